This design comes from an exercise in tuning for small area and a short achievable clock period on the open sky130 flow, not from production work.
Only simulation tests tie the RTL to the original design; equivalence was not proved.
Order is by start time. A run may have started before the one above it ended, and the first run may already hold edits.
The series may have gaps, and a smaller design here may also do less where the tests do not look.
Power figures rest on the tool's default switching activity, not on a simulated workload.

==> flow/run.sh <==
#!/bin/bash
# synth_recipe.tcl (not shown) runs the flow's synth.tcl, then flattens the netlist and writes it again
# the make line also repeats each setting of config.mk as NAME=value (left out here)
make -C /OpenROAD-flow-scripts/flow DESIGN_CONFIG=/design/flow/config.mk WORK_HOME=/design/flow/orfs CLKGATE_MAP_FILE= SYNTH_SCRIPT=/design/flow/synth_recipe.tcl finish
==> flow/constraint.sdc <==
create_clock -name core_clock -period 6.0 [get_ports {clk}]
set_input_delay 1.2000 -clock core_clock [delete_from_list [all_inputs] [get_ports {clk}]]
set_output_delay 1.2000 -clock core_clock [all_outputs]
set_load 0.01 [all_outputs]
==> flow/config.mk <==
export PLATFORM = sky130hd
export DESIGN_NAME = fifo
export DESIGN_NICKNAME = fifo
export VERILOG_FILES = /design/flow/design.v
export SDC_FILE = /design/flow/constraint.sdc
export NUM_CORES = 4
export LEC_CHECK = 0
export CAP_MARGIN = 20
export CORE_MARGIN = 2
export CORE_UTILIZATION = 35
export SETUP_SLACK_MARGIN = 0.3
export SLEW_MARGIN = 20
==> flow/design.v <==
module fifo(clk,res,wr_en,rd_en,wdata,rdata,empty,full,overflow,underflow);
	parameter WIDTH=32;
	parameter FIFO_SIZE=32;
	parameter PTR_WIDTH=$clog2(FIFO_SIZE);
	input clk,res,wr_en,rd_en;
	input [WIDTH-1:0]wdata;
	output reg empty,full,overflow,underflow;
	output reg[WIDTH-1:0]rdata;
	integer i;
	reg[WIDTH-1:0]mem[FIFO_SIZE-1:0];
	reg[PTR_WIDTH-1:0]wr_ptr,rd_ptr;
	reg wr_tg_f,rd_tg_f;
	always@(posedge clk) begin
		if(res==1) begin
			overflow=0;
			underflow=0;
			rdata=0;
			wr_ptr=0;
			rd_ptr=0;
			wr_tg_f=0;
			rd_tg_f=0;
			for(i=0;i<FIFO_SIZE;i=i+1) mem[i]=0;
		end
		else begin
			if(wr_en==1) begin
				if(full==1) overflow=1;
				else begin
					mem[wr_ptr]=wdata;
					if(wr_ptr==FIFO_SIZE-1) begin
						wr_ptr=0;
						wr_tg_f=~wr_tg_f;
					end
					else wr_ptr=wr_ptr+1;
				end
			end
			if(rd_en==1) begin
				if(empty==1) underflow=1;
				else begin
					rdata=mem[rd_ptr];
					if(rd_ptr==FIFO_SIZE-1) begin
						rd_ptr=0;
						rd_tg_f=~rd_tg_f;
					end
					else rd_ptr=rd_ptr+1;
				end
			end
		end
	end
	always@(*) begin
		if(wr_ptr==rd_ptr && wr_tg_f!=rd_tg_f)full=1;
		else full=0;
		if(wr_ptr==rd_ptr && wr_tg_f==rd_tg_f) empty=1;
		else empty=0;
	end
endmodule
==> results_dict.tcl, run 1 <==
set metrics [dict create \
    status "timing/DRC/antenna clean" \
    initial_core_util_pct 35.3 \
    num_vias 46800 \
    met1_length_um 99200 \
    hpwl_um 169000 \
    fin_util_pct 41.0 \
    drive_gt1_share_pct 11.9 \
    required_ns 6.63 \
    async_flop_share_pct 0 \
    route.met3.wl_um 32200 \
    cts.sinks 1070 \
    rows 134 \
    wire_per_inst_um 34.7 \
    place_area_um2 50900 \
    drt_wl_total_um 256000 \
    synth_compound_area_share_pct 16.1 \
    syn_inst 5548 \
    nets 5563 \
    drv_slew 0 \
    die_area_um2 138000 \
    clockBufferDepth 3 \
    min_period_over_period_pct 92.9 \
    p_per_area_nw_per_um2 336 \
    drt_iter0_markers 7096 \
    drc_errors 0 \
    synth_xor_xnor_area_share_pct 0.167 \
    fmax_mhz 179 \
    grt_pass1_wl_um 347000 \
    rsz0062_at_grt "false" \
    ys_types 90 \
    p_int_mw 12.7 \
    cts_tree "built" \
    syn_area_per_cell_um2 8.51 \
    tightestPinTransition_ns 1.31 \
    total_power_mw 18.4 \
    r2r_cells 14 \
    antenna_left 0 \
    fillers 13400 \
    syn-num-nets 5597 \
    viasPerCell 6.33 \
    coreArea_um2 134000 \
    timing.critical_path.from "wr_ptr[0]$_SDFFE_PP0P_" \
    tns_ns 0 \
    skew_ns 0.0853 \
    grt_antenna_before_repair 15 \
    synth_flop_cell "dfxtp_1" \
    ios 72 \
    ctsHoldBuffers 0 \
    routabilityCongestion 1.07 \
    combPwrFrac_pct 17.8 \
    vdd_ir_drop_max_v 0.000275 \
    die_w_um 371 \
    clock_power_share_pct 40.2 \
    drv_cap 0 \
    r2r_setup_slack_ns 0.43 \
    io_buffers 71 \
    synth-edff-count 0 \
    path_max_fanout 18 \
    multi_input_area_um2 24100 \
    synthAdderAreaFrac_pct 0.345 \
    worstSetupEndpoint "rdata[18]$_SDFFE_PP0P_" \
    ys_ff_latch 1070 \
    syn_area_um2 47200 \
    cts-root-buf "clkbuf_16" \
    die_h_um 371 \
    seq_area_um2 21400 \
    grt.overflow.total 0 \
    r2r_end "rdata[18]$_SDFFE_PP0P_" \
    seq_area_frac_synth_pct 45.4 \
    fin_area_um2 54800 \
    synth.area.mux_share_pct 14.7 \
    grt_max_degree 222 \
    p_leak_nw 23.0 \
    yosys.area_share.simple_pct 18.7 \
    dr.pass1.iters 8 \
    slew-limit-headroom_pct 12.4 \
    switchingPower_mw 5.71 \
    startpoint_type "flop" \
    reg2reg_from "wr_ptr[0]$_SDFFE_PP0P_" \
    routed-wl-met2_um 104000 \
    setup_viol 0 \
    numCtsBuffers 114 \
    synth_warnings 2 \
    grt_use_total_pct 36.1 \
    grt_pass1_vias 42400 \
    cts_setup_buffers 0 \
    syn2layout_area_growth_pct 16.2 \
    synth_top_family_by_area "simple AND/OR/NAND/NOR gates" \
    cts.reportedPaths.clkPinSlew_ns 0.06 \
    period_minus_slack_ns 5.57 \
    finalHoldViolations 0 \
    hold_path.class "reg -> reg" \
    clk_latency_ns 0.80 \
    switching_share_pct 31.0 \
    routed.top_layer "met5" \
    worstSetupPathType "reg -> reg" \
    cp-end-kind "flop" \
    htree_num_levels 3 \
    cp_data_arrival_time_ns 6.20 \
    seqPwrFrac_pct 42.0 \
]
## cells by family after synthesis
family,after synthesis
AO/OA/AOI/OAI,1183
XOR/XNOR,9
adder cells (fa/ha/maj),13
buffers and inverters,547
flip-flops,1070
multiplexers,688
AND/OR/NAND/NOR,2038
## state kept, by name (all words and copies together), names as in the netlist
signal / cells
mem: 1024
wr_tg_f: 1
overflow: 1
rd_ptr: 5
rdata: 32
wr_ptr: 5
underflow: 1
rd_tg_f: 1
## cell type report
| cell class | instances | share of cell area, % |
|---|---|---|
| multi-input combinational | 3931 | 43.9 |
| antenna | 12 | 0.0548 |
| tap | 1768 | 4.03 |
| clock inverter | 30 | 0.744 |
| timing repair buffer | 374 | 5.70 |
| clock buffer | 179 | 6.36 |
| inverter | 23 | 0.157 |
| sequential | 1070 | 39.1 |
## stage by stage
step           setup slack (ns)  hold WS, ns  std cells
2_1_floorplan              2.10        0.427       5548
5_1_grt                   0.431        0.469       7375
3_3_place_gp              0.358        0.439       7162
6_report                  0.425        0.454       7387
3_5_place_dp              0.476        0.447       7166
4_1_cts                   0.521        0.455       7375
## metal layers
metal  GRT usage [%]  vias up
met5               0        -
met4            25.5       12
met3            10.0      875
met2            51.2     3490
met1            46.9    22900
li1                -    19500
## power by group through the flow
stage | Sequential [mW] | Combinational (mW) | Clock (mW)
3_5_place_dp | 7.87 | 3.13 | 0
6_report | 7.74 | 3.28 | 7.42
2_1_floorplan | 7.77 | 1.73 | 0
3_3_place_gp | 7.87 | 3.11 | 0
4_1_cts | 7.72 | 3.14 | 7.43
5_1_grt | 7.76 | 3.35 | 7.72
## cells in the final DEF, fill, tap and decap left out, types with 24 or more instances in the layout
cell type,synthesis,routed
o2111ai_1,25,25
buf_4,9,288
o221ai_1,35,34
mux2_2,37,37
o22ai_1,224,224
nor3_1,145,134
clkdlybuf4s50_1,0,62
nand2_1,556,538
or4_1,26,26
o21ai_0,105,105
nor2b_1,44,44
mux2i_1,651,651
nor2_1,962,946
a22oi_1,24,24
nand4_1,42,42
a21oi_1,434,429
dfxtp_1,1070,1070
clkbuf_16,0,115
clkbuf_8,0,37
nor4_1,84,79
a31oi_1,63,57
nand3_1,80,62
clkbuf_1,391,27
## critical path: stages, from the launching register on
cell	delay, ns
dfxtp_1	0.38
ha_1	0.25
inv_1	0.18
nor2_1	0.12
ha_1	0.41
nor2_1	0.68
nand2_1	0.23
a21oi_4	0.73
nand2_2	0.66
buf_4	0.43
mux2i_1	0.23
o22ai_1	0.09
or4_1	0.57
nor3_1	0.38
a31oi_1	0.14
## worst min-delay path by stage
| stage | start | end | slack [ns] | depth (start not counted) |
|---|---|---|---|---|
| 6_report | mem[7][24]$_SDFF_PP0_ | mem[7][24]$_SDFF_PP0_ | 0.45 | 2 |
| 5_1_grt | mem[31][17]$_SDFF_PP0_ | mem[31][17]$_SDFF_PP0_ | 0.47 | 2 |
| 4_1_cts | mem[9][25]$_SDFF_PP0_ | mem[9][25]$_SDFF_PP0_ | 0.45 | 2 |
| 3_5_place_dp | mem[9][17]$_SDFF_PP0_ | mem[9][17]$_SDFF_PP0_ | 0.45 | 2 |
| 3_3_place_gp | mem[23][13]$_SDFF_PP0_ | mem[23][13]$_SDFF_PP0_ | 0.44 | 2 |
| 2_1_floorplan | mem[30][14]$_SDFF_PP0_ | mem[30][14]$_SDFF_PP0_ | 0.43 | 2 |
## synthesized netlist by cell type (all sizes together), types with 14 or more instances
master | n | share of area [%]
buf | 132 | 1.4
or3 | 18 | 0.24
o22ai | 224 | 3.0
a221oi | 22 | 0.42
o22a | 15 | 0.28
nor2 | 962 | 7.7
o221ai | 35 | 0.65
nor3 | 149 | 1.6
nor2b | 44 | 0.58
and3 | 14 | 0.19
nand2 | 559 | 4.5
nand4 | 42 | 0.56
nand3 | 80 | 0.85
or4 | 27 | 0.44
nand2b | 15 | 0.20
a21oi | 435 | 4.6
a211oi | 16 | 0.28
clkbuf | 392 | 3.1
dfxtp | 1070 | 45
o211ai | 25 | 0.44
a31oi | 64 | 0.86
a22oi | 24 | 0.38
o21ai | 112 | 1.2
o2111ai | 25 | 0.46
nor4 | 87 | 1.2
inv | 23 | 0.18
o2bb2ai | 14 | 0.26
mux2i | 651 | 14
mux2 | 37 | 0.88
a22o | 18 | 0.33
## repair_timing
item / 4_1_cts / 5_1_grt
endpoints found under the hold margin: 0 / 0
resized for setup: 0 / 1
endpoints found under the setup margin: 0 / 1
==> inputs of run 2 (changes only) <==
==> flow/design.v (replaced) <==
module fifo(clk,res,wr_en,rd_en,wdata,rdata,empty,full,overflow,underflow);
	parameter WIDTH=32;
	parameter FIFO_SIZE=32;
	parameter PTR_WIDTH=$clog2(FIFO_SIZE);
	input clk,res,wr_en,rd_en;
	input [WIDTH-1:0]wdata;
	output reg empty,full,overflow,underflow;
	output reg[WIDTH-1:0]rdata;
	reg[WIDTH-1:0]mem[FIFO_SIZE-1:0];
	reg[PTR_WIDTH-1:0]wr_ptr,rd_ptr;
	wire do_w = wr_en & ~full;
	wire do_r = rd_en & ~empty;
	wire [PTR_WIDTH-1:0] wr_inc = wr_ptr + 1'b1;
	wire [PTR_WIDTH-1:0] rd_inc = rd_ptr + 1'b1;
	always @(posedge clk)
		if (do_w) mem[wr_ptr] <= wdata;
	always @(posedge clk) begin
		if (res) begin
			wr_ptr <= 0;
			rd_ptr <= 0;
			empty <= 1'b1;
			full <= 1'b0;
			overflow <= 1'b0;
			underflow <= 1'b0;
			rdata <= 0;
		end else begin
			if (do_w) wr_ptr <= wr_inc;
			if (do_r) begin
				rd_ptr <= rd_inc;
				rdata <= mem[rd_ptr];
			end
			if (wr_en & full) overflow <= 1'b1;
			if (rd_en & empty) underflow <= 1'b1;
			if (do_w) empty <= 1'b0;
			else if (do_r) empty <= (rd_inc == wr_ptr);
			if (do_r) full <= 1'b0;
			else if (do_w) full <= (wr_inc == rd_ptr);
		end
	end
endmodule
==> results_dict.tcl, run 2 <==
set metrics [dict create \
    finalHoldViolations 0 \
    dr.pass1.iters 7 \
    cp_data_arrival_time_ns 4.19 \
    reg2reg_from "rd_ptr[0]$_SDFFE_PP0P_" \
    yosysTopAreaCellShare_pct 74.1 \
    status "timing/DRC/antenna clean" \
    slew-limit-headroom_pct 26.0 \
    ctsHoldBuffers 0 \
    drt_wl_total_um 105000 \
    coreArea_um2 118000 \
    tns_ns 0 \
    holdPathStages 2 \
    worstHoldEndpoint "rdata[7]$_SDFFE_PP0P_" \
    cp-end-kind "flop" \
    grt_pass1_wl_um 149000 \
    period_minus_slack_ns 3.89 \
    hpwl_um 64900 \
    antenna_left 0 \
    htree_num_levels 3 \
    synth_warnings 1 \
    seq_area_um2 31700 \
    min_period_over_period_pct 64.9 \
    drt_iter0_markers 2229 \
    grt_max_degree 82 \
    final_common_cell "edfxtp_1" \
    synth_flop_cell "edfxtp_1" \
    ios 72 \
    tightestPinTransition_ns 1.11 \
    syn_area_um2 41500 \
    required_ns 6.30 \
    grt_pass1_vias 20700 \
    rsz0062_at_grt "false" \
    yosysTopAreaCell "edfxtp_1" \
    fmax_mhz 257 \
    seq_area_frac_synth_pct 76.3 \
    total_power_mw 15.8 \
    cts.reportedPaths.clkPinSlew_ns 0.06 \
    cts.sinks 1070 \
    syn-num-nets 2228 \
    layout_common_cells "edfxtp_1, mux2i_1, clkbuf_16" \
    initial_core_util_pct 35.2 \
    slowest_delay_ns 1.07 \
    cts-root-buf "clkbuf_16" \
    path_cells "clkdlybuf4s50_1 > nor2b_1 > nand2_1 > nor2_4" \
    die_h_um 348 \
    largest_register_ffs 1024 \
    ys_top_cells_by_count "edfxtp_1, mux2i_1, a22o_1" \
    rows 126 \
    async_flop_share_pct 0 \
    grt_use_total_pct 17.0 \
    cts_tree "built" \
    syn_area_per_cell_um2 19.0 \
    grt.overflow.total 0 \
    cp_slowest_cell "nor2_4" \
    r2r_end "rdata[3]$_SDFFE_PP0P_" \
    numCtsBuffers 105 \
    p_leak_nw 14.4 \
    fillers 10300 \
    syn2layout_area_growth_pct 14.8 \
    clockBufferDepth 3 \
    io_buffers 71 \
    r2r_setup_slack_ns 2.69 \
    nets 2322 \
    setup_viol 0 \
    viasPerCell 5.37 \
    min_from "rdata[7]$_SDFFE_PP0P_" \
    die_area_um2 121000 \
    synth.most_common_cell "edfxtp_1" \
    skew_ns 0.0409 \
    grt_antenna_before_repair 5 \
    ys_ff_latch 1070 \
    path_max_fanout 32 \
    die_w_um 348 \
    multi_input_area_um2 9240 \
    p_per_area_nw_per_um2 331 \
    drv_cap 0 \
    worstSetupPathType "in -> reg" \
    cts_setup_buffers 0 \
    clk_latency_ns 0.70 \
    drv_slew 0 \
    synth-edff-count 1024 \
    num_vias 21000 \
    synth_area_leaders "edfxtp_1, mux2i_1, dfxtp_1" \
    hold_path.class "reg -> reg" \
    drc_errors 0 \
    cts_resized 0 \
    drive_gt1_share_pct 14.4 \
    vdd_ir_drop_max_v 0.000230 \
    syn_inst 2187 \
    startpoint_type "primary input" \
    wire_per_inst_um 27.0 \
    r2r_cells 6 \
    routabilityCongestion 0.804 \
    ys_types 40 \
]
-- run 2: changes by cell type after synthesis, moves of 329 or more --
cell	change
clkbuf_1	-329
nand2_1	-514
nor2_1	-910
a21oi_1	-410
dfxtp_1	-1024
edfxtp_1	+1024
-- run 2: cell families (layout without fill, tap and decap cells) --
logic type | Yosys count | count (layout) | share of synthesized area [%]
other | 0 | 1 | 0
and+or+nand+nor | 139 | 139 | 1.52
AOI/OAI and AO/OA | 342 | 342 | 6.97
adders and majority gates | 5 | 5 | 0.151
muxes | 475 | 475 | 12.6
buffers and inverters | 139 | 323 | 2.08
xor gates and xnor gates | 17 | 17 | 0.359
DFF | 1070 | 1070 | 76.3
-- run 2: routing by layer --
layer	global-route usage, %	vias to the layer above	share of wire, %
met5	0	-	0.026
met4	4.59	4	2.3
met3	3.66	140	7.8
met2	27.0	761	47
met1	23.7	10900	43
li1	-	9149	-
-- run 2: layout make-up --
class | instances | area share [%]
Antenna cell | 1 | 0.00526
Sequential cell | 1070 | 66.5
Clock buffer | 139 | 5.98
Multi-Input combinational cell | 978 | 19.4
Clock inverter | 58 | 1.28
Tap cell | 1536 | 4.04
Inverter | 3 | 0.0236
Timing Repair Buffer | 123 | 2.75
-- run 2: stage by stage --
step	cells	hold slack (ns)	utilization (%)	cell area (um^2)	worst slack, ns
finish	3908	0.471	40.4	47600	2.11
global placement	3694	0.471	37.2	43800	1.41
floorplan	2187	0.479	-	41500	2.32
CTS	3895	0.478	40.2	47300	2.08
detailed placement	3698	0.456	37.3	43900	1.34
global route	3907	0.491	40.4	47600	1.96
-- run 2: power breakdown --
group / internal (mW) / switching, mW / total, mW
clock network: 3.78 / 2.75 / 6.52
registers: 8.26 / 0.0518 / 8.31
logic: 0.338 / 0.597 / 0.935
total: 12.4 / 3.40 / 15.8
-- run 2: how the worst max path moves through the flow --
stage | cells past startpoint | slack (ns) | end | start
2_1_floorplan | 4 | 2.32 | mem[15][0]$_DFFE_PP_ | wr_en
3_3_place_gp | 4 | 1.41 | mem[26][31]$_DFFE_PP_ | wr_en
3_5_place_dp | 4 | 1.34 | mem[29][0]$_DFFE_PP_ | wr_en
4_1_cts | 4 | 2.08 | mem[10][13]$_DFFE_PP_ | wr_en
5_1_grt | 4 | 1.96 | mem[4][23]$_DFFE_PP_ | wr_en
6_report | 4 | 2.11 | mem[17][26]$_DFFE_PP_ | wr_en
-- run 2: critical path, delay by kind of cell --
| kind | cells | cell delay [ns] |
|---|---|---|
| AND/OR/NAND/NOR | 3 | 2.41 |
| buffers and inverters | 1 | 0.53 |
==> inputs of run 3 (changes only) <==
--- a/flow/design.v
+++ b/flow/design.v
@@ -12,6 +12,26 @@
 	wire do_r = rd_en & ~empty;
 	wire [PTR_WIDTH-1:0] wr_inc = wr_ptr + 1'b1;
 	wire [PTR_WIDTH-1:0] rd_inc = rd_ptr + 1'b1;
+	wire [31:0] rd_sel = 32'd1 << rd_ptr;
+	wire [WIDTH-1:0] rd_word;
+	genvar b, g;
+	generate
+		for (b = 0; b < WIDTH; b = b + 1) begin : rbit
+			wire [10:0] n;
+			for (g = 0; g < 10; g = g + 1) begin : grp
+				fifo_aoi222 u (.a1(rd_sel[3*g]), .a2(mem[3*g][b]),
+				               .b1(rd_sel[3*g+1]), .b2(mem[3*g+1][b]),
+				               .c1(rd_sel[3*g+2]), .c2(mem[3*g+2][b]), .y(n[g]));
+			end
+			fifo_aoi22 u10 (.a1(rd_sel[30]), .a2(mem[30][b]),
+			                .b1(rd_sel[31]), .b2(mem[31][b]), .y(n[10]));
+			wire o0, o1, o2;
+			fifo_nand4 u11 (.a(n[0]), .b(n[1]), .c(n[2]), .d(n[3]), .y(o0));
+			fifo_nand4 u12 (.a(n[4]), .b(n[5]), .c(n[6]), .d(n[7]), .y(o1));
+			fifo_nand3 u13 (.a(n[8]), .b(n[9]), .c(n[10]), .y(o2));
+			assign rd_word[b] = o0 | o1 | o2;
+		end
+	endgenerate
 	always @(posedge clk)
 		if (do_w) mem[wr_ptr] <= wdata;
 	always @(posedge clk) begin
@@ -27,7 +47,7 @@
 			if (do_w) wr_ptr <= wr_inc;
 			if (do_r) begin
 				rd_ptr <= rd_inc;
-				rdata <= mem[rd_ptr];
+				rdata <= rd_word;
 			end
 			if (wr_en & full) overflow <= 1'b1;
 			if (rd_en & empty) underflow <= 1'b1;
@@ -38,3 +58,23 @@
 		end
 	end
 endmodule
+module fifo_aoi222(a1,a2,b1,b2,c1,c2,y);
+	input a1,a2,b1,b2,c1,c2;
+	output y;
+	assign y = ~((a1 & a2) | (b1 & b2) | (c1 & c2));
+endmodule
+module fifo_aoi22(a1,a2,b1,b2,y);
+	input a1,a2,b1,b2;
+	output y;
+	assign y = ~((a1 & a2) | (b1 & b2));
+endmodule
+module fifo_nand4(a,b,c,d,y);
+	input a,b,c,d;
+	output y;
+	assign y = ~(a & b & c & d);
+endmodule
+module fifo_nand3(a,b,c,y);
+	input a,b,c;
+	output y;
+	assign y = ~(a & b & c);
+endmodule
--- a/flow/config.mk
+++ b/flow/config.mk
@@ -7,6 +7,9 @@
 export LEC_CHECK = 0
 export CAP_MARGIN = 20
 export CORE_MARGIN = 2
-export CORE_UTILIZATION = 35
-export SETUP_SLACK_MARGIN = 0.3
+export CORE_UTILIZATION = 50
+export PLACE_DENSITY = 0.65
+export SETUP_SLACK_MARGIN = 3.3
 export SLEW_MARGIN = 20
+export SYNTH_HIERARCHICAL = 1
+export SYNTH_MINIMUM_KEEP_SIZE = 0
==> results_dict.tcl, run 3 <==
set metrics [dict create \
    status "timing/DRC/antenna clean" \
    ios 72 \
    syn-num-nets 1842 \
    rows 100 \
    p_leak_nw 14.2 \
    viasPerCell 6.93 \
    min_period_over_period_pct 47.2 \
    skew_ns 0.0387 \
    p_per_area_nw_per_um2 340 \
    cts.sinks 1070 \
    grt_antenna_before_repair 3 \
    yosysTopAreaCellShare_pct 82.5 \
    layout_common_cells "edfxtp_1, a222oi_1, clkbuf_16" \
    startpoint_type "flop" \
    antenna_left 0 \
    drv_cap 0 \
    ys_top_cells_by_count "edfxtp_1, a222oi_1, nor2_1" \
    yosysTopAreaCell "edfxtp_1" \
    fillers 5079 \
    drc_errors 0 \
    vdd_ir_drop_max_v 0.000222 \
    hpwl_um 61900 \
    synth-edff-count 1024 \
    syn_inst 1796 \
    path_max_fanout 8 \
    total_power_mw 15.4 \
    cts_tree "built" \
    io_buffers 71 \
    rsz0062_at_grt "true" \
    async_flop_share_pct 0 \
    slew-limit-headroom_pct 27.7 \
    worstSetupPathType "reg -> reg" \
    numCtsBuffers 103 \
    grt_use_total_pct 29.1 \
    syn2layout_area_growth_pct 21.2 \
    grt.overflow.total 0 \
    place_area_um2 39500 \
    die_h_um 277 \
    cp-end-kind "flop" \
    drt_wl_total_um 114000 \
    setup_slack_ns 3.17 \
    synth_flop_cell "edfxtp_1" \
    die_area_um2 76800 \
    clockBufferDepth 3 \
    num_vias 22100 \
    period_minus_slack_ns 2.83 \
    grt_pass1_wl_um 156000 \
    nets 2179 \
    setup_viol 0 \
    tns_ns 0 \
    drt_iter0_markers 4346 \
    ctsHoldBuffers 0 \
    grt_max_degree 34 \
    drv_slew 0 \
    die_w_um 277 \
    tightestPinTransition_ns 1.08 \
    cts.reportedPaths.clkPinSlew_ns 0.06 \
    synth.most_common_cell "edfxtp_1" \
    drive_gt1_share_pct 24.0 \
    synth_warnings 7 \
    hold_path.class "reg -> reg" \
    finalHoldViolations 0 \
    fin_area_um2 45200 \
    routabilityCongestion 0.934 \
    wire_per_inst_um 35.8 \
    coreArea_um2 74100 \
    largest_register_ffs 1024 \
    dr.pass1.iters 9 \
    syn_area_um2 37300 \
    seq_area_frac_synth_pct 84.9 \
    fmax_mhz 353 \
    ys_ff_latch 1070 \
    ys_types 37 \
    cp_data_arrival_time_ns 3.36 \
    final_common_cell "edfxtp_1" \
    htree_num_levels 3 \
    clk_latency_ns 0.68 \
    cts-root-buf "clkbuf_16" \
    initial_core_util_pct 50.3 \
    syn_area_per_cell_um2 20.8 \
    dpl_worst_slack_ns 1.44 \
    grt_pass1_vias 21100 \
    synth_area_leaders "edfxtp_1, a222oi_1, dfxtp_1" \
    required_ns 6.53 \
]
## run 3: cell count changes in the layout (fill, tap and decap cells not counted), moves of 36 or more
cell,delta
a22oi_1,-38
nor2_4,+49
o22ai_1,-45
clkdlybuf4s50_1,-41
a222oi_1,+320
buf_4,+53
nand4_1,+64
a22o_1,-90
dlygate4sd2_1,+36
mux2i_1,-437
mux4_2,-38
a221oi_1,-79
## run 3: cell type report
class | instances | area [um^2] | share of cell area [%]
Antenna cell | 2 | 5.00 | 0.0111
Tap cell | 969 | 1210 | 2.68
Multi-Input combinational cell | 744 | 6690 | 14.8
Timing Repair Buffer | 207 | 2150 | 4.75
Sequential cell | 1070 | 31700 | 70.2
Timing Repair inverter | 1 | 7.51 | 0.0166
Clock buffer | 119 | 2640 | 5.84
Inverter | 6 | 26.3 | 0.0582
Clock inverter | 69 | 733 | 1.62
## run 3: repair_timing
action	CTS	global route
buffers inserted	110	8
cloned	38	6
gates resized for setup	169	34
pin swaps	130	72
endpoints found under the setup margin	1092	158
## run 3: power breakdown
group / internal [mW] / leakage, nW / total [mW] / switching, mW
Combinational: 0.143 / 2.91 / 0.591 / 0.449
Clock: 3.78 / 1.65 / 6.49 / 2.70
Sequential: 8.24 / 9.61 / 8.29 / 0.0411
Total: 12.2 / 14.2 / 15.4 / 3.19
## run 3: logic make-up after synthesis
kind of cell             share of synthesized area (%)
AO/OA/AOI/OAI                                     10.3
XOR/XNOR                                         0.352
adder cells (fa/ha/maj)                          0.336
buffers and inverters                            0.282
flip-flops                                        84.9
AND/OR/NAND/NOR                                   3.77
## run 3: path summary, 6_finish.rpt
check                                               to  slack (ns)              startpoint  depth (start not counted)
worst max register to register  rdata[17]$_SDFFE_PP0P_        3.17  rd_ptr[0]$_SDFFE_PP0P_                          8
worst min-delay path            rdata[12]$_SDFFE_PP0P_        0.46  rdata[12]$_SDFFE_PP0P_                          2
worst min register to register  rdata[12]$_SDFFE_PP0P_        0.46  rdata[12]$_SDFFE_PP0P_                          2
worst max-delay path            rdata[17]$_SDFFE_PP0P_        3.17  rd_ptr[0]$_SDFFE_PP0P_                          8
## run 3: metal layers
| layer | track usage [%] | share of wire, % | wire length [um] | vias up |
|---|---|---|---|---|
| li1 | - | - | - | 8902 |
| met1 | 37.5 | 34 | 39200 | 11400 |
| met2 | 47.0 | 48 | 54700 | 1522 |
| met3 | 5.21 | 11 | 13000 | 275 |
| met4 | 16.5 | 6.4 | 7270 | 2 |
| met5 | 0 | 0.011 | 13 | - |
## run 3: per-module statistics from Yosys (local to each module, per instance)
module | cells inside | times used | flops+latches | cell area (um^2)
fifo | 1348 | 1 | 1070 | 33100
fifo_nand4 | 1 | 64 | 0 | 6.26
fifo_aoi22 | 1 | 32 | 0 | 12.5
fifo_nand3 | 1 | 32 | 0 | 5.00
fifo_aoi222 | 1 | 320 | 0 | 10.0
## run 3: through the flow
step	utilization, %	hold slack [ns]	cells
6_report	61.0	0.464	3187
5_1_grt	61.0	0.486	3185
4_1_cts	60.7	0.466	3171
3_5_place_dp	53.4	0.457	2835
3_3_place_gp	53.4	0.451	2835
2_1_floorplan	-	0.474	1796
## run 3: critical path, cell delays in order, from the launching register on
cell and delay, ns:
dfxtp_4 0.36, ha_4 0.18, ha_4 0.17, and3b_2 0.30, buf_12 0.18, a222oi_1 0.73, nand4_1 0.37, nor3_2 0.28
o21ai_0 0.11
==> inputs of run 4 (changes only) <==
==> flow/flow/run.sh (new file) <==
#!/bin/bash
# Standard synthesis, then the standard ORFS layout with the I/O port buffers
# made from sky130_fd_sc_hd__buf_2 instead of the tool's default pick (a delay cell).
set -euo pipefail
bash standard.sh synth > synth_make.log 2>&1
export BUFFER_PORTS_ARGS="-buffer_cell sky130_fd_sc_hd__buf_2"
bash standard.sh finish > layout_make.log 2>&1
==> flow/standard.sh (new file) <==
#!/bin/bash
# synth_recipe.tcl (not shown) runs the flow's synth.tcl, then flattens the netlist and writes it again
# the make line also repeats each setting of config.mk as NAME=value (left out here)
make -C /OpenROAD-flow-scripts/flow DESIGN_CONFIG=/design/flow/config.mk WORK_HOME=/design/flow/orfs CLKGATE_MAP_FILE= SYNTH_SCRIPT=/design/flow/synth_recipe.tcl "${@:-finish}"
removed: flow/run.sh
==> results_dict.tcl, run 4 <==
set metrics [dict create \
    synth_area_leaders "edfxtp_1, a222oi_1, dfxtp_1" \
    vdd_ir_drop_max_v 0.000268 \
    worstSetupPathType "in -> reg" \
    final_common_cell "edfxtp_1" \
    place_area_um2 39300 \
    r2r_cells 3 \
    slew-limit-headroom_pct 18.4 \
    drive_gt1_share_pct 22.4 \
    viasPerCell 7.05 \
    r2r_end "mem[10][24]$_DFFE_PP_" \
    grt_antenna_before_repair 3 \
    required_ns 6.27 \
    tns_ns 0 \
    ys_ff_latch 1070 \
    wire_per_inst_um 35.6 \
    skew_ns 0.0336 \
    grt_pass1_wl_um 148000 \
    holdPathStages 2 \
    cp_data_arrival_time_ns 3.65 \
    ios 72 \
    clockBufferDepth 3 \
    synth_warnings 7 \
    drv_cap 0 \
    largest_register_ffs 1024 \
    drt_wl_total_um 111000 \
    synth-edff-count 1024 \
    rsz0062_at_grt "true" \
    ys_top_cells_by_count "edfxtp_1, a222oi_1, nor2_1" \
    synth.most_common_cell "edfxtp_1" \
    yosysTopAreaCell "edfxtp_1" \
    cp_top_family "simple AND/OR/NAND/NOR gates" \
    yosysTopAreaCellShare_pct 82.5 \
    seq_area_frac_synth_pct 84.9 \
    period_minus_slack_ns 3.39 \
    drc_errors 0 \
    p_per_area_nw_per_um2 342 \
    fin_area_um2 44200 \
    async_flop_share_pct 0 \
    syn2layout_area_growth_pct 18.5 \
    grt.overflow.total 0 \
    initial_core_util_pct 50.3 \
    path_cells "buf_2 > nor2b_2 > nand2_1 > nor2_4" \
    drv_slew 0 \
    worstHoldEndpoint "rdata[17]$_SDFFE_PP0P_" \
    hpwl_um 61800 \
    synth_flop_cell "edfxtp_1" \
    die_h_um 277 \
    min_period_over_period_pct 56.4 \
    antenna_left 0 \
    syn_area_per_cell_um2 20.8 \
    ctsHoldBuffers 0 \
    r2r_setup_slack_ns 2.93 \
    cts-root-buf "clkbuf_16" \
    min_from "rdata[17]$_SDFFE_PP0P_" \
    die_w_um 277 \
    drt_iter0_markers 4269 \
    critPathBufInv 1 \
    finalHoldViolations 0 \
    grt_max_degree 34 \
    tightestPinTransition_ns 1.22 \
    setup_viol 0 \
    reg2reg_from "full$_SDFFE_PP0P_" \
    htree_num_levels 3 \
    numCtsBuffers 102 \
    io_buffers 71 \
    cp-end-kind "flop" \
    fmax_mhz 295 \
    rows 100 \
    syn-num-nets 1842 \
    crit_cells 4 \
    nets 2119 \
    cts.sinks 1070 \
    grt_use_total_pct 27.4 \
    cts_tree "built" \
    grt_pass1_vias 20100 \
    slowest_delay_ns 1.12 \
    num_vias 22000 \
    path_max_fanout 32 \
    syn_area_um2 37300 \
    syn_inst 1796 \
    dr.pass1.iters 7 \
    startpoint_type "primary input" \
    clk_latency_ns 0.68 \
    status "timing/DRC/antenna clean" \
    cts.reportedPaths.clkPinSlew_ns 0.06 \
    p_leak_nw 13.7 \
    coreArea_um2 74100 \
    layout_common_cells "edfxtp_1, a222oi_1, clkbuf_16" \
    cp_slowest_cell "nor2_4" \
    ys_types 37 \
    hold_path.class "reg -> reg" \
    routabilityCongestion 0.949 \
    die_area_um2 76800 \
]
[run 4: cell counts after synthesis]
No cell type changed its count.
[run 4: where the power goes]
group          leakage (nW)  total, mW  switching (mW)  internal (mW)
clock                  1.59       6.26            2.68           3.58
sequential             9.60       8.28          0.0385           8.24
combinational          2.49      0.555           0.432          0.122
[run 4: what timing repair did]
item / 4_1_cts / 5_1_grt
buffers inserted: 22 / 56
pin swaps: 53 / 103
endpoints found under the setup margin: 1056 / 897
gates cloned: 12 / 19
gates resized for setup: 62 / 60
endpoints found under the hold margin: 0 / 0
[run 4: cell type report]
type	count	area (um^2)
Fill cell	5213	29900
Clock buffer	127	2710
Antenna cell	2	5.00
Timing Repair inverter	1	7.51
Multi-Input combinational cell	729	6510
Tap cell	969	1210
Sequential cell	1070	31700
Timing Repair Buffer	163	1470
Inverter	6	30.0
Clock inverter	58	529
[run 4: cells by family (layout without fill, tap and decap cells)]
kind of cell / after synthesis / after routing / synth area share [%]
AND/OR/NAND/NOR: 282 / 308 / 3.77
other: 0 / 2 / 0
XOR/XNOR: 15 / 15 / 0.352
adder cells (fa/ha/maj): 10 / 10 / 0.336
buffers and inverters: 23 / 355 / 0.282
AO/OA/AOI/OAI: 396 / 396 / 10.3
flip-flops: 1070 / 1070 / 84.9
[run 4: worst register-to-register path: stages (launching register included)]
cell and delay [ns]:
dfxtp_1 0.35, nor2b_2 0.37, nand2_1 0.80, nor2_4 1.13
[run 4: per-layer routing]
metal  track usage [%]  up-vias  share of wire (%)
li1                  -     8761                  -
met1              35.7    11400                 35
met2              45.7     1634                 49
met3              4.77      226                 12
met4              11.9        0                5.0
met5                 0        -                  0
[run 4: worst max path at each step]
stage,slack (ns),start,end
2_1_floorplan,2.99,wr_en,mem[10][0]$_DFFE_PP_
3_3_place_gp,1.91,wr_en,mem[10][18]$_DFFE_PP_
3_5_place_dp,1.87,wr_en,mem[9][12]$_DFFE_PP_
4_1_cts,2.74,wr_en,mem[9][10]$_DFFE_PP_
5_1_grt,2.63,wr_en,mem[10][24]$_DFFE_PP_
6_report,2.61,wr_en,mem[10][24]$_DFFE_PP_
[run 4: per-stage QoR]
step                instances  power (mW)  utilization [%]  hold slack [ns]  worst slack (ns)
floorplan                1796        8.59                -            0.474              2.99
global placement         2829        8.91             53.0            0.446              1.91
detailed placement       2829        8.93             53.0            0.457              1.87
CTS                      3048        15.1             58.2            0.472              2.74
global route             3123        15.5             59.6            0.494              2.63
finish                   3125        15.1             59.6            0.463              2.61
[run 4: modules after synthesis (local to each module, per instance)]
module	cells inside	times used
fifo_aoi22	1	32
fifo_nand4	1	64
fifo_aoi222	1	320
fifo	1348	1
fifo_nand3	1	32
==> inputs of run 5 (changes only) <==
--- a/flow/design.v
+++ b/flow/design.v
@@ -12,7 +12,7 @@
 	wire do_r = rd_en & ~empty;
 	wire [PTR_WIDTH-1:0] wr_inc = wr_ptr + 1'b1;
 	wire [PTR_WIDTH-1:0] rd_inc = rd_ptr + 1'b1;
-	wire [31:0] rd_sel = 32'd1 << rd_ptr;
+	reg [FIFO_SIZE-1:0] rd_sel;    
 	wire [WIDTH-1:0] rd_word;
 	genvar b, g;
 	generate
@@ -38,6 +38,7 @@
 		if (res) begin
 			wr_ptr <= 0;
 			rd_ptr <= 0;
+			rd_sel <= 1;
 			empty <= 1'b1;
 			full <= 1'b0;
 			overflow <= 1'b0;
@@ -47,6 +48,7 @@
 			if (do_w) wr_ptr <= wr_inc;
 			if (do_r) begin
 				rd_ptr <= rd_inc;
+				rd_sel <= {rd_sel[FIFO_SIZE-2:0], rd_sel[FIFO_SIZE-1]};
 				rdata <= rd_word;
 			end
 			if (wr_en & full) overflow <= 1'b1;
==> results_dict.tcl, run 5 <==
set metrics [dict create \
    cts-root-buf "clkbuf_16" \
    reg2reg_from "wr_ptr[3]$_SDFFE_PP0P_" \
    setup_viol 0 \
    syn2layout_area_growth_pct 14.0 \
    r2r_setup_slack_ns 3.12 \
    tns_ns 0 \
    layout_common_cells "edfxtp_1, a222oi_1, clkbuf_16" \
    largest_register_ffs 1024 \
    ctsHoldBuffers 0 \
    grt_use_total_pct 27.6 \
    r2r_end "mem[25][27]$_DFFE_PP_" \
    htree_num_levels 3 \
    cp-end-kind "flop" \
    r2r_cells 2 \
    worstHoldEndpoint "overflow$_SDFFE_PP0P_" \
    cts_setup_buffers 0 \
    drc_errors 0 \
    yosysTopAreaCell "edfxtp_1" \
    synth.most_common_cell "edfxtp_1" \
    syn_area_per_cell_um2 20.2 \
    holdPathStages 2 \
    cp_data_arrival_time_ns 3.21 \
    numCtsBuffers 106 \
    die_w_um 280 \
    ys_top_cells_by_count "edfxtp_1, a222oi_1, dfxtp_1" \
    routabilityCongestion 0.907 \
    fmax_mhz 343 \
    yosysTopAreaCellShare_pct 80.5 \
    wire_per_inst_um 35.1 \
    grt_max_degree 79 \
    clockBufferDepth 3 \
    io_buffers 71 \
    async_flop_share_pct 0 \
    dpl.cell_count 2922 \
    drt_wl_total_um 110000 \
    rows 101 \
    antennaDiodeCount 0 \
    startpoint_type "primary input" \
    slew-limit-headroom_pct 19.5 \
    fin_util_pct 57.4 \
    syn_inst 1896 \
    hpwl_um 64000 \
    initial_core_util_pct 50.4 \
    seq_area_um2 32400 \
    nets 2099 \
    syn-num-nets 1937 \
    stdcell_count 3130 \
    period_minus_slack_ns 2.92 \
    hold_path.class "reg -> reg" \
    cp_slowest_cell "nor2_4" \
    synth-edff-count 1024 \
    dr.pass1.iters 8 \
    drive_gt1_share_pct 16.0 \
    ys_types 31 \
    status "timing/DRC/antenna clean" \
    timing.critical_path.from "wr_en" \
    vdd_ir_drop_max_v 0.000239 \
    path_max_fanout 32 \
    synth_area_leaders "edfxtp_1, a222oi_1, dfxtp_1" \
    clk_latency_ns 0.69 \
    tightestPinTransition_ns 1.21 \
    p_leak_nw 13.3 \
    num_vias 21900 \
    drv_cap 0 \
    drv_slew 0 \
    cts.sinks 1102 \
    seq_area_frac_synth_pct 84.6 \
    die_area_um2 78600 \
    ys_ff_latch 1102 \
    required_ns 6.29 \
    grt_pass1_vias 20000 \
    worstSetupPathType "in -> reg" \
    multi_input_area_um2 6070 \
    grt.overflow.total 0 \
    p_per_area_nw_per_um2 358 \
    antenna_left 0 \
    slowest_delay_ns 1.00 \
    skew_ns 0.0425 \
    rsz0062_at_grt "true" \
    min_period_over_period_pct 48.6 \
    fillers 5574 \
    synth_warnings 7 \
    path_cells "buf_2 > nor2b_1 > buf_4 > nand2_2 > nor2_4" \
    grt_antenna_before_repair 3 \
    coreArea_um2 75800 \
    synth_flop_cell "edfxtp_1" \
    min_from "overflow$_SDFFE_PP0P_" \
    syn_area_um2 38200 \
    cts_tree "built" \
    ios 72 \
    final_common_cell "edfxtp_1" \
    die_h_um 280 \
    finalHoldViolations 0 \
    grt_pass1_wl_um 151000 \
    drt_iter0_markers 4763 \
    cts.reportedPaths.clkPinSlew_ns 0.06 \
    viasPerCell 6.99 \
]
-- run 5: changes by cell type after synthesis, moves of 7 or more --
cell      change
a21oi_1      +32
clkbuf_1      +9
dfxtp_1      +32
nand2_1      +25
nor2_1        +7
nor4_1       +32
o21ai_0      -27
-- run 5: routing by layer --
layer / global-route usage (%) / vias to the layer above / share of wire (%)
met4: 11.1 / 0 / 4.1
li1: - / 8847 / -
met3: 4.65 / 181 / 13
met1: 40.5 / 11300 / 38
met2: 41.5 / 1602 / 45
met5: 0 / - / 0
-- run 5: modules after synthesis (local to each module, per instance) --
module	copies in the design	cells	flip-flops and latches
fifo	1	1448	1102
fifo_nand3	32	1	0
fifo_nand4	64	1	0
fifo_aoi222	320	1	0
fifo_aoi22	32	1	0
-- run 5: kinds of logic after synthesis --
logic type	count (synthesis)	synth area share, %
AOI/OAI and AO/OA	398	10.1
xor gates and xnor gates	13	0.347
DFF	1102	84.6
and+or+nand+nor	343	4.44
adders and majority gates	5	0.164
buffers and inverters	35	0.409
-- run 5: area by class of cell --
| cell class | instances | area share [%] |
|---|---|---|
| Clock inverter | 59 | 1.24 |
| Clock buffer | 143 | 6.66 |
| Tap cell | 978 | 2.81 |
| Inverter | 4 | 0.0431 |
| Timing Repair Buffer | 79 | 0.969 |
| Sequential cell | 1102 | 74.3 |
| Timing Repair inverter | 1 | 0.0172 |
| Multi-Input combinational cell | 764 | 13.9 |
-- run 5: worst max path at each step --
stage	to	slack, ns
finish	mem[22][14]$_DFFE_PP_	3.08
global route	mem[24][2]$_DFFE_PP_	3.04
CTS	mem[1][31]$_DFFE_PP_	3.20
detailed placement	mem[1][7]$_DFFE_PP_	2.52
global placement	mem[8][9]$_DFFE_PP_	2.56
floorplan	mem[24][0]$_DFFE_PP_	3.29
-- run 5: critical path, delay by kind of cell --
kind          cells  cell delay (ns)
buf+inv           2             0.34
simple gates      3             1.63
-- run 5: power breakdown --
group / switching [mW] / leakage [nW] / internal, mW
combinational: 0.454 / 1.75 / 0.0913
sequential: 0.0426 / 9.87 / 8.48
clock: 2.82 / 1.69 / 3.71
total: 3.32 / 13.3 / 12.3
-- run 5: per-stage QoR --
step / area (um^2) / setup WS, ns / total power, mW / hold slack (ns)
CTS: 43500 / 3.20 / 15.6 / 0.471
global route: 43500 / 3.04 / 16.0 / 0.513
detailed placement: 40000 / 2.52 / 9.21 / 0.454
finish: 43500 / 3.08 / 15.6 / 0.473
floorplan: 38500 / 3.29 / 8.84 / 0.493
global placement: 40000 / 2.56 / 9.20 / 0.446
-- run 5: repair_timing --
item	CTS	global route
gates resized for setup	4	8
setup endpoints to repair	687	738
gates cloned	4	2
pin swaps	9	15
==> inputs of run 6 (changes only) <==
--- a/flow/design.v
+++ b/flow/design.v
@@ -2,29 +2,51 @@
 	parameter WIDTH=32;
 	parameter FIFO_SIZE=32;
 	parameter PTR_WIDTH=$clog2(FIFO_SIZE);
+	localparam HALF=WIDTH/2;
+	localparam NGO=8;             
 	input clk,res,wr_en,rd_en;
 	input [WIDTH-1:0]wdata;
 	output reg empty,full,overflow,underflow;
 	output reg[WIDTH-1:0]rdata;
-	reg[WIDTH-1:0]mem[FIFO_SIZE-1:0];
 	reg[PTR_WIDTH-1:0]wr_ptr,rd_ptr;
-	wire do_w = wr_en & ~full;
+	reg[FIFO_SIZE-1:0]rd_sel;     
 	wire do_r = rd_en & ~empty;
 	wire [PTR_WIDTH-1:0] wr_inc = wr_ptr + 1'b1;
 	wire [PTR_WIDTH-1:0] rd_inc = rd_ptr + 1'b1;
-	reg [FIFO_SIZE-1:0] rd_sel;    
+	wire [FIFO_SIZE-1:0] wr_dec = {{(FIFO_SIZE-1){1'b0}},1'b1} << wr_ptr;
+	wire [NGO-1:0] go;
+	wire do_w = go[0];
+	genvar b, g, k;
+	generate
+		for (g = 0; g < NGO; g = g + 1) begin : wgo
+			fifo_andn u (.a(wr_en), .b(full), .y(go[g]));
+		end
+	endgenerate
+	wire [WIDTH-1:0] word [FIFO_SIZE-1:0];
+	generate
+		for (k = 0; k < FIFO_SIZE; k = k + 1) begin : w
+			wire we_lo, we_hi;
+			fifo_and2 ul (.a(go[(2*k)%NGO]), .b(wr_dec[k]), .y(we_lo));
+			fifo_and2 uh (.a(go[(2*k+1)%NGO]), .b(wr_dec[k]), .y(we_hi));
+			reg [WIDTH-1:0] q;
+			always @(posedge clk) begin
+				if (we_lo) q[HALF-1:0] <= wdata[HALF-1:0];
+				if (we_hi) q[WIDTH-1:HALF] <= wdata[WIDTH-1:HALF];
+			end
+			assign word[k] = q;
+		end
+	endgenerate
 	wire [WIDTH-1:0] rd_word;
-	genvar b, g;
 	generate
 		for (b = 0; b < WIDTH; b = b + 1) begin : rbit
 			wire [10:0] n;
 			for (g = 0; g < 10; g = g + 1) begin : grp
-				fifo_aoi222 u (.a1(rd_sel[3*g]), .a2(mem[3*g][b]),
-				               .b1(rd_sel[3*g+1]), .b2(mem[3*g+1][b]),
-				               .c1(rd_sel[3*g+2]), .c2(mem[3*g+2][b]), .y(n[g]));
+				fifo_aoi222 u (.a1(rd_sel[3*g]), .a2(word[3*g][b]),
+				               .b1(rd_sel[3*g+1]), .b2(word[3*g+1][b]),
+				               .c1(rd_sel[3*g+2]), .c2(word[3*g+2][b]), .y(n[g]));
 			end
-			fifo_aoi22 u10 (.a1(rd_sel[30]), .a2(mem[30][b]),
-			                .b1(rd_sel[31]), .b2(mem[31][b]), .y(n[10]));
+			fifo_aoi22 u10 (.a1(rd_sel[30]), .a2(word[30][b]),
+			                .b1(rd_sel[31]), .b2(word[31][b]), .y(n[10]));
 			wire o0, o1, o2;
 			fifo_nand4 u11 (.a(n[0]), .b(n[1]), .c(n[2]), .d(n[3]), .y(o0));
 			fifo_nand4 u12 (.a(n[4]), .b(n[5]), .c(n[6]), .d(n[7]), .y(o1));
@@ -32,8 +54,6 @@
 			assign rd_word[b] = o0 | o1 | o2;
 		end
 	endgenerate
-	always @(posedge clk)
-		if (do_w) mem[wr_ptr] <= wdata;
 	always @(posedge clk) begin
 		if (res) begin
 			wr_ptr <= 0;
@@ -60,6 +80,16 @@
 		end
 	end
 endmodule
+module fifo_andn(a,b,y);
+	input a,b;
+	output y;
+	assign y = a & ~b;
+endmodule
+module fifo_and2(a,b,y);
+	input a,b;
+	output y;
+	assign y = a & b;
+endmodule
 module fifo_aoi222(a1,a2,b1,b2,c1,c2,y);
 	input a1,a2,b1,b2,c1,c2;
 	output y;
--- a/flow/config.mk
+++ b/flow/config.mk
@@ -8,6 +8,8 @@
 export CAP_MARGIN = 20
 export CORE_MARGIN = 2
 export CORE_UTILIZATION = 50
+export CTS_CLUSTER_DIAMETER = 100
+export CTS_CLUSTER_SIZE = 30
 export PLACE_DENSITY = 0.65
 export SETUP_SLACK_MARGIN = 3.3
 export SLEW_MARGIN = 20
==> results_dict.tcl, run 6 <==
set metrics [dict create \
    worstSetupPathType "reg -> reg" \
    grt_max_degree 79 \
    min_from "underflow$_SDFFE_PP0P_" \
    num_vias 21200 \
    worstHoldEndpoint "underflow$_SDFFE_PP0P_" \
    drv_slew 0 \
    p_leak_nw 12.6 \
    cp_data_arrival_time_ns 3.23 \
    cts.reportedPaths.clkPinSlew_ns 0.11 \
    io_buffers 71 \
    die_w_um 282 \
    syn_area_per_cell_um2 19.8 \
    numCtsBuffers 42 \
    cp_slowest_cell "a222oi_1" \
    drv_cap 0 \
    routabilityCongestion 0.881 \
    ios 72 \
    seq_area_frac_synth_pct 83.4 \
    fmax_mhz 363 \
    final_common_cell "edfxtp_1" \
    fillers 5955 \
    p_per_area_nw_per_um2 300 \
    cts_tree "built" \
    skew_ns 0.0256 \
    synth_warnings 7 \
    grt_pass1_vias 19800 \
    finalHoldViolations 0 \
    ys_top_cells_by_count "edfxtp_1, a222oi_1, dfxtp_1" \
    dr.pass1.iters 10 \
    cts.sinks 1102 \
    viasPerCell 6.74 \
    antenna_left 0 \
    hold_path.class "reg -> reg" \
    r2r_setup_slack_ns 3.24 \
    largest_register_ffs 1024 \
    timing.critical_path.from "rd_sel[14]$_SDFFE_PP0P_" \
    coreArea_um2 77100 \
    grt_pass1_wl_um 140000 \
    multi_input_area_um2 6260 \
    layout_common_cells "edfxtp_1, a222oi_1, nand2_1" \
    setup_slack_ns 3.24 \
    syn-num-nets 2000 \
    clockBufferDepth 3 \
    ys_types 38 \
    cts-root-buf "clkbuf_16" \
    synth.most_common_cell "edfxtp_1" \
    wire_per_inst_um 31.3 \
    synth-edff-count 1024 \
    nets 2115 \
    required_ns 6.47 \
    tightestPinTransition_ns 1.13 \
    r2r_cells 5 \
    rsz0062_at_grt "true" \
    startpoint_type "flop" \
    period_minus_slack_ns 2.76 \
    syn_inst 1957 \
    synth_flop_cell "edfxtp_1" \
    ctsHoldBuffers 0 \
    ys_ff_latch 1102 \
    dpl_worst_slack_ns 2.93 \
    rows 102 \
    holdPathStages 2 \
    grt.overflow.total 0 \
    async_flop_share_pct 0 \
    seq_area_um2 32300 \
    r2r_end "rdata[7]$_SDFFE_PP0P_" \
    vdd_ir_drop_max_v 0.000207 \
    reg2reg_from "rd_sel[14]$_SDFFE_PP0P_" \
    syn_area_um2 38700 \
    die_area_um2 79700 \
    hpwl_um 62000 \
    syn2layout_area_growth_pct 7.79 \
    slew-limit-headroom_pct 25.0 \
    clk_latency_ns 0.61 \
    htree_num_levels 2 \
    setup_viol 0 \
    die_h_um 282 \
    yosysTopAreaCell "edfxtp_1" \
    drive_gt1_share_pct 9.79 \
    drc_errors 0 \
    yosysTopAreaCellShare_pct 79.4 \
    grt_antenna_before_repair 4 \
    cp-end-kind "flop" \
    initial_core_util_pct 50.2 \
    synth_area_leaders "edfxtp_1, a222oi_1, dfxtp_1" \
    drt_wl_total_um 98500 \
    status "timing/DRC/antenna clean" \
    cts_setup_buffers 0 \
    min_period_over_period_pct 46.0 \
    path_max_fanout 18 \
    grt_use_total_pct 24.5 \
    tns_ns 0 \
    slowest_delay_ns 0.71 \
    drt_iter0_markers 4349 \
    path_cells "buf_4 > a222oi_1 > nand4_1 > nor4_1 > nor3_1" \
]
run 6: critical path, delay by kind of cell, from the launching register on:
family                 cells  cell delay [ns]
and+or+nand+nor            3             0.98
AOI/OAI and AO/OA          1             0.71
DFF                        1             0.59
buffers and inverters      1             0.35
run 6: metrics by stage:
step	hold slack, ns	total power, mW	instance area (um^2)	util [%]	instances
after floorplan	0.478	8.85	38700	-	1957
after global placement	0.461	9.12	40500	52.5	3068
after detailed placement	0.474	9.14	40500	52.5	3068
after CTS	0.497	12.6	41700	54.1	3145
after global routing	0.515	12.9	41700	54.1	3145
final	0.489	12.5	41700	54.2	3147
run 6: logic make-up after synthesis:
group | synth area share (%)
flip-flops | 83.4
adder cells (fa/ha/maj) | 0.226
AND/OR/NAND/NOR | 5.60
multiplexers | 0.0258
buffers and inverters | 0.498
AO/OA/AOI/OAI | 9.87
XOR/XNOR | 0.339
run 6: worst max-delay path by stage:
| stage | depth (start not counted) | slack [ns] | endpoint |
|---|---|---|---|
| finish | 5 | 3.24 | rdata[7]$_SDFFE_PP0P_ |
| detailed placement | 3 | 2.93 | w[28].q[13]$_DFFE_PP_ |
| global placement | 3 | 2.95 | w[20].q[10]$_DFFE_PP_ |
| floorplan | 2 | 3.78 | w[16].q[0]$_DFFE_PP_ |
| global route | 5 | 3.20 | rdata[5]$_SDFFE_PP0P_ |
| CTS | 1 | 3.27 | full |
run 6: where the power goes:
part           internal, mW  leakage, nW  switching (mW)
sequential             8.47         9.86          0.0453
clock                  1.44        0.596            2.14
combinational        0.0954         2.17           0.351
run 6: area by class of cell:
type                    count  area share [%]
diodes                      2          0.0120
clock buffers              76            2.98
clock inverters             1          0.0210
inverters                   4          0.0360
multi-input cells         820            15.0
flip-flops and latches   1102            77.4
well taps                1040            3.12
repair buffers            102            1.41
run 6: modules after synthesis (local to each module, per instance):
module	flops+latches	cells	copies in the design
fifo_nand4	0	1	64
fifo_andn	0	1	8
fifo_nand3	0	1	32
fifo_and2	0	1	64
fifo_aoi222	0	1	320
fifo_aoi22	0	1	32
fifo	1102	1437	1
run 6: what timing repair did:
action                     CTS  global route
setup endpoints to repair    3            90
resized for setup            3             9
pin swaps                    0             4
hold endpoints to repair     0             0
run 6: routing by layer:
| metal | global-route usage [%] | routed length (um) |
|---|---|---|
| met1 | 36.6 | 39700 |
| met2 | 38.9 | 47000 |
| met3 | 2.97 | 9820 |
| met4 | 5.59 | 1920 |
| met5 | 0 | 0 |
==> inputs of run 7 (changes only) <==
==> flow/design.v (replaced) <==
module fifo(clk,res,wr_en,rd_en,wdata,rdata,empty,full,overflow,underflow);
	parameter WIDTH=32;
	parameter FIFO_SIZE=32;
	parameter PTR_WIDTH=$clog2(FIFO_SIZE);
	localparam HALF=WIDTH/2;
	localparam NGO=8;             
	input clk,res,wr_en,rd_en;
	input [WIDTH-1:0]wdata;
	output reg empty,full,overflow,underflow;
	output reg[WIDTH-1:0]rdata;
	reg[PTR_WIDTH-1:0]wr_ptr,rd_ptr;
	reg[FIFO_SIZE-1:0]rd_sel;     
	reg nfull, nempty;
	wire do_r = rd_en & nempty;
	wire [PTR_WIDTH-1:0] wr_inc = wr_ptr + 1'b1;
	wire [PTR_WIDTH-1:0] rd_inc = rd_ptr + 1'b1;
	wire [NGO-1:0] go;
	wire do_w = go[0];
	genvar b, g, k;
	generate
		for (g = 0; g < NGO; g = g + 1) begin : wgo
			fifo_and2 u (.a(wr_en), .b(nfull), .y(go[g]));
		end
	endgenerate
	wire [3:0] pa;
	wire [7:0] pb;
	fifo_dec2 upa (.a(wr_ptr[1:0]), .y(pa));
	fifo_dec3 upb (.a(wr_ptr[4:2]), .y(pb));
	wire [WIDTH-1:0] word [FIFO_SIZE-1:0];
	generate
		for (k = 0; k < FIFO_SIZE; k = k + 1) begin : w
			wire we_lo, we_hi;
			fifo_and3 ul (.a(go[(2*k)%NGO]), .b(pa[k%4]), .c(pb[k/4]), .y(we_lo));
			fifo_and3 uh (.a(go[(2*k+1)%NGO]), .b(pa[k%4]), .c(pb[k/4]), .y(we_hi));
			reg [WIDTH-1:0] q;
			always @(posedge clk) begin
				if (we_lo) q[HALF-1:0] <= wdata[HALF-1:0];
				if (we_hi) q[WIDTH-1:HALF] <= wdata[WIDTH-1:HALF];
			end
			assign word[k] = q;
		end
	endgenerate
	wire [WIDTH-1:0] rd_word_n;
	generate
		for (b = 0; b < WIDTH; b = b + 1) begin : rbit
			wire [10:0] n;
			for (g = 0; g < 10; g = g + 1) begin : grp
				fifo_aoi222 u (.a1(rd_sel[3*g]), .a2(word[3*g][b]),
				               .b1(rd_sel[3*g+1]), .b2(word[3*g+1][b]),
				               .c1(rd_sel[3*g+2]), .c2(word[3*g+2][b]), .y(n[g]));
			end
			fifo_aoi22 u10 (.a1(rd_sel[30]), .a2(word[30][b]),
			                .b1(rd_sel[31]), .b2(word[31][b]), .y(n[10]));
			wire o0, o1, o2;
			fifo_nand4 u11 (.a(n[0]), .b(n[1]), .c(n[2]), .d(n[3]), .y(o0));
			fifo_nand4 u12 (.a(n[4]), .b(n[5]), .c(n[6]), .d(n[7]), .y(o1));
			fifo_nand3 u13 (.a(n[8]), .b(n[9]), .c(n[10]), .y(o2));
			fifo_nor3 u14 (.a(o0), .b(o1), .c(o2), .y(rd_word_n[b]));
		end
	endgenerate
	always @(posedge clk) begin
		if (res) begin
			wr_ptr <= 0;
			rd_ptr <= 0;
			rd_sel <= 1;
			empty <= 1'b1;
			nempty <= 1'b0;
			full <= 1'b0;
			nfull <= 1'b1;
			overflow <= 1'b0;
			underflow <= 1'b0;
			rdata <= 0;
		end else begin
			if (do_w) wr_ptr <= wr_inc;
			if (do_r) begin
				rd_ptr <= rd_inc;
				rd_sel <= {rd_sel[FIFO_SIZE-2:0], rd_sel[FIFO_SIZE-1]};
				rdata <= ~rd_word_n;
			end
			if (wr_en & ~nfull) overflow <= 1'b1;
			if (rd_en & ~nempty) underflow <= 1'b1;
			if (do_w) begin
				empty <= 1'b0;
				nempty <= 1'b1;
			end else if (do_r) begin
				empty <= (rd_inc == wr_ptr);
				nempty <= (rd_inc != wr_ptr);
			end
			if (do_r) begin
				full <= 1'b0;
				nfull <= 1'b1;
			end else if (do_w) begin
				full <= (wr_inc == rd_ptr);
				nfull <= (wr_inc != rd_ptr);
			end
		end
	end
endmodule
module fifo_and2(a,b,y);
	input a,b;
	output y;
	assign y = a & b;
endmodule
module fifo_and3(a,b,c,y);
	input a,b,c;
	output y;
	assign y = a & b & c;
endmodule
module fifo_dec2(a,y);
	input [1:0] a;
	output [3:0] y;
	assign y = 4'd1 << a;
endmodule
module fifo_dec3(a,y);
	input [2:0] a;
	output [7:0] y;
	assign y = 8'd1 << a;
endmodule
module fifo_aoi22(a1,a2,b1,b2,y);
	input a1,a2,b1,b2;
	output y;
	assign y = ~((a1 & a2) | (b1 & b2));
endmodule
module fifo_nand4(a,b,c,d,y);
	input a,b,c,d;
	output y;
	assign y = ~(a & b & c & d);
endmodule
module fifo_aoi222(a1,a2,b1,b2,c1,c2,y);
	input a1,a2,b1,b2,c1,c2;
	output y;
	assign y = ~((a1 & a2) | (b1 & b2) | (c1 & c2));
endmodule
module fifo_nand3(a,b,c,y);
	input a,b,c;
	output y;
	assign y = ~(a & b & c);
endmodule
module fifo_nor3(a,b,c,y);
	input a,b,c;
	output y;
	assign y = ~(a | b | c);
endmodule
--- a/flow/config.mk
+++ b/flow/config.mk
@@ -7,11 +7,11 @@
 export LEC_CHECK = 0
 export CAP_MARGIN = 20
 export CORE_MARGIN = 2
-export CORE_UTILIZATION = 50
+export CORE_UTILIZATION = 60
 export CTS_CLUSTER_DIAMETER = 100
 export CTS_CLUSTER_SIZE = 30
-export PLACE_DENSITY = 0.65
-export SETUP_SLACK_MARGIN = 3.3
+export PLACE_DENSITY = 0.72
+export SETUP_SLACK_MARGIN = 3.8
 export SLEW_MARGIN = 20
 export SYNTH_HIERARCHICAL = 1
 export SYNTH_MINIMUM_KEEP_SIZE = 0
==> results_dict.tcl, run 7 <==
set metrics [dict create \
    cp_slowest_cell "dfxtp_4" \
    path_max_fanout 2 \
    wire_per_inst_um 30.1 \
    place_area_um2 40400 \
    seq_area_um2 32400 \
    die_h_um 258 \
    cp_data_arrival_time_ns 1.16 \
    die_area_um2 66600 \
    setup_slack_ns 3.64 \
    grt_antenna_before_repair 3 \
    drc_errors 0 \
    ios 72 \
    min_period_over_period_pct 39.4 \
    cts.reportedPaths.clkPinSlew_ns 0.11 \
    fmax_mhz 423 \
    tightestPinTransition_ns 0.853 \
    cts_tree "built" \
    total_power_mw 12.6 \
    numCtsBuffers 42 \
    cts.sinks 1104 \
    synth.most_common_cell "edfxtp_1" \
    critPathBufInv 1 \
    grt.overflow.total 0 \
    nets 2098 \
    ctsHoldBuffers 0 \
    rsz0062_at_grt "true" \
    slew-limit-headroom_pct 43.1 \
    grt_use_total_pct 26.4 \
    fin_area_um2 42100 \
    syn2layout_area_growth_pct 8.69 \
    yosysTopAreaCell "edfxtp_1" \
    syn_area_per_cell_um2 20.1 \
    rows 93 \
    clk_latency_ns 0.63 \
    dpl_worst_slack_ns 3.09 \
    startpoint_type "flop" \
    syn_area_um2 38700 \
    p_per_area_nw_per_um2 299 \
    seq_area_frac_synth_pct 83.6 \
    setup_viol 0 \
    coreArea_um2 64100 \
    syn-num-nets 1964 \
    grt_max_degree 53 \
    antenna_left 0 \
    layout_common_cells "edfxtp_1, a222oi_1, nand2_1" \
    clockBufferDepth 3 \
    grt_pass1_vias 20100 \
    worstSetupPathType "reg -> out" \
    io_buffers 71 \
    r2r_setup_slack_ns 3.85 \
    async_flop_share_pct 0 \
    drive_gt1_share_pct 17.0 \
    syn_inst 1926 \
    grt_pass1_wl_um 130000 \
    slowest_delay_ns 0.42 \
    required_ns 4.80 \
    path_cells "buf_6" \
    synth_area_leaders "edfxtp_1, a222oi_1, dfxtp_1" \
    skew_ns 0.0201 \
    final_common_cell "edfxtp_1" \
    period_minus_slack_ns 2.36 \
    viasPerCell 7.11 \
    drv_slew 0 \
    synth_flop_cell "edfxtp_1" \
    routabilityCongestion 0.841 \
    vdd_ir_drop_max_v 0.000188 \
    ys_ff_latch 1104 \
    cp-end-kind "primary output" \
    num_vias 21000 \
    tns_ns 0 \
    htree_num_levels 2 \
    multi_input_area_um2 6390 \
    drv_cap 0 \
    drt_iter0_markers 3856 \
    initial_core_util_pct 60.4 \
    die_w_um 258 \
    cts-root-buf "clkbuf_16" \
    ys_top_cells_by_count "edfxtp_1, a222oi_1, dfxtp_1" \
    cp_top_family "flip-flops" \
    ys_types 46 \
    synth_warnings 7 \
    hold_path.class "reg -> reg" \
    hpwl_um 52400 \
    dr.pass1.iters 9 \
    finalHoldViolations 0 \
    drt_wl_total_um 88700 \
    largest_register_ffs 1024 \
    yosysTopAreaCellShare_pct 79.4 \
    synth-edff-count 1024 \
    status "timing/DRC/antenna clean" \
    fillers 4149 \
    p_leak_nw 12.8 \
]
[run 7: cell types whose count changed after synthesis, moves of 8 or more]
cell / change
nor3_2: +32
a211oi_1: +31
nor4_1: -32
nor3_1: -30
buf_2: -8
nor2_1: -23
nor2b_4: -8
and2_1: -56
and3_1: +62
[run 7: per-stage QoR]
step	util, %	instances	hold WS (ns)
6_report	65.6	2951	0.507
4_1_cts	65.5	2943	0.508
3_3_place_gp	63.0	2861	0.446
3_5_place_dp	63.0	2861	0.480
5_1_grt	65.6	2950	0.525
2_1_floorplan	-	1926	0.470
[run 7: cell families (layout without fill, tap and decap cells)]
| logic type | Yosys count | count (layout) | share of synthesized area [%] |
|---|---|---|---|
| AOI/OAI and AO/OA | 432 | 432 | 10.6 |
| xor gates and xnor gates | 14 | 14 | 0.336 |
| adders and majority gates | 2 | 2 | 0.0646 |
| buffers and inverters | 29 | 196 | 0.307 |
| DFF | 1104 | 1104 | 83.6 |
| muxes | 1 | 1 | 0.0259 |
| other | 0 | 2 | 0 |
| and+or+nand+nor | 344 | 345 | 5.08 |
[run 7: what timing repair did]
action	in CTS	in global routing
setup endpoints to repair	528	463
pin swaps	0	8
cloned	1	0
resized for setup	85	18
setup buffers	3	6
[run 7: worst paths after layout]
kind / startpoint / endpoint / depth (start not counted)
worst min register to register: rd_sel[24]$_SDFFE_PP0P_ / rd_sel[24]$_SDFFE_PP0P_ / 2
worst min-delay path: rd_sel[24]$_SDFFE_PP0P_ / rd_sel[24]$_SDFFE_PP0P_ / 2
worst max register to register: rd_sel[21]$_SDFFE_PP0P_ / rdata[31]$_SDFFE_PP0P_ / 5
worst max-delay path: empty$_SDFFE_PP1P_ / empty / 1
[run 7: routing by layer]
metal  up-vias  track usage [%]  wire [um]
li1       8873                -          -
met2      1265             41.2      41800
met3        87             4.97      10500
met4         4             5.15       1200
met5         -                0         23
met1     10800             39.8      35200
[run 7: layout make-up]
cell class / instances / area share (%)
sequential: 1104 / 77.1
inverter: 3 / 0.0268
clock inverter: 1 / 0.0208
clock buffer: 77 / 2.96
timing repair buffer: 115 / 2.18
tap: 855 / 2.54
antenna: 2 / 0.0119
multi-input combinational: 794 / 15.2
[run 7: report_power, final]
group / internal [mW] / leakage, nW / switching, mW
registers: 8.48 / 9.90 / 0.0448
logic: 0.149 / 2.33 / 0.339
clock network: 1.43 / 0.596 / 2.14
total: 10.1 / 12.8 / 2.52
[run 7: Yosys stat by module (local to each module, per instance), a selection]
module       times used  flip-flops and latches
fifo_and2             8                       0
fifo_and3            64                       0
fifo_aoi22           32                       0
fifo_aoi222         320                       0
fifo_dec2             1                       0
fifo_dec3             1                       0
fifo_nand4           64                       0
==> inputs of run 8 (changes only) <==
--- a/flow/config.mk
+++ b/flow/config.mk
@@ -11,7 +11,7 @@
 export CTS_CLUSTER_DIAMETER = 100
 export CTS_CLUSTER_SIZE = 30
 export PLACE_DENSITY = 0.72
-export SETUP_SLACK_MARGIN = 3.8
+export SETUP_SLACK_MARGIN = 3.5
 export SLEW_MARGIN = 20
 export SYNTH_HIERARCHICAL = 1
 export SYNTH_MINIMUM_KEEP_SIZE = 0
==> results_dict.tcl, run 8 <==
set metrics [dict create \
    status "timing/DRC/antenna clean" \
    layout_common_cells "edfxtp_1, a222oi_1, nand2_1, buf_2, dfxtp_1" \
    synth_compound_area_share_pct 10.6 \
    cts-root-buf "clkbuf_16" \
    syn_area_um2 38700 \
    fillers 4257 \
    whs_ns 0.468 \
    routabilityCongestion 0.881 \
    syn_area_per_cell_um2 20.1 \
    synthAdderAreaFrac_pct 0.0646 \
    yosysTopAreaCell "edfxtp_1" \
    grt_util_met1_pct 39.9 \
    worstSetupPathType "in -> reg" \
    reg2reg_from "wr_ptr[3]$_SDFFE_PP0P_" \
    slew-limit-headroom_pct 26.8 \
    clockBufferDepth 3 \
    initial_core_util_pct 60.4 \
    grt_antenna_before_repair 2 \
    tns_ns 0 \
    hpwl_um 59200 \
    wire_per_inst_um 32.9 \
    final_common_cell "edfxtp_1" \
    skew_ns 0.0167 \
    required_ns 6.26 \
    finalHoldViolations 0 \
    holdPathStages 2 \
    rows 93 \
    clk_latency_ns 0.63 \
    largest_register_ffs 1024 \
    grt_max_degree 61 \
    die_area_um2 66600 \
    yosys.area_share.simple_pct 5.08 \
    syn2layout_area_growth_pct 7.46 \
    min_from "rd_sel[24]$_SDFFE_PP0P_" \
    die_h_um 258 \
    r2r_end "w[11].q[23]$_DFFE_PP_" \
    grt.overflow.total 0 \
    die_w_um 258 \
    synth.most_common_cell "edfxtp_1" \
    htree_num_levels 2 \
    rsz0062_at_grt "false" \
    startpoint_type "primary input" \
    synth-edff-count 1024 \
    cts.reportedPaths.clkPinSlew_ns 0.11 \
    coreArea_um2 64100 \
    ys_top_cells_by_count "edfxtp_1, a222oi_1, dfxtp_1" \
    p_per_area_nw_per_um2 303 \
    ys_ff_latch 1104 \
    viasPerCell 7.22 \
    cts_tree "built" \
    drt_iter0_markers 3974 \
    synth_top_family_by_area "compound AO/OA/AOI/OAI gates" \
    drc_errors 0 \
    seq_area_frac_synth_pct 83.6 \
    top_usage_layer "met2" \
    dr.pass1.iters 8 \
    synth_flop_cell "edfxtp_1" \
    ys_types 46 \
    hold_path.class "reg -> reg" \
    cp-end-kind "flop" \
    vdd_ir_drop_max_v 0.000201 \
    drv_cap 0 \
    synth.area.mux_share_pct 0.0259 \
    grtUsageMet2_pct 46.8 \
    antenna_left 0 \
    grt_use_total_pct 28.5 \
    r2r_setup_slack_ns 3.51 \
    nets 2084 \
    min_period_over_period_pct 41.9 \
    p_leak_nw 12.7 \
    drt_wl_total_um 96600 \
    drive_gt1_share_pct 13.1 \
    ctsHoldBuffers 0 \
    gr-usage-met3_pct 5.37 \
    r2r_cells 2 \
    num_vias 21200 \
    setup_viol 0 \
    syn_inst 1926 \
    grt_pass1_wl_um 136000 \
    io_buffers 71 \
    synth_area_leaders "edfxtp_1, a222oi_1, dfxtp_1" \
    async_flop_share_pct 0 \
    syn-num-nets 1964 \
    grt_pass1_vias 19900 \
    path_max_fanout 16 \
    cp_data_arrival_time_ns 2.77 \
    synth_xor_xnor_area_share_pct 0.336 \
    cts.sinks 1104 \
    worstHoldEndpoint "rd_sel[24]$_SDFFE_PP0P_" \
    tightestPinTransition_ns 1.10 \
    numCtsBuffers 42 \
    drv_slew 0 \
    period_minus_slack_ns 2.51 \
    fmax_mhz 398 \
    ios 72 \
    synth_warnings 7 \
    yosysTopAreaCellShare_pct 79.4 \
]
-- run 8: cell types whose count changed in the layout (fill, tap and decap cells not counted), moves of 2 or more --
cell / change
and2_4: -2
nor3b_4: -2
dfxtp_4: -6
and3_2: -30
buf_6: -38
buf_4: -11
dfxtp_1: +38
and3_1: +32
dfxtp_2: -32
buf_2: +36
and3_4: -2
-- run 8: how the worst max path moves through the flow --
stage,endpoint,startpoint,cells past startpoint
CTS,w[5].q[29]$_DFFE_PP_,wr_ptr[2]$_SDFFE_PP0P_,2
finish,w[9].q[10]$_DFFE_PP_,wr_en,3
global route,w[19].q[30]$_DFFE_PP_,wr_ptr[4]$_SDFFE_PP0P_,2
global placement,w[28].q[10]$_DFFE_PP_,wr_en,3
floorplan,nempty$_SDFFE_PP0P_,wr_en,4
detailed placement,w[24].q[12]$_DFFE_PP_,wr_en,3
-- run 8: routing by layer --
metal  vias to the layer above  part of all wire, %
li1                       8839                    -
met1                     10800                   37
met2                      1374                   49
met3                       156                   11
met4                         2                  2.8
met5                         -                0.011
-- run 8: repair_timing --
action                     4_1_cts  5_1_grt
buffers inserted                 0        0
setup endpoints to repair      401      417
pin swaps                        0        7
gates resized for setup          8       33
-- run 8: power breakdown --
part / switching (mW) / internal, mW
combinational: 0.381 / 0.119
clock: 2.14 / 1.43
sequential: 0.0436 / 8.48
-- run 8: area by class of cell --
class	instances	area (um^2)	share of cell area, %
Sequential cell	1104	32400	77.8
Multi-Input combinational cell	793	6310	15.2
Clock buffer	76	1240	2.99
Tap cell	855	1070	2.57
Timing Repair Buffer	102	588	1.41
Inverter	3	11.3	0.0271
Clock inverter	1	8.76	0.0211
Antenna cell	1	2.50	0.00602
-- run 8: kinds of logic (layout without fill, tap and decap cells) --
logic type | Yosys count | count (layout)
DFF | 1104 | 1104
AOI/OAI and AO/OA | 432 | 432
and+or+nand+nor | 344 | 344
buffers and inverters | 29 | 182
xor gates and xnor gates | 14 | 14
adders and majority gates | 2 | 2
muxes | 1 | 1
other | 0 | 1
-- run 8: modules after synthesis (local to each module, per instance), a selection --
module	cells inside	copies in the design
fifo_nor3	1	32
fifo_dec3	8	1
fifo_nand4	1	64
fifo_dec2	4	1
fifo_and3	1	64
fifo_and2	1	8
fifo	1362	1
-- run 8: through the flow --
step | total power [mW] | utilization (%) | instance area [um^2] | std cells | worst slack [ns]
after floorplan | 8.89 | - | 38700 | 1926 | 3.54
after global placement | 9.17 | 62.8 | 40300 | 2857 | 2.73
after detailed placement | 9.19 | 62.8 | 40300 | 2857 | 2.66
after CTS | 12.6 | 64.8 | 41600 | 2934 | 3.51
after global routing | 12.9 | 64.9 | 41600 | 2934 | 3.50
final | 12.6 | 64.9 | 41600 | 2935 | 3.49
-- run 8: worst max-delay path, cell delays in order --
cell	delay, ns
buf_2	0.18
and2_1	0.58
and3_1	0.81
==> inputs of run 9 (changes only) <==
--- a/flow/design.v
+++ b/flow/design.v
@@ -9,7 +9,9 @@
 	output reg empty,full,overflow,underflow;
 	output reg[WIDTH-1:0]rdata;
 	reg[PTR_WIDTH-1:0]wr_ptr,rd_ptr;
-	reg[FIFO_SIZE-1:0]rd_sel;     
+	reg[3:0]rs_lo;
+	reg[7:0]rs_hi;
+	wire[FIFO_SIZE-1:0]rd_sel;
 	reg nfull, nempty;
 	wire do_r = rd_en & nempty;
 	wire [PTR_WIDTH-1:0] wr_inc = wr_ptr + 1'b1;
@@ -40,6 +42,11 @@
 			assign word[k] = q;
 		end
 	endgenerate
+	generate
+		for (k = 0; k < FIFO_SIZE; k = k + 1) begin : rs
+			fifo_and2 u (.a(rs_lo[k%4]), .b(rs_hi[k/4]), .y(rd_sel[k]));
+		end
+	endgenerate
 	wire [WIDTH-1:0] rd_word_n;
 	generate
 		for (b = 0; b < WIDTH; b = b + 1) begin : rbit
@@ -62,7 +69,8 @@
 		if (res) begin
 			wr_ptr <= 0;
 			rd_ptr <= 0;
-			rd_sel <= 1;
+			rs_lo <= 1;
+			rs_hi <= 1;
 			empty <= 1'b1;
 			nempty <= 1'b0;
 			full <= 1'b0;
@@ -74,7 +82,8 @@
 			if (do_w) wr_ptr <= wr_inc;
 			if (do_r) begin
 				rd_ptr <= rd_inc;
-				rd_sel <= {rd_sel[FIFO_SIZE-2:0], rd_sel[FIFO_SIZE-1]};
+				rs_lo <= {rs_lo[2:0], rs_lo[3]};
+				if (rs_lo[3]) rs_hi <= {rs_hi[6:0], rs_hi[7]};
 				rdata <= ~rd_word_n;
 			end
 			if (wr_en & ~nfull) overflow <= 1'b1;
--- a/flow/config.mk
+++ b/flow/config.mk
@@ -11,7 +11,7 @@
 export CTS_CLUSTER_DIAMETER = 100
 export CTS_CLUSTER_SIZE = 30
 export PLACE_DENSITY = 0.72
-export SETUP_SLACK_MARGIN = 3.5
+export SETUP_SLACK_MARGIN = 3.8
 export SLEW_MARGIN = 20
 export SYNTH_HIERARCHICAL = 1
 export SYNTH_MINIMUM_KEEP_SIZE = 0
==> results_dict.tcl, run 9 <==
set metrics [dict create \
    min_from "underflow$_SDFFE_PP0P_" \
    cts_tree "built" \
    ys_types 43 \
    r2r_end "rdata[24]$_SDFFE_PP0P_" \
    combPwrFrac_pct 3.9 \
    whs_ns 0.482 \
    ys_ff_latch 1084 \
    seq_area_frac_synth_pct 83.5 \
    hold_path.class "reg -> reg" \
    syn_inst 1873 \
    cp-end-kind "flop" \
    reg2reg_from "rs_lo[3]$_SDFFE_PP0P_" \
    grt_pass1_vias 20000 \
    fin_util_pct 67.9 \
    startpoint_type "flop" \
    dr.pass1.iters 9 \
    numCtsBuffers 42 \
    grt_use_total_pct 29.2 \
    skew_ns 0.0292 \
    yosysTopAreaCellShare_pct 80.4 \
    initial_core_util_pct 60.6 \
    die_w_um 256 \
    switching_share_pct 20.3 \
    async_flop_share_pct 0 \
    r2r_cells 6 \
    die_area_um2 65800 \
    antenna_left 0 \
    drt_iter0_markers 4941 \
    nets 2114 \
    yosysTopAreaCell "edfxtp_1" \
    ctsHoldBuffers 0 \
    p_int_mw 9.92 \
    die_h_um 256 \
    drv_slew 0 \
    seq_area_um2 32000 \
    fmax_mhz 408 \
    finalHoldViolations 0 \
    clk_latency_ns 0.63 \
    rsz0062_at_grt "true" \
    synth.most_common_cell "edfxtp_1" \
    drt_wl_total_um 99700 \
    routabilityCongestion 0.832 \
    drc_errors 0 \
    cp_data_arrival_time_ns 2.92 \
    drive_gt1_share_pct 20.9 \
    synth_area_leaders "edfxtp_1, a222oi_1, dfxtp_1" \
    min_period_over_period_pct 40.9 \
    grt_max_degree 59 \
    layout_common_cells "edfxtp_1, a222oi_1, nand4_1" \
    grt_pass1_wl_um 139000 \
    synth_warnings 7 \
    switchingPower_mw 2.52 \
    period_minus_slack_ns 2.45 \
    fillers 4002 \
    p_per_area_nw_per_um2 290 \
    multi_input_area_um2 6440 \
    ios 72 \
    tns_ns 0 \
    clockBufferDepth 3 \
    drv_cap 0 \
    rows 92 \
    synth-edff-count 1024 \
    num_vias 21800 \
    io_buffers 71 \
    hpwl_um 57800 \
    path_max_fanout 8 \
    cts.reportedPaths.clkPinSlew_ns 0.12 \
    htree_num_levels 2 \
    cts.sinks 1084 \
    grt.overflow.total 0 \
    largest_register_ffs 1024 \
    syn_area_per_cell_um2 20.4 \
    cts-root-buf "clkbuf_16" \
    vdd_ir_drop_max_v 0.000303 \
    fin_area_um2 42900 \
    syn2layout_area_growth_pct 12.0 \
    synth_flop_cell "edfxtp_1" \
    status "timing/DRC/antenna clean" \
    ys_top_cells_by_count "edfxtp_1, a222oi_1, nand4_1" \
    p_leak_nw 13.3 \
    r2r_setup_slack_ns 3.55 \
    grt_antenna_before_repair 3 \
    slew-limit-headroom_pct 29.8 \
    viasPerCell 7.37 \
    place_area_um2 39900 \
    final_common_cell "edfxtp_1" \
    timing.critical_path.from "rs_lo[3]$_SDFFE_PP0P_" \
    coreArea_um2 63100 \
    tightestPinTransition_ns 1.05 \
    syn_area_um2 38200 \
    seqPwrFrac_pct 67.4 \
    worstHoldEndpoint "underflow$_SDFFE_PP0P_" \
    setup_viol 0 \
    worstSetupPathType "reg -> reg" \
    required_ns 6.46 \
    clock_power_share_pct 28.8 \
    wire_per_inst_um 33.7 \
    syn-num-nets 1911 \
    total_power_mw 12.4 \
    holdPathStages 2 \
]
-- run 9: cell count changes in the layout (fill, tap and decap cells not counted), sizes merged, moves of 5 or more --
cell,previous run,this run
a21oi,38,16
buf,102,160
clkbuf,76,85
bufbuf,0,5
dfxtp,80,60
and2,10,45
nand2,71,31
-- run 9: stage by stage --
stage / std cells / worst slack (ns)
2_1_floorplan: 1873 / 3.87
3_3_place_gp: 2805 / 2.95
3_5_place_dp: 2805 / 2.94
4_1_cts: 2912 / 3.64
5_1_grt: 2956 / 3.56
6_report: 2958 / 3.55
-- run 9: cells by family after synthesis --
family                   count (synthesis)  share of synthesized area [%]
multiplexers                             1                         0.0262
flip-flops                            1084                           83.5
AO/OA/AOI/OAI                          411                           10.5
XOR/XNOR                                14                          0.340
buffers and inverters                   23                          0.272
AND/OR/NAND/NOR                        338                           5.29
adder cells (fa/ha/maj)                  2                         0.0654
-- run 9: layout make-up --
class | instances | area share (%)
well taps | 846 | 2.47
repair buffers | 174 | 4.71
inverters | 5 | 0.0438
flip-flops and latches | 1084 | 74.8
diodes | 2 | 0.0117
multi-input cells | 769 | 15.0
clock inverters | 2 | 0.0730
clock buffers | 76 | 2.90
-- run 9: worst max path at each step --
stage	depth (start not counted)	end	slack [ns]
3_5_place_dp	3	w[28].q[1]$_DFFE_PP_	2.94
4_1_cts	1	empty	3.64
5_1_grt	6	rdata[10]$_SDFFE_PP0P_	3.56
2_1_floorplan	4	nfull$_SDFFE_PP1P_	3.87
3_3_place_gp	3	w[28].q[1]$_DFFE_PP_	2.95
6_report	6	rdata[24]$_SDFFE_PP0P_	3.55
-- run 9: worst max-delay path, cell delays in order (launching register included) --
cell and delay, ns:
dfxtp_4 0.40, and2_4 0.21, buf_12 0.14, a222oi_1 0.75
nand4_1 0.41, nor3_2 0.27, a211oi_1 0.09
-- run 9: what timing repair did --
item,CTS,global route
resized for setup,181,60
setup buffers,21,34
pin swaps,86,111
cloned,8,10
setup endpoints to repair,741,449
-- run 9: layer usage --
metal | GRT usage (%) | up-vias | share of wire [%]
li1 | - | 8858 | -
met2 | 47.1 | 1573 | 48
met3 | 3.65 | 158 | 11
met4 | 8.11 | 4 | 3.2
met1 | 43.0 | 11200 | 37
met5 | 0 | - | 0.026
-- run 9: modules after synthesis, one instance, submodules excluded, excerpt --
module | cells inside | flip-flops and latches | copies in the design | area [um^2]
fifo_dec3 | 8 | 0 | 1 | 65.1
fifo | 1277 | 1084 | 1 | 33000
fifo_aoi222 | 1 | 0 | 320 | 10.0
fifo_and3 | 1 | 0 | 64 | 6.26
fifo_aoi22 | 1 | 0 | 32 | 12.5
fifo_nand4 | 1 | 0 | 64 | 6.26
fifo_nor3 | 1 | 0 | 32 | 10.0
fifo_and2 | 1 | 0 | 40 | 6.26
-- run 9: power by group through the flow --
stage	sequential, mW	combinational [mW]	clock (mW)
4_1_cts	8.38	0.460	3.61
2_1_floorplan	8.54	0.170	0
3_5_place_dp	8.55	0.425	0
5_1_grt	8.39	0.504	3.86
3_3_place_gp	8.55	0.410	0
6_report	8.38	0.480	3.58
==> inputs of run 10 (changes only) <==
--- a/flow/config.mk
+++ b/flow/config.mk
@@ -7,10 +7,10 @@
 export LEC_CHECK = 0
 export CAP_MARGIN = 20
 export CORE_MARGIN = 2
-export CORE_UTILIZATION = 60
+export CORE_UTILIZATION = 70
 export CTS_CLUSTER_DIAMETER = 100
 export CTS_CLUSTER_SIZE = 30
-export PLACE_DENSITY = 0.72
+export PLACE_DENSITY = 0.8
 export SETUP_SLACK_MARGIN = 3.8
 export SLEW_MARGIN = 20
 export SYNTH_HIERARCHICAL = 1
==> results_dict.tcl, run 10 <==
set metrics [dict create \
    cts-root-buf "clkbuf_16" \
    ys_top_cells_by_count "edfxtp_1, a222oi_1, nand4_1" \
    cp_data_arrival_time_ns 1.15 \
    antennaDiodeCount 0 \
    p_leak_nw 13.2 \
    final_common_cell "edfxtp_1" \
    startpoint_type "flop" \
    cts_tree "built" \
    num_vias 22100 \
    drv_cap 0 \
    worstSetupPathType "reg -> out" \
    drt_wl_total_um 99800 \
    initial_core_util_pct 70.9 \
    grt_use_total_pct 34.1 \
    gr-usage-met3_pct 6.15 \
    yosysTopAreaCell "edfxtp_1" \
    hpwl_um 57300 \
    path_cells "buf_6" \
    synth_flop_cell "edfxtp_1" \
    r2r_cells 7 \
    clock_power_share_pct 28.1 \
    drive_gt1_share_pct 20.4 \
    path_max_fanout 2 \
    coreArea_um2 53900 \
    seq_area_frac_synth_pct 83.5 \
    vdd_ir_drop_max_v 0.000234 \
    layout_common_cells "edfxtp_1, a222oi_1, nand4_1" \
    cts.sinks 1084 \
    tns_ns 0 \
    die_area_um2 56500 \
    top_usage_layer "met2" \
    viasPerCell 7.92 \
    holdPathStages 2 \
    grt_util_met1_pct 49.9 \
    grt.overflow.total 0 \
    ctsHoldBuffers 0 \
    setup_viol 0 \
    rows 85 \
    switching_share_pct 20.5 \
    synth-edff-count 1024 \
    min_period_over_period_pct 39.1 \
    cp-end-kind "primary output" \
    seqPwrFrac_pct 67.5 \
    syn-num-nets 1911 \
    grt_pass1_vias 20400 \
    syn_inst 1873 \
    slowest_delay_ns 0.38 \
    worstHoldEndpoint "rdata[10]$_SDFFE_PP0P_" \
    grt_max_degree 76 \
    nets 2101 \
    rsz0062_at_grt "true" \
    tightestPinTransition_ns 1.10 \
    syn2layout_area_growth_pct 11.0 \
    status "timing/DRC/antenna clean" \
    htree_num_levels 2 \
    drt_iter0_markers 5448 \
    required_ns 4.80 \
    synth_area_leaders "edfxtp_1, a222oi_1, dfxtp_1" \
    skew_ns 0.0336 \
    cp_slowest_cell "dfxtp_4" \
    r2r_setup_slack_ns 3.66 \
    syn_area_per_cell_um2 20.4 \
    reg2reg_from "rs_lo[0]$_SDFFE_PP1P_" \
    p_int_mw 9.87 \
    ys_types 43 \
    wire_per_inst_um 35.8 \
    combPwrFrac_pct 4.3 \
    period_minus_slack_ns 2.35 \
    hold_path.class "reg -> reg" \
    largest_register_ffs 1024 \
    yosysTopAreaCellShare_pct 80.4 \
    ios 72 \
    finalHoldViolations 0 \
    p_per_area_nw_per_um2 293 \
    clk_latency_ns 0.64 \
    grt_pass1_wl_um 136000 \
    syn_area_um2 38200 \
    cts.reportedPaths.clkPinSlew_ns 0.11 \
    cp_top_family "flip-flops" \
    synth.most_common_cell "edfxtp_1" \
    place_area_um2 39700 \
    min_from "rdata[10]$_SDFFE_PP0P_" \
    routabilityCongestion 0.908 \
    slew-limit-headroom_pct 26.4 \
    die_h_um 238 \
    fin_area_um2 42400 \
    critPathBufInv 1 \
    clockBufferDepth 3 \
    switchingPower_mw 2.55 \
    grt_antenna_before_repair 2 \
    numCtsBuffers 42 \
    antenna_left 0 \
    die_w_um 238 \
    grtUsageMet2_pct 52.7 \
    io_buffers 71 \
    async_flop_share_pct 0 \
    ys_ff_latch 1084 \
    fmax_mhz 426 \
    drv_slew 0 \
    dr.pass1.iters 9 \
    synth_warnings 7 \
    r2r_end "rdata[17]$_SDFFE_PP0P_" \
    drc_errors 0 \
]
-- run 10: what timing repair did --
action	in CTS	in global routing
gates cloned	3	13
resized for setup	154	84
pin swaps	49	104
endpoints found under the setup margin	692	901
setup buffers	18	26
-- run 10: how the worst max path moves through the flow --
stage / to / start / cells after the start
detailed placement: w[24].q[4]$_DFFE_PP_ / wr_en / 3
floorplan: nfull$_SDFFE_PP1P_ / wr_en / 4
CTS: rdata[31] / rdata[31]$_SDFFE_PP0P_ / 1
global route: overflow / overflow$_SDFFE_PP0P_ / 1
finish: rdata[31] / rdata[31]$_SDFFE_PP0P_ / 1
global placement: w[4].q[8]$_DFFE_PP_ / wr_en / 3
-- run 10: through the flow --
step / hold slack (ns) / setup WS, ns / util (%) / std cells / power, mW
2_1_floorplan: 0.465 / 3.87 / - / 1873 / 8.71
3_3_place_gp: 0.450 / 2.93 / 73.7 / 2655 / 8.99
3_5_place_dp: 0.465 / 2.88 / 73.7 / 2655 / 9.02
4_1_cts: 0.513 / 3.64 / 77.3 / 2752 / 12.4
5_1_grt: 0.531 / 3.63 / 78.7 / 2791 / 12.7
6_report: 0.521 / 3.65 / 78.7 / 2791 / 12.4
-- run 10: routing by layer --
metal,wire (um),vias up
met2,46000,2028
met3,14600,265
met4,5070,0
li1,-,8825
met5,0,-
met1,34200,11000
-- run 10: area by class of cell --
class                           count  area, um^2
Inverter                            5        18.8
Sequential cell                  1084       32000
Multi-Input combinational cell    767        6450
Tap cell                          696         871
Fill cell                        2679       11500
Clock inverter                      2        38.8
Clock buffer                       74        1190
Timing Repair Buffer              163        1820
-- run 10: tightest hold or removal path, stage by stage (launching register included) --
cell	delay (ns)
dfxtp_2	0.34
nor2_1	0.10
a211oi_1	0.05
-- run 10: logic make-up after synthesis --
kind of cell	after synthesis	share of synthesized area (%)
DFF	1084	83.5
AOI/OAI and AO/OA	411	10.5
and+or+nand+nor	338	5.29
buffers and inverters	23	0.272
xor gates and xnor gates	14	0.340
adders and majority gates	2	0.0654
muxes	1	0.0262
-- run 10: power groups by stage --
stage / combinational, mW / sequential [mW] / clock, mW
after floorplan: 0.170 / 8.54 / 0
after global placement: 0.445 / 8.55 / 0
after detailed placement: 0.465 / 8.55 / 0
after CTS: 0.497 / 8.39 / 3.49
after global routing: 0.554 / 8.40 / 3.74
final: 0.538 / 8.39 / 3.50
-- run 10: modules after synthesis (local to each module, per instance) --
module	cells inside	flops+latches	cell area (um^2)	copies in the design
fifo	1277	1084	33000	1
fifo_dec3	8	0	65.1	1
fifo_dec2	4	0	26.3	1
fifo_aoi22	1	0	12.5	32
fifo_aoi222	1	0	10.0	320
fifo_nor3	1	0	10.0	32
fifo_and2	1	0	6.26	40
fifo_and3	1	0	6.26	64
fifo_nand4	1	0	6.26	64
fifo_nand3	1	0	5.00	32
==> inputs of run 11 (changes only) <==
--- a/flow/design.v
+++ b/flow/design.v
@@ -9,9 +9,7 @@
 	output reg empty,full,overflow,underflow;
 	output reg[WIDTH-1:0]rdata;
 	reg[PTR_WIDTH-1:0]wr_ptr,rd_ptr;
-	reg[3:0]rs_lo;
-	reg[7:0]rs_hi;
-	wire[FIFO_SIZE-1:0]rd_sel;
+	reg[FIFO_SIZE-1:0]rd_sel;     
 	reg nfull, nempty;
 	wire do_r = rd_en & nempty;
 	wire [PTR_WIDTH-1:0] wr_inc = wr_ptr + 1'b1;
@@ -42,11 +40,6 @@
 			assign word[k] = q;
 		end
 	endgenerate
-	generate
-		for (k = 0; k < FIFO_SIZE; k = k + 1) begin : rs
-			fifo_and2 u (.a(rs_lo[k%4]), .b(rs_hi[k/4]), .y(rd_sel[k]));
-		end
-	endgenerate
 	wire [WIDTH-1:0] rd_word_n;
 	generate
 		for (b = 0; b < WIDTH; b = b + 1) begin : rbit
@@ -69,8 +62,7 @@
 		if (res) begin
 			wr_ptr <= 0;
 			rd_ptr <= 0;
-			rs_lo <= 1;
-			rs_hi <= 1;
+			rd_sel <= 1;
 			empty <= 1'b1;
 			nempty <= 1'b0;
 			full <= 1'b0;
@@ -82,8 +74,7 @@
 			if (do_w) wr_ptr <= wr_inc;
 			if (do_r) begin
 				rd_ptr <= rd_inc;
-				rs_lo <= {rs_lo[2:0], rs_lo[3]};
-				if (rs_lo[3]) rs_hi <= {rs_hi[6:0], rs_hi[7]};
+				rd_sel <= {rd_sel[FIFO_SIZE-2:0], rd_sel[FIFO_SIZE-1]};
 				rdata <= ~rd_word_n;
 			end
 			if (wr_en & ~nfull) overflow <= 1'b1;
--- a/flow/config.mk
+++ b/flow/config.mk
@@ -7,11 +7,11 @@
 export LEC_CHECK = 0
 export CAP_MARGIN = 20
 export CORE_MARGIN = 2
-export CORE_UTILIZATION = 70
+export CORE_UTILIZATION = 60
 export CTS_CLUSTER_DIAMETER = 100
 export CTS_CLUSTER_SIZE = 30
-export PLACE_DENSITY = 0.8
-export SETUP_SLACK_MARGIN = 3.8
+export PLACE_DENSITY = 0.72
+export SETUP_SLACK_MARGIN = 4.1
 export SLEW_MARGIN = 20
 export SYNTH_HIERARCHICAL = 1
 export SYNTH_MINIMUM_KEEP_SIZE = 0
==> results_dict.tcl, run 11 <==
set metrics [dict create \
    drt_iter0_markers 4363 \
    grt_use_total_pct 26.8 \
    rsz0062_at_grt "true" \
    seqPwrFrac_pct 67.2 \
    tightestPinTransition_ns 0.747 \
    setup_slack_ns 3.67 \
    cts_tree "built" \
    drt_wl_total_um 93200 \
    async_flop_share_pct 0 \
    fmax_mhz 430 \
    finalHoldViolations 0 \
    cp_data_arrival_time_ns 1.13 \
    vdd_ir_drop_max_v 0.000200 \
    antenna_left 0 \
    worstSetupPathType "reg -> out" \
    syn_area_per_cell_um2 20.1 \
    slew-limit-headroom_pct 50.2 \
    ys_types 46 \
    dr.pass1.iters 9 \
    slowest_delay_ns 0.38 \
    largest_register_ffs 1024 \
    p_per_area_nw_per_um2 291 \
    whs_ns 0.455 \
    drv_cap 0 \
    p_leak_nw 13.3 \
    seq_area_frac_synth_pct 83.6 \
    synth_flop_cell "edfxtp_1" \
    ctsHoldBuffers 0 \
    required_ns 4.80 \
    place_area_um2 40900 \
    combPwrFrac_pct 4.7 \
    critPathBufInv 1 \
    htree_num_levels 2 \
    switching_share_pct 20.2 \
    path_cells "buf_6" \
    period_minus_slack_ns 2.33 \
    hpwl_um 51700 \
    viasPerCell 7.11 \
    status "timing/DRC/antenna clean" \
    syn_area_um2 38700 \
    drc_errors 0 \
    die_w_um 258 \
    wire_per_inst_um 30.9 \
    fin_area_um2 43600 \
    cts-root-buf "clkbuf_16" \
    synth_warnings 7 \
    skew_ns 0.0232 \
    clk_latency_ns 0.62 \
    die_h_um 258 \
    routabilityCongestion 0.772 \
    layout_common_cells "edfxtp_1, a222oi_1, buf_4" \
    grt_pass1_wl_um 132000 \
    initial_core_util_pct 60.4 \
    drive_gt1_share_pct 23.4 \
    rows 93 \
    grt_antenna_before_repair 3 \
    cts.sinks 1104 \
    io_buffers 71 \
    clockBufferDepth 3 \
    coreArea_um2 64100 \
    cp_slowest_cell "dfxtp_4" \
    final_common_cell "edfxtp_1" \
    hold_path.class "reg -> reg" \
    ios 72 \
    synth.most_common_cell "edfxtp_1" \
    path_max_fanout 2 \
    switchingPower_mw 2.57 \
    nets 2159 \
    cp-end-kind "primary output" \
    drv_slew 0 \
    grt_max_degree 44 \
    dpl_worst_slack_ns 2.77 \
    synth_area_leaders "edfxtp_1, a222oi_1, dfxtp_1" \
    num_vias 21400 \
    synth-edff-count 1024 \
    syn_inst 1926 \
    syn2layout_area_growth_pct 12.6 \
    cp_top_family "flip-flops" \
    ys_top_cells_by_count "edfxtp_1, a222oi_1, dfxtp_1" \
    clock_power_share_pct 28.1 \
    fin_util_pct 68.0 \
    p_int_mw 10.1 \
    die_area_um2 66600 \
    r2r_setup_slack_ns 3.98 \
    ys_ff_latch 1104 \
    yosysTopAreaCellShare_pct 79.4 \
    grt.overflow.total 0 \
    startpoint_type "flop" \
    setup_viol 0 \
    fillers 4025 \
    syn-num-nets 1964 \
    numCtsBuffers 42 \
    tns_ns 0 \
    yosysTopAreaCell "edfxtp_1" \
    grt_pass1_vias 20300 \
    cts.reportedPaths.clkPinSlew_ns 0.11 \
    min_period_over_period_pct 38.8 \
]
==> run 11: cell types whose count changed after synthesis, sizes merged, moves of 6 or more <==
cell	previous run	this run
a21oi	16	38
and2	42	10
buf	10	4
clkbuf	8	22
dfxtp	60	80
nand2	31	71
==> run 11: logic make-up (layout without fill, tap and decap cells) <==
| group | after synthesis | count (layout) | share of synthesized area (%) |
|---|---|---|---|
| xor gates and xnor gates | 14 | 14 | 0.336 |
| DFF | 1104 | 1104 | 83.6 |
| and+or+nand+nor | 344 | 350 | 5.08 |
| muxes | 1 | 1 | 0.0259 |
| adders and majority gates | 2 | 2 | 0.0646 |
| buffers and inverters | 29 | 251 | 0.307 |
| AOI/OAI and AO/OA | 432 | 432 | 10.6 |
| other | 0 | 2 | 0 |
==> run 11: stage by stage <==
step	instances	power, mW
finish	3011	12.7
global placement	2861	9.16
floorplan	1926	8.97
global route	3011	13.0
CTS	2978	12.7
detailed placement	2861	9.19
==> run 11: modules after synthesis (local to each module, per instance) <==
| module | cell area [um^2] | cells inside | times used |
|---|---|---|---|
| fifo | 33700 | 1362 | 1 |
| fifo_and2 | 6.26 | 1 | 8 |
| fifo_and3 | 6.26 | 1 | 64 |
| fifo_aoi22 | 12.5 | 1 | 32 |
| fifo_aoi222 | 10.0 | 1 | 320 |
| fifo_dec2 | 26.3 | 4 | 1 |
| fifo_dec3 | 65.1 | 8 | 1 |
| fifo_nand3 | 5.00 | 1 | 32 |
| fifo_nand4 | 6.26 | 1 | 64 |
| fifo_nor3 | 10.0 | 1 | 32 |
==> run 11: power groups by stage <==
stage	clock network, mW	logic, mW	registers [mW]
finish	3.56	0.599	8.52
global route	3.86	0.637	8.53
CTS	3.60	0.572	8.52
detailed placement	0	0.492	8.70
global placement	0	0.473	8.69
floorplan	0	0.269	8.70
==> run 11: timing repair <==
action,4_1_cts,5_1_grt
pin swaps,49,65
endpoints found under the setup margin,973,275
gates resized for setup,144,32
setup buffers,36,20
cloned,4,11
==> run 11: path summary, 6_finish.rpt <==
kind,startpoint,to,cells past startpoint
worst max-delay path,rdata[17]$_SDFFE_PP0P_,rdata[17],1
worst min-delay path,rd_sel[26]$_SDFFE_PP0P_,rd_sel[27]$_SDFFE_PP0P_,2
worst max register to register,rd_sel[21]$_SDFFE_PP0P_,rdata[14]$_SDFFE_PP0P_,6
worst min register to register,rd_sel[26]$_SDFFE_PP0P_,rd_sel[27]$_SDFFE_PP0P_,2
==> run 11: layout make-up <==
class                      instances  area [um^2]  area share [%]
clock inverter                     1         8.76          0.0201
antenna                            2         5.00          0.0115
sequential                      1104        32500            74.5
multi-input combinational        799         7080            16.2
timing repair buffer             171         1710            3.92
clock buffer                      76         1240            2.85
tap                              855         1070            2.46
inverter                           3         11.3          0.0258
==> run 11: routing by layer <==
metal  GRT usage (%)  share of wire, %  up-vias
met5               0                 0        -
met4            5.83               2.2        0
met3            4.01                11      122
met2            42.3                48     1299
met1            40.6                39    11000
li1                -                 -     9000
==> inputs of run 12 (changes only) <==
--- a/flow/design.v
+++ b/flow/design.v
@@ -43,18 +43,19 @@
 	wire [WIDTH-1:0] rd_word_n;
 	generate
 		for (b = 0; b < WIDTH; b = b + 1) begin : rbit
-			wire [10:0] n;
+			wire [9:0] n;
 			for (g = 0; g < 10; g = g + 1) begin : grp
 				fifo_aoi222 u (.a1(rd_sel[3*g]), .a2(word[3*g][b]),
 				               .b1(rd_sel[3*g+1]), .b2(word[3*g+1][b]),
 				               .c1(rd_sel[3*g+2]), .c2(word[3*g+2][b]), .y(n[g]));
 			end
-			fifo_aoi22 u10 (.a1(rd_sel[30]), .a2(word[30][b]),
-			                .b1(rd_sel[31]), .b2(word[31][b]), .y(n[10]));
+			wire n30, n31;
+			fifo_nand2 u30 (.a(rd_sel[30]), .b(word[30][b]), .y(n30));
+			fifo_nand2 u31 (.a(rd_sel[31]), .b(word[31][b]), .y(n31));
 			wire o0, o1, o2;
 			fifo_nand4 u11 (.a(n[0]), .b(n[1]), .c(n[2]), .d(n[3]), .y(o0));
 			fifo_nand4 u12 (.a(n[4]), .b(n[5]), .c(n[6]), .d(n[7]), .y(o1));
-			fifo_nand3 u13 (.a(n[8]), .b(n[9]), .c(n[10]), .y(o2));
+			fifo_nand4 u13 (.a(n[8]), .b(n[9]), .c(n30), .d(n31), .y(o2));
 			fifo_nor3 u14 (.a(o0), .b(o1), .c(o2), .y(rd_word_n[b]));
 		end
 	endgenerate
@@ -116,10 +117,10 @@
 	output [7:0] y;
 	assign y = 8'd1 << a;
 endmodule
-module fifo_aoi22(a1,a2,b1,b2,y);
-	input a1,a2,b1,b2;
+module fifo_nand2(a,b,y);
+	input a,b;
 	output y;
-	assign y = ~((a1 & a2) | (b1 & b2));
+	assign y = ~(a & b);
 endmodule
 module fifo_nand4(a,b,c,d,y);
 	input a,b,c,d;
@@ -131,11 +132,6 @@
 	output y;
 	assign y = ~((a1 & a2) | (b1 & b2) | (c1 & c2));
 endmodule
-module fifo_nand3(a,b,c,y);
-	input a,b,c;
-	output y;
-	assign y = ~(a & b & c);
-endmodule
 module fifo_nor3(a,b,c,y);
 	input a,b,c;
 	output y;
--- a/flow/config.mk
+++ b/flow/config.mk
@@ -11,7 +11,7 @@
 export CTS_CLUSTER_DIAMETER = 100
 export CTS_CLUSTER_SIZE = 30
 export PLACE_DENSITY = 0.72
-export SETUP_SLACK_MARGIN = 4.1
+export SETUP_SLACK_MARGIN = 3.8
 export SLEW_MARGIN = 20
 export SYNTH_HIERARCHICAL = 1
 export SYNTH_MINIMUM_KEEP_SIZE = 0
==> results_dict.tcl, run 12 <==
set metrics [dict create \
    finalHoldViolations 0 \
    num_vias 20900 \
    die_h_um 258 \
    drv_cap 0 \
    cts_tree "built" \
    rows 92 \
    startpoint_type "flop" \
    viasPerCell 7.05 \
    critPathBufInv 1 \
    seq_area_frac_synth_pct 83.8 \
    place_area_um2 40200 \
    syn_inst 1958 \
    yosys.area_share.simple_pct 5.82 \
    final_common_cell "edfxtp_1" \
    synth-edff-count 1024 \
    period_minus_slack_ns 2.34 \
    grt_pass1_wl_um 131000 \
    grt_use_total_pct 26.7 \
    ys_ff_latch 1104 \
    cts.sinks 1104 \
    io_buffers 71 \
    fin_util_pct 66.3 \
    cp_top_family "flip-flops" \
    fmax_mhz 427 \
    ios 72 \
    tns_ns 0 \
    numCtsBuffers 42 \
    synth_area_leaders "edfxtp_1, a222oi_1, dfxtp_1" \
    yosysTopAreaCellShare_pct 79.7 \
    syn-num-nets 1996 \
    layout_common_cells "edfxtp_1, a222oi_1, nand2_1" \
    drt_iter0_markers 3720 \
    fillers 4076 \
    grt_antenna_before_repair 1 \
    synth.most_common_cell "edfxtp_1" \
    vdd_ir_drop_max_v 0.000364 \
    drc_errors 0 \
    htree_num_levels 2 \
    coreArea_um2 63300 \
    p_per_area_nw_per_um2 299 \
    p_leak_nw 12.8 \
    synth_top_family_by_area "compound AO/OA/AOI/OAI gates" \
    grt_pass1_vias 20200 \
    slew-limit-headroom_pct 27.8 \
    drive_gt1_share_pct 15.6 \
    syn_area_per_cell_um2 19.7 \
    required_ns 4.80 \
    drv_slew 0 \
    yosysTopAreaCell "edfxtp_1" \
    async_flop_share_pct 0 \
    ys_top_cells_by_count "edfxtp_1, a222oi_1, nand2_1" \
    die_area_um2 66400 \
    synth.area.mux_share_pct 0.0259 \
    slowest_delay_ns 0.39 \
    clockBufferDepth 3 \
    min_period_over_period_pct 39.0 \
    path_cells "buf_6" \
    grt.overflow.total 0 \
    setup_viol 0 \
    r2r_cells 5 \
    holdPathStages 2 \
    synth_warnings 7 \
    hold_path.class "reg -> reg" \
    grt_max_degree 80 \
    hpwl_um 52900 \
    path_max_fanout 2 \
    cp_data_arrival_time_ns 1.14 \
    cts-root-buf "clkbuf_16" \
    largest_register_ffs 1024 \
    crit_cells 1 \
    clk_latency_ns 0.64 \
    cts.reportedPaths.clkPinSlew_ns 0.12 \
    rsz0062_at_grt "true" \
    skew_ns 0.0392 \
    ys_types 45 \
    worstSetupPathType "reg -> out" \
    routabilityCongestion 0.843 \
    status "timing/DRC/antenna clean" \
    tightestPinTransition_ns 1.08 \
    syn_area_um2 38600 \
    initial_core_util_pct 61.0 \
    fin_area_um2 42000 \
    drt_wl_total_um 89400 \
    wire_per_inst_um 30.1 \
    nets 2126 \
    synth_compound_area_share_pct 9.61 \
    antenna_left 0 \
    die_w_um 258 \
    syn2layout_area_growth_pct 8.77 \
    dr.pass1.iters 9 \
    cp-end-kind "primary output" \
    synth_xor_xnor_area_share_pct 0.337 \
    cp_slowest_cell "dfxtp_4" \
    synth_flop_cell "edfxtp_1" \
    synthAdderAreaFrac_pct 0.0648 \
]
[run 12: cells by family after synthesis]
group / after synthesis
compound gates: 400
xor+xnor: 14
fa+ha+maj: 2
buf+inv: 29
flops: 1104
mux: 1
simple gates: 408
[run 12: area by class of cell]
cell class                 count  area, um^2  share of cell area, %
antenna                        1        2.50                0.00596
clock buffer                  76        1220                   2.91
clock inverter                 1        8.76                 0.0209
inverter                       3        11.3                 0.0268
multi-input combinational    826        6340                   15.1
sequential                  1104       32500                   77.3
tap                          846        1060                   2.52
timing repair buffer         111         881                   2.10
[run 12: through the flow]
stage | total power, mW | instances | hold WS (ns) | worst slack [ns]
after floorplan | 8.89 | 1958 | 0.470 | 3.75
after global placement | 9.14 | 2882 | 0.441 | 3.08
after detailed placement | 9.16 | 2882 | 0.450 | 3.04
after CTS | 12.6 | 2966 | 0.465 | 3.64
after global routing | 12.9 | 2967 | 0.486 | 3.63
final | 12.6 | 2968 | 0.467 | 3.66
[run 12: path summary, 6_finish.rpt]
kind / start / end / slack, ns
max: overflow$_SDFFE_PP0P_ / overflow / 3.66
min: rd_sel[26]$_SDFFE_PP0P_ / rd_sel[26]$_SDFFE_PP0P_ / 0.47
max reg2reg: rd_sel[2]$_SDFFE_PP0P_ / rdata[6]$_SDFFE_PP0P_ / 3.82
min reg2reg: rd_sel[26]$_SDFFE_PP0P_ / rd_sel[26]$_SDFFE_PP0P_ / 0.47
[run 12: timing repair]
item,CTS,global route
resized for setup,113,24
hold endpoints to repair,0,0
setup endpoints to repair,800,333
gates cloned,1,0
hold buffers,0,0
buffers inserted,6,1
pin swaps,1,4
[run 12: power by group]
part | switching [mW] | internal, mW | total (mW) | leakage, nW
registers | 0.0492 | 8.48 | 8.53 | 9.90
logic | 0.359 | 0.148 | 0.506 | 2.27
clock network | 2.12 | 1.41 | 3.52 | 0.585
total | 2.52 | 10.0 | 12.6 | 12.8
[run 12: per-layer routing]
layer	part of all wire, %	GRT usage, %	vias to the layer above
met3	8.9	3.22	146
met2	50	45.0	1143
met4	3.3	9.06	0
li1	-	-	8919
met1	38	36.7	10700
met5	0	0	-
[run 12: per-module statistics from Yosys, one instance, submodules excluded]
| module | cell area [um^2] | cells | times used |
|---|---|---|---|
| fifo_nor3 | 10.0 | 1 | 32 |
| fifo_and2 | 6.26 | 1 | 8 |
| fifo | 33700 | 1362 | 1 |
| fifo_and3 | 6.26 | 1 | 64 |
| fifo_nand4 | 6.26 | 1 | 96 |
| fifo_aoi222 | 10.0 | 1 | 320 |
| fifo_dec3 | 65.1 | 8 | 1 |
| fifo_nand2 | 3.75 | 1 | 64 |
| fifo_dec2 | 26.3 | 4 | 1 |
==> inputs of run 13 (changes only) <==
--- a/flow/config.mk
+++ b/flow/config.mk
@@ -11,7 +11,7 @@
 export CTS_CLUSTER_DIAMETER = 100
 export CTS_CLUSTER_SIZE = 30
 export PLACE_DENSITY = 0.72
-export SETUP_SLACK_MARGIN = 3.8
+export SETUP_SLACK_MARGIN = 3.65
 export SLEW_MARGIN = 20
 export SYNTH_HIERARCHICAL = 1
 export SYNTH_MINIMUM_KEEP_SIZE = 0
==> results_dict.tcl, run 13 <==
set metrics [dict create \
    ios 72 \
    grt_util_met1_pct 41.9 \
    die_w_um 258 \
    grt_max_degree 102 \
    nets 2121 \
    syn_area_per_cell_um2 19.7 \
    tns_ns 0 \
    hold_path.class "reg -> reg" \
    grtUsageMet2_pct 43.4 \
    seq_area_um2 32400 \
    yosysTopAreaCell "edfxtp_1" \
    worstSetupPathType "reg -> reg" \
    cts-root-buf "clkbuf_16" \
    multi_input_area_um2 6280 \
    io_buffers 71 \
    die_h_um 258 \
    worstSetupEndpoint "rdata[16]$_SDFFE_PP0P_" \
    skew_ns 0.0238 \
    hpwl_um 58200 \
    rows 92 \
    clk_latency_ns 0.63 \
    rsz0062_at_grt "true" \
    synth_warnings 7 \
    cp_data_arrival_time_ns 2.84 \
    timing.critical_path.from "rd_sel[26]$_SDFFE_PP0P_" \
    stdcell_count 2963 \
    seq_area_frac_synth_pct 83.8 \
    p_leak_nw 12.7 \
    drc_errors 0 \
    synth_area_leaders "edfxtp_1, a222oi_1, dfxtp_1" \
    vdd_ir_drop_max_v 0.000233 \
    syn2layout_area_growth_pct 7.81 \
    dpl.cell_count 2883 \
    syn_area_um2 38600 \
    synth-edff-count 1024 \
    synth_flop_cell "edfxtp_1" \
    clockBufferDepth 3 \
    drv_cap 0 \
    required_ns 6.47 \
    tightestPinTransition_ns 1.17 \
    min_period_over_period_pct 39.4 \
    top_usage_layer "met2" \
    r2r_end "rdata[16]$_SDFFE_PP0P_" \
    grt_use_total_pct 28.0 \
    status "timing/DRC/antenna clean" \
    ys_types 45 \
    numCtsBuffers 42 \
    grt.overflow.total 0 \
    cts_tree "built" \
    cp-end-kind "flop" \
    slew-limit-headroom_pct 21.9 \
    async_flop_share_pct 0 \
    reg2reg_from "rd_sel[26]$_SDFFE_PP0P_" \
    antenna_left 0 \
    drv_slew 0 \
    drt_iter0_markers 4287 \
    num_vias 21400 \
    synth.most_common_cell "edfxtp_1" \
    cts.reportedPaths.clkPinSlew_ns 0.11 \
    htree_num_levels 2 \
    wire_per_inst_um 32.1 \
    final_common_cell "edfxtp_1" \
    layout_common_cells "edfxtp_1, a222oi_1, nand2_1" \
    place_area_um2 40200 \
    dr.pass1.iters 6 \
    p_per_area_nw_per_um2 302 \
    setup_viol 0 \
    fin_area_um2 41600 \
    fillers 4210 \
    gr-usage-met3_pct 4.31 \
    routabilityCongestion 0.889 \
    r2r_cells 5 \
    syn_inst 1958 \
    coreArea_um2 63300 \
    grt_pass1_wl_um 134000 \
    drt_wl_total_um 95100 \
    dpl_worst_slack_ns 2.95 \
    ys_ff_latch 1104 \
    fmax_mhz 423 \
    grt_antenna_before_repair 3 \
    viasPerCell 7.23 \
    drive_gt1_share_pct 13.8 \
    period_minus_slack_ns 2.36 \
    syn-num-nets 1996 \
    die_area_um2 66400 \
    ys_top_cells_by_count "edfxtp_1, a222oi_1, nand2_1" \
    cts.sinks 1104 \
    yosysTopAreaCellShare_pct 79.7 \
    setup_slack_ns 3.64 \
    finalHoldViolations 0 \
    startpoint_type "flop" \
    r2r_setup_slack_ns 3.64 \
    largest_register_ffs 1024 \
    path_max_fanout 18 \
    initial_core_util_pct 61.0 \
    grt_pass1_vias 19600 \
]
run 13: cell count changes in the layout (fill, tap and decap cells not counted), moves of 5 or more:
cell and change:
buf_4 -5, and3_4 -13, dfxtp_2 -25, buf_6 -32, and3_2 +11, dfxtp_1 +32
buf_2 +32, dfxtp_4 -7
run 13: metal layers:
metal	wire [um]	part of all wire, %	up-vias
li1	-	-	8910
met1	36600	39	10900
met2	44800	47	1460
met3	10700	11	118
met4	3000	3.1	2
met5	11	0.012	-
run 13: how the worst min path moves through the flow:
stage                                  from                       to  slack, ns  depth (start not counted)
finish               rd_sel[6]$_SDFFE_PP0P_   rd_sel[7]$_SDFFE_PP0P_       0.47                          2
global route        rd_sel[14]$_SDFFE_PP0P_  rd_sel[15]$_SDFFE_PP0P_       0.50                          2
CTS                  rd_sel[6]$_SDFFE_PP0P_   rd_sel[7]$_SDFFE_PP0P_       0.47                          2
detailed placement   rd_sel[6]$_SDFFE_PP0P_   rd_sel[7]$_SDFFE_PP0P_       0.45                          2
global placement     rd_sel[6]$_SDFFE_PP0P_   rd_sel[7]$_SDFFE_PP0P_       0.44                          2
floorplan            rd_ptr[4]$_SDFFE_PP0P_   rd_ptr[4]$_SDFFE_PP0P_       0.47                          2
run 13: kinds of logic after synthesis:
| kind of cell | share of synthesized area (%) |
|---|---|
| mux | 0.0259 |
| fa+ha+maj | 0.0648 |
| buf+inv | 0.308 |
| compound gates | 9.61 |
| simple gates | 5.82 |
| flops | 83.8 |
| xor+xnor | 0.337 |
run 13: critical path, cell delays in order, from the launching register on:
cell and delay (ns):
dfxtp_2 0.44, buf_4 0.27, a222oi_1 0.46, nand4_1 0.44
nor3_4 0.48, a211oi_1 0.12
run 13: stage by stage:
| stage | hold slack [ns] | total power [mW] | utilization, % |
|---|---|---|---|
| 2_1_floorplan | 0.470 | 8.89 | - |
| 3_3_place_gp | 0.435 | 9.16 | 63.4 |
| 3_5_place_dp | 0.453 | 9.18 | 63.5 |
| 4_1_cts | 0.473 | 12.6 | 65.5 |
| 5_1_grt | 0.504 | 12.9 | 65.7 |
| 6_report | 0.475 | 12.6 | 65.7 |
run 13: power by group:
group | total (mW) | switching [mW] | leakage, nW | internal (mW)
Sequential | 8.52 | 0.0424 | 9.89 | 8.48
Clock | 3.54 | 2.16 | 0.576 | 1.38
Combinational | 0.497 | 0.373 | 2.24 | 0.124
Total | 12.6 | 2.57 | 12.7 | 9.99
run 13: per-module statistics from Yosys (local to each module, per instance):
module,flip-flops and latches,times used,cells inside,cell area [um^2]
fifo,1104,1,1362,33700
fifo_and3,0,64,1,6.26
fifo_aoi222,0,320,1,10.0
fifo_nand2,0,64,1,3.75
fifo_nor3,0,32,1,10.0
fifo_dec2,0,1,4,26.3
fifo_nand4,0,96,1,6.26
fifo_and2,0,8,1,6.26
fifo_dec3,0,1,8,65.1
run 13: timing repair:
item	in CTS	in global routing
setup endpoints to repair	706	647
resized for setup	47	59
buffers inserted	0	1
pin swaps	8	18
gates cloned	0	1
hold buffers	0	0
run 13: layout make-up:
cell class	instances	share of cell area, %
repair buffers	106	1.55
clock inverters	2	0.0421
clock buffers	75	2.88
well taps	846	2.54
inverters	3	0.0271
multi-input cells	826	15.1
flip-flops and latches	1104	77.9
diodes	1	0.00602
==> inputs of run 14 (changes only) <==
--- a/flow/design.v
+++ b/flow/design.v
@@ -9,7 +9,9 @@
 	output reg empty,full,overflow,underflow;
 	output reg[WIDTH-1:0]rdata;
 	reg[PTR_WIDTH-1:0]wr_ptr,rd_ptr;
-	reg[FIFO_SIZE-1:0]rd_sel;     
+	reg[3:0]rs_lo;
+	reg[7:0]rs_hi;
+	wire[FIFO_SIZE-1:0]rd_sel;
 	reg nfull, nempty;
 	wire do_r = rd_en & nempty;
 	wire [PTR_WIDTH-1:0] wr_inc = wr_ptr + 1'b1;
@@ -40,6 +42,11 @@
 			assign word[k] = q;
 		end
 	endgenerate
+	generate
+		for (k = 0; k < FIFO_SIZE; k = k + 1) begin : rs
+			fifo_and2 u (.a(rs_lo[k%4]), .b(rs_hi[k/4]), .y(rd_sel[k]));
+		end
+	endgenerate
 	wire [WIDTH-1:0] rd_word_n;
 	generate
 		for (b = 0; b < WIDTH; b = b + 1) begin : rbit
@@ -63,7 +70,8 @@
 		if (res) begin
 			wr_ptr <= 0;
 			rd_ptr <= 0;
-			rd_sel <= 1;
+			rs_lo <= 1;
+			rs_hi <= 1;
 			empty <= 1'b1;
 			nempty <= 1'b0;
 			full <= 1'b0;
@@ -75,7 +83,8 @@
 			if (do_w) wr_ptr <= wr_inc;
 			if (do_r) begin
 				rd_ptr <= rd_inc;
-				rd_sel <= {rd_sel[FIFO_SIZE-2:0], rd_sel[FIFO_SIZE-1]};
+				rs_lo <= {rs_lo[2:0], rs_lo[3]};
+				if (rs_lo[3]) rs_hi <= {rs_hi[6:0], rs_hi[7]};
 				rdata <= ~rd_word_n;
 			end
 			if (wr_en & ~nfull) overflow <= 1'b1;
--- a/flow/config.mk
+++ b/flow/config.mk
@@ -11,7 +11,7 @@
 export CTS_CLUSTER_DIAMETER = 100
 export CTS_CLUSTER_SIZE = 30
 export PLACE_DENSITY = 0.72
-export SETUP_SLACK_MARGIN = 3.65
+export SETUP_SLACK_MARGIN = 3.8
 export SLEW_MARGIN = 20
 export SYNTH_HIERARCHICAL = 1
 export SYNTH_MINIMUM_KEEP_SIZE = 0
==> results_dict.tcl, run 14 <==
set metrics [dict create \
    dr.pass1.iters 8 \
    die_area_um2 65600 \
    dpl.cell_count 2837 \
    grt.overflow.total 0 \
    clockBufferDepth 3 \
    seq_area_frac_synth_pct 83.8 \
    clk_latency_ns 0.63 \
    cts_tree "built" \
    cts.sinks 1084 \
    min_period_over_period_pct 40.2 \
    setup_viol 0 \
    ios 72 \
    async_flop_share_pct 0 \
    drv_slew 0 \
    stdcell_count 2969 \
    p_per_area_nw_per_um2 293 \
    yosysTopAreaCellShare_pct 80.6 \
    nets 2126 \
    syn-num-nets 1943 \
    synth_flop_cell "edfxtp_1" \
    syn2layout_area_growth_pct 11.7 \
    hpwl_um 55800 \
    finalHoldViolations 0 \
    initial_core_util_pct 60.6 \
    layout_common_cells "edfxtp_1, a222oi_1, nand4_1" \
    grt_use_total_pct 27.8 \
    io_buffers 71 \
    antenna_left 0 \
    num_vias 21500 \
    setup_slack_ns 3.59 \
    grt_max_degree 43 \
    hold_path.class "reg -> reg" \
    die_h_um 256 \
    grt_antenna_before_repair 4 \
    synth_warnings 7 \
    drive_gt1_share_pct 18.0 \
    yosysTopAreaCell "edfxtp_1" \
    p_leak_nw 13.2 \
    fin_util_pct 67.7 \
    rows 92 \
    grt_pass1_vias 19300 \
    dpl_worst_slack_ns 2.93 \
    drc_errors 0 \
    fmax_mhz 414 \
    final_common_cell "edfxtp_1" \
    cp_data_arrival_time_ns 2.91 \
    drv_cap 0 \
    drt_wl_total_um 97200 \
    syn_area_um2 38100 \
    coreArea_um2 63000 \
    status "timing/DRC/antenna clean" \
    startpoint_type "flop" \
    tightestPinTransition_ns 0.816 \
    required_ns 6.49 \
    wire_per_inst_um 32.7 \
    htree_num_levels 2 \
    skew_ns 0.0318 \
    synth_area_leaders "edfxtp_1, a222oi_1, dfxtp_1" \
    tns_ns 0 \
    cp-end-kind "flop" \
    drt_iter0_markers 4591 \
    period_minus_slack_ns 2.41 \
    slew-limit-headroom_pct 45.6 \
    synth.most_common_cell "edfxtp_1" \
    cts-root-buf "clkbuf_16" \
    ctsHoldBuffers 0 \
    worstSetupPathType "reg -> reg" \
    cts.reportedPaths.clkPinSlew_ns 0.12 \
    path_max_fanout 7 \
    synth-edff-count 1024 \
    ys_types 42 \
    routabilityCongestion 0.898 \
    die_w_um 256 \
    total_power_mw 12.5 \
    viasPerCell 7.23 \
    syn_area_per_cell_um2 20.0 \
    vdd_ir_drop_max_v 0.000218 \
    largest_register_ffs 1024 \
    ys_top_cells_by_count "edfxtp_1, a222oi_1, nand4_1" \
    syn_inst 1905 \
    numCtsBuffers 42 \
    rsz0062_at_grt "true" \
    grt_pass1_wl_um 132000 \
    ys_ff_latch 1084 \
]
run 14: power by group:
part	internal, mW	total (mW)	leakage (nW)	switching, mW
clock network	1.44	3.56	0.603	2.12
registers	8.34	8.39	9.74	0.0471
logic	0.148	0.525	2.88	0.376
total	9.93	12.5	13.2	2.55
run 14: modules after synthesis (local to each module, per instance), a selection:
module       flip-flops and latches  cell area [um^2]  copies in the design
fifo                           1084             33000                     1
fifo_dec3                         0              65.1                     1
fifo_dec2                         0              26.3                     1
fifo_aoi222                       0              10.0                   320
fifo_and3                         0              6.26                    64
fifo_nand4                        0              6.26                    96
fifo_and2                         0              6.26                    40
fifo_nand2                        0              3.75                    64
run 14: critical path: stages (launching register included):
cell and delay [ns]:
dfxtp_4 0.39, buf_6 0.13, and2_4 0.20, buf_12 0.15, buf_12 0.13, a222oi_1 0.54, nand4_1 0.31, nor3_2 0.29
a211oi_1 0.12
run 14: metrics by stage:
stage | cell area, um^2 | hold WS [ns]
after floorplan | 38200 | 0.465
after global placement | 39800 | 0.480
after detailed placement | 39800 | 0.493
after CTS | 42000 | 0.514
after global routing | 42600 | 0.535
final | 42600 | 0.510
run 14: cell type report:
class                      instances  area (um^2)
fill                            3935        20400
clock buffer                      76         1240
antenna                            2         5.00
tap                              846         1060
multi-input combinational        799         6300
clock inverter                     1         30.0
timing repair buffer             156         1910
sequential                      1084        32000
inverter                           5         18.8
run 14: metal layers:
layer / wire, um / global-route usage, % / part of all wire (%)
met5: 0 / 0 / 0
met4: 2460 / 7.47 / 2.5
met3: 13300 / 4.96 / 14
met2: 45100 / 42.7 / 46
met1: 36400 / 41.9 / 37
run 14: worst paths after layout:
check	startpoint	end	slack [ns]	cells past startpoint
hold / removal	rs_hi[3]$_SDFFE_PP0P_	rs_hi[4]$_SDFFE_PP0P_	0.51	2
setup / recovery	rs_lo[0]$_SDFFE_PP1P_	rdata[6]$_SDFFE_PP0P_	3.59	8
hold reg to reg	rs_hi[3]$_SDFFE_PP0P_	rs_hi[4]$_SDFFE_PP0P_	0.51	2
setup reg to reg	rs_lo[0]$_SDFFE_PP1P_	rdata[6]$_SDFFE_PP0P_	3.59	8
run 14: timing repair:
item / 4_1_cts / 5_1_grt
setup endpoints to repair: 840 / 519
gates cloned: 10 / 12
pin swaps: 84 / 87
setup buffers: 10 / 21
gates resized for setup: 167 / 56
run 14: kinds of logic (layout without fill, tap and decap cells):
group                      after synthesis  after routing  share of synthesized area (%)
AOI/OAI and AO/OA                      379            379                           9.45
xor gates and xnor gates                14             14                          0.341
adders and majority gates                2              2                         0.0656
buffers and inverters                   23            238                          0.272
DFF                                   1084           1084                           83.8
muxes                                    1              1                         0.0263
other                                    0              2                              0
and+or+nand+nor                        402            403                           6.04
==> inputs of run 15 (changes only) <==
--- a/flow/design.v
+++ b/flow/design.v
@@ -9,9 +9,7 @@
 	output reg empty,full,overflow,underflow;
 	output reg[WIDTH-1:0]rdata;
 	reg[PTR_WIDTH-1:0]wr_ptr,rd_ptr;
-	reg[3:0]rs_lo;
-	reg[7:0]rs_hi;
-	wire[FIFO_SIZE-1:0]rd_sel;
+	reg[FIFO_SIZE-1:0]rd_sel;     
 	reg nfull, nempty;
 	wire do_r = rd_en & nempty;
 	wire [PTR_WIDTH-1:0] wr_inc = wr_ptr + 1'b1;
@@ -42,11 +40,6 @@
 			assign word[k] = q;
 		end
 	endgenerate
-	generate
-		for (k = 0; k < FIFO_SIZE; k = k + 1) begin : rs
-			fifo_and2 u (.a(rs_lo[k%4]), .b(rs_hi[k/4]), .y(rd_sel[k]));
-		end
-	endgenerate
 	wire [WIDTH-1:0] rd_word_n;
 	generate
 		for (b = 0; b < WIDTH; b = b + 1) begin : rbit
@@ -70,8 +63,7 @@
 		if (res) begin
 			wr_ptr <= 0;
 			rd_ptr <= 0;
-			rs_lo <= 1;
-			rs_hi <= 1;
+			rd_sel <= 1;
 			empty <= 1'b1;
 			nempty <= 1'b0;
 			full <= 1'b0;
@@ -83,8 +75,7 @@
 			if (do_w) wr_ptr <= wr_inc;
 			if (do_r) begin
 				rd_ptr <= rd_inc;
-				rs_lo <= {rs_lo[2:0], rs_lo[3]};
-				if (rs_lo[3]) rs_hi <= {rs_hi[6:0], rs_hi[7]};
+				rd_sel <= {rd_sel[FIFO_SIZE-2:0], rd_sel[FIFO_SIZE-1]};
 				rdata <= ~rd_word_n;
 			end
 			if (wr_en & ~nfull) overflow <= 1'b1;
--- a/flow/config.mk
+++ b/flow/config.mk
@@ -7,10 +7,10 @@
 export LEC_CHECK = 0
 export CAP_MARGIN = 20
 export CORE_MARGIN = 2
-export CORE_UTILIZATION = 60
+export CORE_UTILIZATION = 66
 export CTS_CLUSTER_DIAMETER = 100
 export CTS_CLUSTER_SIZE = 30
-export PLACE_DENSITY = 0.72
+export PLACE_DENSITY = 0.76
 export SETUP_SLACK_MARGIN = 3.8
 export SLEW_MARGIN = 20
 export SYNTH_HIERARCHICAL = 1
==> results_dict.tcl, run 15 <==
set metrics [dict create \
    status "timing/DRC/antenna clean" \
    cp_slowest_cell "dfxtp_4" \
    stdcell_count 2891 \
    dpl_worst_slack_ns 3.01 \
    antenna_left 0 \
    syn_area_um2 38600 \
    synth_compound_area_share_pct 9.61 \
    clk_latency_ns 0.64 \
    viasPerCell 7.33 \
    syn_area_per_cell_um2 19.7 \
    grt_max_degree 80 \
    fillers 3377 \
    io_buffers 71 \
    ctsHoldBuffers 0 \
    coreArea_um2 57800 \
    hold_path.class "reg -> reg" \
    drt_wl_total_um 89200 \
    synth_area_leaders "edfxtp_1, a222oi_1, dfxtp_1" \
    synth_warnings 7 \
    tns_ns 0 \
    htree_num_levels 2 \
    grt_pass1_wl_um 131000 \
    seq_area_frac_synth_pct 83.8 \
    ios 72 \
    synth.area.mux_share_pct 0.0259 \
    slew-limit-headroom_pct 35.0 \
    initial_core_util_pct 66.8 \
    antennaDiodeCount 0 \
    dr.pass1.iters 8 \
    drc_errors 0 \
    die_area_um2 60400 \
    p_per_area_nw_per_um2 300 \
    worstSetupPathType "reg -> out" \
    drv_cap 0 \
    cp_data_arrival_time_ns 1.14 \
    numCtsBuffers 42 \
    total_power_mw 12.6 \
    hpwl_um 52500 \
    min_period_over_period_pct 38.9 \
    cts-root-buf "clkbuf_16" \
    grt_pass1_vias 20600 \
    skew_ns 0.0245 \
    fmax_mhz 428 \
    yosysTopAreaCellShare_pct 79.7 \
    yosys.area_share.simple_pct 5.82 \
    rsz0062_at_grt "true" \
    ys_ff_latch 1104 \
    cts.reportedPaths.clkPinSlew_ns 0.11 \
    layout_common_cells "edfxtp_1, a222oi_1, nand2_1" \
    p_leak_nw 12.8 \
    startpoint_type "flop" \
    setup_slack_ns 3.66 \
    fin_area_um2 41900 \
    clockBufferDepth 3 \
    cp-end-kind "primary output" \
    drt_iter0_markers 3890 \
    vdd_ir_drop_max_v 0.000342 \
    critPathBufInv 1 \
    tightestPinTransition_ns 0.976 \
    synth_top_family_by_area "compound AO/OA/AOI/OAI gates" \
    synth-edff-count 1024 \
    die_h_um 246 \
    synth_xor_xnor_area_share_pct 0.337 \
    wire_per_inst_um 30.8 \
    cp_top_family "flip-flops" \
    required_ns 4.80 \
    seq_area_um2 32400 \
    synthAdderAreaFrac_pct 0.0648 \
    multi_input_area_um2 6290 \
    drive_gt1_share_pct 15.5 \
    routabilityCongestion 0.832 \
    grt_antenna_before_repair 0 \
    grt_use_total_pct 29.8 \
    finalHoldViolations 0 \
    num_vias 21200 \
    cts_tree "built" \
    ys_types 45 \
    syn_inst 1958 \
    slowest_delay_ns 0.40 \
    path_cells "buf_6" \
    setup_viol 0 \
    yosysTopAreaCell "edfxtp_1" \
    final_common_cell "edfxtp_1" \
    async_flop_share_pct 0 \
    syn-num-nets 1996 \
    rows 88 \
    min_from "overflow$_SDFFE_PP0P_" \
    largest_register_ffs 1024 \
    syn2layout_area_growth_pct 8.51 \
    timing.critical_path.from "full$_SDFFE_PP0P_" \
    place_area_um2 40100 \
    synth.most_common_cell "edfxtp_1" \
    nets 2130 \
    cts.sinks 1104 \
    period_minus_slack_ns 2.34 \
    synth_flop_cell "edfxtp_1" \
    ys_top_cells_by_count "edfxtp_1, a222oi_1, nand2_1" \
    reg2reg_from "rd_sel[22]$_SDFFE_PP0P_" \
    drv_slew 0 \
    grt.overflow.total 0 \
    die_w_um 246 \
    path_max_fanout 2 \
    dpl.cell_count 2803 \
]
run 15: logic make-up (layout without fill, tap and decap cells):
| kind of cell | count (synthesis) | count (layout) |
|---|---|---|
| buf+inv | 29 | 196 |
| fa+ha+maj | 2 | 2 |
| flops | 1104 | 1104 |
| mux | 1 | 1 |
| simple gates | 408 | 409 |
| compound gates | 400 | 400 |
| xor+xnor | 14 | 14 |
run 15: metrics by stage:
stage	utilization (%)	hold slack (ns)
after global placement	69.4	0.454
after global routing	72.4	0.532
final	72.4	0.494
after CTS	72.3	0.495
after floorplan	-	0.470
after detailed placement	69.4	0.455
run 15: routing by layer:
layer  track usage (%)  routed length (um)
met1              40.9               32200
met2              50.0               44800
met3              3.99                8710
met4              10.7                3480
met5                 0                   0
run 15: per-module statistics from Yosys, one instance, submodules excluded:
module	copies in the design	cell area, um^2	cells inside	flops+latches
fifo_aoi222	320	10.0	1	0
fifo_nand4	96	6.26	1	0
fifo_and3	64	6.26	1	0
fifo_dec2	1	26.3	4	0
fifo_nand2	64	3.75	1	0
fifo	1	33700	1362	1104
fifo_nor3	32	10.0	1	0
fifo_dec3	1	65.1	8	0
fifo_and2	8	6.26	1	0
run 15: report_power, final:
group	internal, mW	switching, mW	leakage (nW)	total [mW]
logic	0.152	0.335	2.31	0.487
clock network	1.44	2.12	0.596	3.56
registers	8.48	0.0510	9.90	8.53
run 15: path summary, 6_finish.rpt:
check | to | slack [ns] | depth (start not counted)
max | full | 3.66 | 1
min | overflow$_SDFFE_PP0P_ | 0.49 | 2
max reg2reg | rdata[29]$_SDFFE_PP0P_ | 3.81 | 5
min reg2reg | overflow$_SDFFE_PP0P_ | 0.49 | 2
run 15: layout make-up:
type,count,area share (%)
repair buffers,115,2.20
clock inverters,1,0.0209
flip-flops and latches,1104,77.5
clock buffers,77,2.98
well taps,765,2.29
inverters,3,0.0269
multi-input cells,826,15.0
run 15: what timing repair did:
action                                  CTS  global route
setup buffers                             7             2
cloned                                    1             0
pin swaps                                 4            10
endpoints found under the setup margin  485           431
resized for setup                        96            21

==> re-timing with driven ports <==
The results above use ideal ports. As a check the final layouts listed here were re-extracted and re-timed, cells and wires unchanged. Step 1, drivers: a clkbuf_16 drives clk and a buf_2 each remaining input, both assumed. Step 2 also shifts input and output timing later by t, the mid clock arrival at the registers, as if the neighbouring blocks saw the same clock. Slacks: ideal ports / drivers / drivers and shift; pairs: ideal ports / drivers.
| run | t, ns | setup WS [ns] | hold slack, ns | worst slew at a driven data input, ns |
|---|---|---|---|---|
| run 1 | 0.844 | 0.425 / 0.425 / 0.364 | 0.454 / 0.454 / 0.454 | 0.08 |
| run 2 | 0.749 | 2.106 / 2.150 / 1.401 | 0.471 / 0.470 / 0.470 | 0.06 |
| run 3 | 0.722 | 3.170 / 3.170 / 2.633 | 0.464 / 0.464 / 0.464 | 0.05 |
| run 4 | 0.737 | 2.613 / 2.661 / 1.924 | 0.463 / 0.463 / 0.463 | 0.04 |
| run 5 | 0.726 | 3.081 / 3.112 / 2.385 | 0.473 / 0.473 / 0.473 | 0.04 |
| run 6 | 0.666 | 3.242 / 3.242 / 2.890 | 0.489 / 0.489 / 0.489 | 0.06 |
| run 7 | 0.684 | 3.637 / 3.573 / 3.133 | 0.507 / 0.507 / 0.507 | 0.07 |
| run 8 | 0.685 | 3.488 / 3.493 / 2.808 | 0.468 / 0.468 / 0.468 | 0.06 |
| run 9 | 0.678 | 3.548 / 3.548 / 3.152 | 0.482 / 0.482 / 0.482 | 0.06 |
| run 10 | 0.681 | 3.652 / 3.590 / 3.081 | 0.521 / 0.521 / 0.521 | 0.07 |
| run 11 | 0.677 | 3.674 / 3.614 / 3.431 | 0.455 / 0.455 / 0.455 | 0.07 |
| run 12 | 0.684 | 3.659 / 3.593 / 3.134 | 0.467 / 0.467 / 0.467 | 0.11 |
| run 13 | 0.682 | 3.635 / 3.589 / 3.003 | 0.475 / 0.475 / 0.475 | 0.10 |
| run 14 | 0.680 | 3.586 / 3.567 / 3.112 | 0.510 / 0.510 / 0.510 | 0.10 |
| run 15 | 0.684 | 3.664 / 3.602 / 3.164 | 0.494 / 0.494 / 0.494 | 0.05 |
After both steps every run listed still meets setup and hold. The setup slack of run 2, which loses most, moves by +0.044 ns with the drivers and by -0.705 ns with both steps.
